Source: an optimization exercise on an open RTL-to-GDS flow (aim: a short achievable clock period and few clock cycles). Production flows keep margins and buffers that such runs may drop. Where RTL was checked, it was by simulation tests only, not by an equivalence proof against the original. Order is by start time. A run may have started before the one above it ended, and the first run may already hold edits. The series may have gaps, and a smaller design here may also do less where the tests do not look. The RTL of run 1 was laid out without a check of its function. Power figures rest on the tool's default switching activity, not on a simulated workload.

`design.v`:
```
`timescale 1ns / 1ps
module adder32(
    input [31:0] in1,
    input [31:0] in2,
    output [31:0] out
    );
    assign out = in1 + in2;
endmodule
`timescale 1ns / 1ps
module alu_control(
    input [1:0] alu_op,
    input [2:0] fun3,
    input [6:0] fun7,
    output reg [3:0] out,
    output reg invert
    );
    always @(*) begin
    invert = 0;
        case(alu_op) 
            2'b00: out = 4'd2; 
            2'b01: begin     
                case (fun3)
                    3'b000: out = 4'd3;   
                    3'b001: begin out = 4'd3; invert = 1; end   
                    3'b100: begin out = 4'd6; invert = 1; end   
                    3'b101: begin out = 4'd6; invert = 0; end 
                    3'b110: begin out = 4'd7; invert = 1; end  
                    3'b111: begin out = 4'd7; invert = 0; end
                    default: out = 4'd0;
                endcase
            end
            2'b10: begin       
                case ({fun7[5], fun3})   
                    4'b0000: out = 4'd2;  
                    4'b0111: out = 4'd0;  
                    4'b0110: out = 4'd1;  
                    4'b0100: out = 4'd4;  
                    4'b0010: out = 4'd6;  
                    4'b0011: out = 4'd7;  
                    4'b0001: out = 4'd5; 
                    4'b1000: out = 4'd2;  
                    4'b1111: out = 4'd0;  
                    4'b1110: out = 4'd1;  
                    4'b1100: out = 4'd4;  
                    4'b1010: out = 4'd6;  
                    4'b1011: out = 4'd7;  
                    4'b1001: out = 4'd5; 
                    4'b0101: out = 4'd8; 
                    4'b1101: out = 4'd9; 
                    default: out = 4'd0;
                endcase
            end
            2'b11: begin        
                case ({fun7[5], fun3})
                    4'b0000: out = 4'd2;  
                    4'b1000: out = 4'd3; 
                    4'b0111: out = 4'd0; 
                    4'b0110: out = 4'd1; 
                    4'b0100: out = 4'd4; 
                    4'b0001: out = 4'd5; 
                    4'b0101: out = 4'd8; 
                    4'b1101: out = 4'd9; 
                    4'b0010: out = 4'd6;  
                    4'b0011: out = 4'd7;  
                    default: out = 4'd0;
                endcase
            end          
        endcase 
    end
endmodule
`timescale 1ns / 1ps
module control_unit (
    input [6:0] opcode,
    input [2:0] func3,
    output reg byte_op,
    output reg half_op,
    output reg unsigned_op, 
    output reg mem_read, mem_write, reg_write,
    output reg [1:0] alu_op, pc_src, alu_src,
    output reg [2:0] mem_to_reg
);
    always @(*) begin
        mem_read   = 0;
        mem_write  = 0;
        reg_write  = 0;
        alu_src    = 0;
        alu_op     = 2'b00;
        pc_src     = 2'b00;
        mem_to_reg = 3'b000;
        byte_op = 0;
        half_op = 0;
        unsigned_op = 0;
        if (opcode == 7'd3 || opcode == 7'd35) begin
            case (func3)
                3'd0: begin  
                    byte_op = 1;
                    half_op = 0;
                    unsigned_op = 0;
                end
                3'd1: begin  
                    byte_op = 0;
                    half_op = 1;
                    unsigned_op = 0;
                end
                3'd2: begin  
                    byte_op = 0;
                    half_op = 0;
                    unsigned_op = 0;
                end
                3'd4: begin  
                    byte_op = 1;
                    half_op = 0;
                    unsigned_op = 1;
                end
                3'd5: begin  
                    byte_op = 0;
                    half_op = 1;
                    unsigned_op = 1;
                end
            endcase
        end
        case (opcode)
            7'd51: begin
            alu_src = 0;
            mem_to_reg = 3'b000;
            reg_write = 1;
            mem_read = 0;
            mem_write = 0;
            alu_op = 2'b11;
            pc_src = 2'b00;
            end
            7'd19: begin
            alu_src = 1;
            mem_to_reg = 3'b000;
            reg_write = 1;
            mem_read = 0;
            mem_write = 0;
            alu_op = 2'b10;
            pc_src = 2'b00;
            end
            7'd3: begin
            alu_src = 1;
            mem_to_reg = 3'b001;
            reg_write = 1;
            mem_read = 1;
            mem_write = 0;
            alu_op = 2'b00;
            pc_src = 2'b00;
            end
            7'd35: begin
            alu_src = 2;
            mem_to_reg = 3'b000; 
            reg_write = 0;
            mem_read = 0;
            mem_write = 1;
            alu_op = 2'b00;
            pc_src = 2'b00;
            end
            7'd99: begin
            alu_src = 0;
            mem_to_reg = 3'b000; 
            reg_write = 0;
            mem_read = 0;
            mem_write = 0;
            alu_op = 2'b01;
            pc_src = 2'b01;
            end
            7'd111: begin
            alu_src = 0;
            mem_to_reg = 3'b010; 
            reg_write = 1;
            mem_read = 0;
            mem_write = 0;
            alu_op = 2'b00; 
            pc_src = 2'b10;
            end
            7'd103: begin
            alu_src = 1;
            mem_to_reg = 3'b010; 
            reg_write = 1;
            mem_read = 0;
            mem_write = 0;
            alu_op = 2'b00;
            pc_src = 2'b11;
            end
            7'd55: begin
            alu_src = 0;
            mem_to_reg = 3'b011; 
            reg_write = 1;
            mem_read = 0;
            mem_write = 0;
            alu_op = 2'b00;
            pc_src = 2'b00;
            end
            7'd23: begin
            alu_src = 0;
            mem_to_reg = 3'b100; 
            reg_write = 1;
            mem_read = 0;
            mem_write = 0;
            alu_op = 2'b00;
            end
        endcase
    end
endmodule
`timescale 1ns / 1ps
module load_op(
    input byte_op,
    input half_op,
    input unsigned_op,
    input [1:0] byte_offset,
    input [31:0] data_from_mem,
    output reg [31:0] op_data
);
    always @(*) begin
        if(byte_op) begin
            case(byte_offset)
            2'b00:
            op_data = unsigned_op ?
                {24'b0, data_from_mem[7:0]} :
                {{24{data_from_mem[7]}}, data_from_mem[7:0]};
            2'b01:
            op_data = unsigned_op ?
                {24'b0, data_from_mem[15:8]} :
                {{24{data_from_mem[15]}}, data_from_mem[15:8]};
            2'b10:
            op_data = unsigned_op ?
                {24'b0, data_from_mem[23:16]} :
                {{24{data_from_mem[23]}}, data_from_mem[23:16]};
            2'b11:
            op_data = unsigned_op ?
                {24'b0, data_from_mem[31:24]} :
                {{24{data_from_mem[31]}}, data_from_mem[31:24]};
            endcase
        end else if(half_op) begin
            case(byte_offset[1])
            1'b0:
            op_data = unsigned_op ?
                {16'b0, data_from_mem[15:0]} :
                {{16{data_from_mem[15]}}, data_from_mem[15:0]};
            1'b1:
            op_data = unsigned_op ?
                {16'b0, data_from_mem[31:16]} :
                {{16{data_from_mem[31]}}, data_from_mem[31:16]};
            endcase
        end else begin
            op_data = data_from_mem;
        end
    end
endmodule
`timescale 1ns / 1ps
module main_alu(
    input invert,
    input [31:0] src1, src2,
    input [3:0] operation,
    output reg zero_flag,
    output reg [31:0] out
);
    always @(*) begin
        case (operation)
            4'b0000: out = src1 & src2;              
            4'b0001: out = src1 | src2;              
            4'b0010: out = src1 + src2;            
            4'b0011: out = src1 - src2;            
            4'b0100: out = src1 ^ src2;            
            4'b0101: out = src1 << src2[4:0];      
            4'b0110: out = ($signed(src1) < $signed(src2)) ? 1 : 0; 
            4'b0111: out = (src1 < src2) ? 1 : 0;  
            4'b1000: out = src1 >> src2[4:0];        
            4'b1001: out = $signed(src1) >>> src2[4:0]; 
            default: out = 32'h0;
        endcase
        if (invert == 1'b0)
            zero_flag = (out == 32'h0) ? 1'b1 : 1'b0; 
        else
            zero_flag = (out == 32'h0) ? 1'b0 : 1'b1;  
    end
endmodule
`timescale 1ns / 1ps
module mux_4X1(
    input [31:0] in0,
    input [31:0] in1,
    input [31:0] in2,
    input [31:0] in3,
    input [1:0]sel,
    output reg [31:0] out
    );
    always @(*) begin
        case(sel)
            2'b00: out = in0;
            2'b01: out = in1;
            2'b10: out = in2;
            2'b11: out = in3;
        endcase
    end
endmodule
`timescale 1ns / 1ps
module mux_5x1 (
    input  [31:0] in0,
    input  [31:0] in1,
    input  [31:0] in2,
    input  [31:0] in3,
    input  [31:0] in4,
    input  [2:0]  sel,
    output reg [31:0] out
);
    always @(*) begin
        case (sel)
            3'b000: out = in0;
            3'b001: out = in1;
            3'b010: out = in2;
            3'b011: out = in3;
            3'b100: out = in4;
            default: out = 32'b0;
        endcase
    end
endmodule
`timescale 1ns / 1ps
module pc(
    input clk,
    input rst,
    input [31:0] jump_address,
    output reg [31:0] pc_next
);
    reg [31:0] pc_value;
    always @(posedge clk or posedge rst) begin
        if (rst) begin
            pc_value <= 32'b0;   
        end else begin
            pc_value <= jump_address;
        end
    end
    always @(*) begin
        pc_next = pc_value;  
    end
endmodule
`timescale 1ns / 1ps
module pc_src_control(
    input [1:0] pc_mux_control,
    input zero_flag,
    output reg [1:0] pc_control
    );
    always @(*) begin
        if(pc_mux_control == 2'b01 && zero_flag == 1) begin
            pc_control = 01;
        end else if(pc_mux_control == 2'b10 || pc_mux_control == 2'b11) begin
            pc_control = pc_mux_control;
        end else begin
            pc_control = 00;
        end
    end
endmodule
`timescale 1ns / 1ps
module reg_file (
    input clk,
    input rst,
    input [4:0] dest_reg, src1_reg, src2_reg,
    input [31:0] reg_write_data,
    input reg_write_control,
    output [31:0] src1_reg_value, src2_reg_value
);
    reg [31:0] registers [0:31];
   integer i;
    always @(posedge clk or posedge rst) begin
        if (rst) begin
            for (i = 0; i < 32; i = i + 1)
                registers[i] <= 32'd0;
        end else if (reg_write_control && dest_reg != 0) begin
            registers[dest_reg] <= reg_write_data;
        end
    end
    assign src1_reg_value = registers[src1_reg];
    assign src2_reg_value = registers[src2_reg];
endmodule
`timescale 1ns / 1ps
module sign_ext_12_to_32(
    input [31:0] instruction,
    output [31:0] out, u_type_immediate, jal_offset, s_type_immediate, b_type_immediate
    );
    assign b_type_immediate = { {20{instruction[31]}}, instruction[7], instruction[30:25], instruction[11:8], 1'b0 };
    assign jal_offset = { {12{instruction[31]}}, instruction[19:12], instruction[20], instruction[30:21], 1'b0 };
    assign out = {{20{instruction[31]}}, instruction[31:20]};
    assign s_type_immediate = {{20{instruction[31]}}, instruction[31:25], instruction[11:7]};   
    assign u_type_immediate = {instruction[31:12], 12'b0};
endmodule
`timescale 1ns / 1ps
module single_cycle_rv32i_core(
    input clk,
    input rst,
    output [31:0] instruction_address,
    input [31:0] instruction,
    output mem_write,
    output mem_read,
    output byte_op,
    output half_op,
    output [31:0] mem_address,
    input [31:0] mem_data_from_mem,
    output [31:0] mem_data_to_mem
);
    wire [31:0] pc_in_add, pc_out_add;
    pc pc_instance(
        .clk(clk), 
        .rst(rst), 
        .jump_address(pc_in_add), 
        .pc_next(pc_out_add)
    );
    assign instruction_address = pc_out_add;
    wire [31:0] sign_ext_out_shifted;
    wire [31:0] sign_ext_out;
    wire [31:0] u_type_immediate, jal_offset, s_type_immediate, b_type_immediate;
    sign_ext_12_to_32 sign_ext_12_to_32_instance(
        .instruction(instruction), 
        .out(sign_ext_out), 
        .b_type_immediate(b_type_immediate),
        .u_type_immediate(u_type_immediate),
        .jal_offset(jal_offset),
        .s_type_immediate(s_type_immediate)
    );
    wire func3, reg_write_control, unsigned_op;
    wire [1:0] alu_op_control, pc_src, alu_src_control;
    wire [2:0] mem_to_reg_control;
    control_unit control_unit_instance(
        .opcode(instruction[6:0]),
        .func3(instruction[14:12]), 
        .mem_read(mem_read), 
        .mem_write(mem_write), 
        .alu_src(alu_src_control), 
        .reg_write(reg_write_control),
        .alu_op(alu_op_control), 
        .mem_to_reg(mem_to_reg_control),
        .pc_src(pc_src),
        .byte_op(byte_op),
        .half_op(half_op),
        .unsigned_op(unsigned_op)
    );
    wire [31:0] load_op_data;
    load_op load_op_instance(
        .byte_op(byte_op),
        .half_op(half_op),
        .unsigned_op(unsigned_op),
        .byte_offset(mem_address[1:0]),
        .data_from_mem(mem_data_from_mem),
        .op_data(load_op_data)
    );
    wire [3:0] alu_control_unit;
    wire invert;
    alu_control alu_control_instance(
        .alu_op(alu_op_control),
        .fun3(instruction[14:12]),
        .fun7(instruction[31:25]),
        .out(alu_control_unit),
        .invert(invert)
    );
    wire [1:0] pc_src_control;
    wire zero_flag;
    pc_src_control pc_src_control_instance(
        .pc_mux_control(pc_src),
        .zero_flag(zero_flag),
        .pc_control(pc_src_control)
    );
    wire [31:0] rs1, rs2, reg_write_data;
    reg_file reg_file_instance(
        .clk(clk),
        .rst(rst),
        .dest_reg(instruction[11:7]), 
        .src1_reg(instruction[19:15]), 
        .src2_reg(instruction[24:20]),
        .reg_write_data(reg_write_data),
        .reg_write_control(reg_write_control),
        .src1_reg_value(rs1), 
        .src2_reg_value(rs2)
    );
    assign mem_data_to_mem = rs2;
    wire [31:0] alu_src_value;
    mux_4X1 alu_src_mux(
        .in0(rs2),
        .in1(sign_ext_out),
        .in2(s_type_immediate),
        .in3(0),
        .sel(alu_src_control),
        .out(alu_src_value)
    ); 
    wire [31:0] alu_out;
    main_alu main_alu_instance(
        .invert(invert),
        .src1(rs1), 
        .src2(alu_src_value),
        .operation(alu_control_unit),
        .zero_flag(zero_flag),
        .out(alu_out)
    );
    assign mem_address = alu_out;
    wire [31:0] pc_plus_4;
    adder32 adder32_instance_const4(
        .in1(4),
        .in2(pc_out_add),
        .out(pc_plus_4)
    );
    wire [31:0] pc_plus_immediate_out;
    adder32 adder32_instance_immediate(
        .in1(pc_out_add),
        .in2(b_type_immediate),
        .out(pc_plus_immediate_out)
    );
    wire [31:0] jal_pc;
    adder32 jal_adder(
        .in1(pc_out_add),
        .in2(jal_offset),
        .out(jal_pc)
    );
    wire [31:0] jalr_pc;
    assign jalr_pc = {alu_out[31:1], 1'b0};
    mux_4X1 pc_mux(
        .in0(pc_plus_4),
        .in1(pc_plus_immediate_out),
        .in2(jal_pc), 
        .in3(jalr_pc), 
        .sel(pc_src_control),
        .out(pc_in_add)
    );
    wire [31:0] pc_plus_u_type_immediate;
    adder32 u_type_adder(
        .in1(u_type_immediate),
        .in2(pc_out_add),
        .out(pc_plus_u_type_immediate)
    );
    mux_5x1 reg_write_mux(
        .in0(alu_out),
        .in1(load_op_data),
        .in2(pc_plus_4), 
        .in3(u_type_immediate), 
        .in4(pc_plus_u_type_immediate),
        .sel(mem_to_reg_control),
        .out(reg_write_data)
    );
endmodule
```
`config.mk`:
```
export PLATFORM = sky130hd
export DESIGN_NAME = single_cycle_rv32i_core
export DESIGN_NICKNAME = single_cycle_rv32i_core
export VERILOG_FILES = /design/flow/design.v
export SDC_FILE = /design/flow/constraint.sdc
export NUM_CORES = 4
export LEC_CHECK = 0
export CAP_MARGIN = 20
export CORE_MARGIN = 2
export CORE_UTILIZATION = 25
export PLACE_DENSITY = 0.4
export SLEW_MARGIN = 20
```
`constraint.sdc`:
```
create_clock -name core_clock -period 13.0 [get_ports {clk}]
set_input_delay 2.6000 -clock core_clock [delete_from_list [all_inputs] [get_ports {clk}]]
set_output_delay 2.6000 -clock core_clock [all_outputs]
set_load 0.01 [all_outputs]
```
`run.sh`:
```
#!/bin/bash
# synth_recipe.tcl (not shown) runs the flow's synth.tcl, then flattens the netlist and writes it again
# the make line also repeats each setting of config.mk as NAME=value (left out here)
make -C /OpenROAD-flow-scripts/flow DESIGN_CONFIG=/design/flow/config.mk WORK_HOME=/design/flow/orfs CLKGATE_MAP_FILE= SYNTH_SCRIPT=/design/flow/synth_recipe.tcl finish
```
==> run summary, run 1 <==
- For the pin with the worst max-slew slack, the measured transition is 1.31 ns.
* Clock buffers created by TritonCTS: between 100 and 150
- Synth Flop Type: dfrtp_1
* Number of pins with negative max-slew slack in the final report: 0
- Biggest area contributors in the synthesized netlist: dfrtp_1 40%, a21oi_1 7.4%, nand3_1 7.1%
* Fraction of final layout cells with drive strength greater than 1: 0.102
* Maximum level of the CTS H-tree: 4
* FF-to-FF setup slack: 4.20 ns
* Row Count: 187
- Starting utilization of the core area: 0.251
- Bufs on Longest Clock Path: 3
* Syn Nets: around 8.4k
- Period utilization: 0.981
* Unrepaired setup endpoints after global routing: no
* Number of buffers inserted for hold repair after clock tree synthesis: 0
- Max-slew headroom: 0.119
* Total global-route track usage: 0.314
- The final-report hold violation count was 0.
- The area growth from synthesis to layout is 17.6%.
* Area of the mapped netlist: 65300 um2
- Max-cap violations in this run came to 0.
* Fraction of the yosys area taken by sequential cells: 0.404
- At the end of routability-driven placement, the weighted congestion stood at 0.979.
* Total setup violations reported at the end of the flow: 0
* CTS tree: done
- Worst Setup Path Type: input pin to output pin
- Proportion of synthesized flip-flops having asynchronous set or reset: 1.00
- After detailed routing, the number of vias per cell comes to 6.16.
- Biggest fanout along the worst timing path: 18
- Yosys synthesis warning count: 10
- The number of global-route vias before repair came to 66.9k.
- Count of mapped cells out of synthesis: 8162
- Once layout is complete, the cells apart from fillers number approximately 12k.
- Across all setup checks in the final design, the least slack found is 0.251 ns.
* Number of remaining DRC errors: 0
- Worst setup slack before clock tree synthesis: -0.339 ns
* Hpwl dp: 292000 um
* Pin count of the biggest net entering global routing: 143
- Worst ir drop on vdd: ~0.15 mV
- Of the total synthesized cell area, the portion taken by XOR and XNOR cells is 0.0126.
- For the worst setup path, the data required time is approximately 10 ns.
- In this run the count of I/O pins placed on the die edge is 166.
- Data arrival time of the worst path: 10.15 ns
- The min-delay analysis places its worst path in the category register to register.
- After the last flow step, the layout net total stands at 8320.
* Buffers inserted during post-CTS setup optimization: 0
- In this design, the critical path's most frequently occurring cell is buf_4.
- From left edge to right edge, the die measures 515 um.
* Synthesized flop and latch total: about 1.1k
* Routed length per instance: approximately 37 um
- Starting DRT DRC Count: 10.7k
- The flow ran to the end and the layout has no timing, DRC or antenna violations.
* Detailed Routing Iterations Pass 1: 10
- Clock-pin slew reported for the worst setup and hold paths after clock tree synthesis: 0.06 ns
* Fin Setup TNS: 0 ns
- The number of antenna violations at the first check in global routing was 20.
- In the post-synthesis netlist, the cell with the most instances is nor2_1.
- For this run, the share of the core covered by cells in the final layout is 0.296.
* Clock latency at the later pin of the worst-skew pair: 0.83 ns
* Full die area: about 270000 um2
- Pwr Density: 138 nW/um2
* Vert. Die Dim: roughly 520 um
- Proportion of synthesized area in mux cells: 0.0162
- On the critical path, the stage with the largest delay is an instance of clkdlybuf4s50_1.
- Dominant combinational cell family by area after synthesis: simple AND/OR/NAND/NOR gates
- Number of buffers inserted by port buffering: 164
- The root buffer cell chosen for the clock tree is clkbuf_16.
* Placed Cells incl. Taps: 11.4k
* Buffers plus inverters on the worst setup path: 9
* Compound-cell area share of the yosys netlist: 0.239
- Area of the core: between 200000 and 300000 um2
- The finished cells cover 76800 um2.
* Final critical delay including setup and external delays: 12.75 ns
- Post-Synth Adder-Cell Area: 0.0303
- In this design, the stage delay of the slowest critical-path cell is 0.60 ns.
- The worst setup path is launched from an input pin.
- The count of nets left with antenna violations once routing finished came out at 0.
- Setup crit end kind: output pin
- Post-synth EDFFs: 0
* Max Freq: 78.4 MHz
- Remaining Overflow, GRT: 0
- Top cell type by total area after synthesis: dfrtp_1
- The average instance in the mapped netlist occupies 8.00 um2.
- Of the total synthesized cell area, the portion taken by AND, OR, NAND and NOR gates is 0.242.
* Placement-stage cell area: 72400 um2
- Post-detailed-routing wire length: 430000 um
- Detailed-route via count: ~71k
- Summed over all cells, the static leakage comes to 33.3 nW.
- Of the post-synthesis cell area, the dominant cell type holds 0.404.
- Ranking of synthesized cells by instance count: 1081 x nor2_1, 1055 x dfrtp_1, 971 x a21oi_1
- Count of unique library cells instantiated by Yosys: approximately 100
* Wire length of the first global-routing pass: 584000 um
- In this design, the largest share of critical-path delay is due to buffers and inverters.
- The clock drives 1055 sinks.
* Worst clock skew: between 0.04 and 0.05 ns
[report_power, final]
| group | internal, W | switching [W] | total, W | leakage [nW] |
|---|---|---|---|---|
| Clock | 0.00222 | 0.00161 | 0.00383 | 2.13 |
| Combinational | 0.000915 | 0.00195 | 0.00286 | 16.7 |
| Sequential | 0.00354 | 0.000386 | 0.00393 | 14.4 |
[cells by family (layout without fill, tap and decap cells)]
logic type	Yosys count	count (layout)
muxes	101	101
buffers and inverters	913	945
xor gates and xnor gates	94	94
other	1	9
DFF	1055	1055
AOI/OAI and AO/OA	2458	2458
and+or+nand+nor	3384	3384
adders and majority gates	156	156
[cell type report]
class | instances | area [um2]
well taps | 3402 | 4260
repair buffers | 583 | 5080
diodes | 8 | 20.0
multi-input cells | 6194 | 36200
flip-flops and latches | 1055 | 26400
clock buffers | 190 | 3850
inverters | 131 | 495
fillers | 27800 | 183000
clock inverters | 41 | 513
[worst reg2reg max path: cells and delay by family, from the launching register on]
family	cells	cell delay, ns
flip-flops	1	0.48
AND/OR/NAND/NOR	7	2.12
AO/OA/AOI/OAI	15	4.34
XOR/XNOR	1	0.09
buffers and inverters	4	0.96
adder cells (fa/ha/maj)	2	0.64
[layer usage]
layer	share of wire	vias to the layer above	global-route usage
li1	-	29700	-
met1	0.42	35800	0.426
met2	0.42	4721	0.460
met3	0.099	1174	0.0764
met4	0.060	22	0.161
met5	0.00034	-	0
[per-stage QoR]
step	total power [W]	hold slack [ns]
6_report	0.0106	0.403
5_1_grt	0.0110	0.415
4_1_cts	0.0106	0.404
3_5_place_dp	0.00675	0.391
3_3_place_gp	0.00675	0.392
2_1_floorplan	0.00536	0.451
[sequential cells by signal, indices dropped and copies added (netlist names)]
name,flops
reg_file_instance.registers,1024
pc_instance.pc_value,31
[final timing paths]
check,cells after the start,end,start
worst min-delay path,0,reg_file_instance.registers[0][17]$_DFFE_PP0P_,reg_file_instance.registers[0][17]$_DFFE_PP0P_
min in group asynchronous,2,reg_file_instance.registers[24][19]$_DFFE_PP0P_,rst
worst max register to register,29,pc_instance.pc_value[31]$_DFF_PP0_,reg_file_instance.registers[11][1]$_DFFE_PP0P_
worst max-delay path,28,mem_address[31],instruction[22]
max in group asynchronous,5,reg_file_instance.registers[24][13]$_DFFE_PP0P_,rst
worst min register to register,0,reg_file_instance.registers[0][17]$_DFFE_PP0P_,reg_file_instance.registers[0][17]$_DFFE_PP0P_
[placed cells by master (no fill, tap or decap), types with 89 or more instances in the layout]
| cell type | count |
|---|---|
| a221oi_1 | 89 |
| nand3_1 | 924 |
| and3_1 | 117 |
| dfrtp_1 | 1055 |
| clkdlybuf4s50_1 | 154 |
| ha_1 | 151 |
| nor3_1 | 92 |
| nand4_1 | 239 |
| a21oi_1 | 959 |
| nand2_1 | 631 |
| clkbuf_16 | 137 |
| o21ai_0 | 337 |
| nor2_1 | 1024 |
| inv_1 | 123 |
| a22oi_1 | 402 |
| buf_4 | 394 |
[repair_timing]
item | in CTS | in global routing
endpoints found under the setup margin | 2 | 5
gates resized for setup | 6 | 12
gates cloned | 0 | 0
==> run 2, diff against run 1 <==
--- a/design.v
+++ b/design.v
@@ -399,138 +399,163 @@
 );
-    wire [31:0] pc_in_add, pc_out_add;
-    pc pc_instance(
-        .clk(clk), 
-        .rst(rst), 
-        .jump_address(pc_in_add), 
-        .pc_next(pc_out_add)
-    );
-    assign instruction_address = pc_out_add;
-    wire [31:0] sign_ext_out_shifted;
-    wire [31:0] sign_ext_out;
-    wire [31:0] u_type_immediate, jal_offset, s_type_immediate, b_type_immediate;
-    sign_ext_12_to_32 sign_ext_12_to_32_instance(
-        .instruction(instruction), 
-        .out(sign_ext_out), 
-        .b_type_immediate(b_type_immediate),
-        .u_type_immediate(u_type_immediate),
-        .jal_offset(jal_offset),
-        .s_type_immediate(s_type_immediate)
-    );
-    wire func3, reg_write_control, unsigned_op;
-    wire [1:0] alu_op_control, pc_src, alu_src_control;
-    wire [2:0] mem_to_reg_control;
-    control_unit control_unit_instance(
-        .opcode(instruction[6:0]),
-        .func3(instruction[14:12]), 
-        .mem_read(mem_read), 
-        .mem_write(mem_write), 
-        .alu_src(alu_src_control), 
-        .reg_write(reg_write_control),
-        .alu_op(alu_op_control), 
-        .mem_to_reg(mem_to_reg_control),
-        .pc_src(pc_src),
-        .byte_op(byte_op),
-        .half_op(half_op),
-        .unsigned_op(unsigned_op)
-    );
-    wire [31:0] load_op_data;
-    load_op load_op_instance(
-        .byte_op(byte_op),
-        .half_op(half_op),
-        .unsigned_op(unsigned_op),
-        .byte_offset(mem_address[1:0]),
-        .data_from_mem(mem_data_from_mem),
-        .op_data(load_op_data)
-    );
-    wire [3:0] alu_control_unit;
-    wire invert;
-    alu_control alu_control_instance(
-        .alu_op(alu_op_control),
-        .fun3(instruction[14:12]),
-        .fun7(instruction[31:25]),
-        .out(alu_control_unit),
-        .invert(invert)
-    );
-    wire [1:0] pc_src_control;
-    wire zero_flag;
-    pc_src_control pc_src_control_instance(
-        .pc_mux_control(pc_src),
-        .zero_flag(zero_flag),
-        .pc_control(pc_src_control)
-    );
-    wire [31:0] rs1, rs2, reg_write_data;
-    reg_file reg_file_instance(
-        .clk(clk),
-        .rst(rst),
-        .dest_reg(instruction[11:7]), 
-        .src1_reg(instruction[19:15]), 
-        .src2_reg(instruction[24:20]),
-        .reg_write_data(reg_write_data),
-        .reg_write_control(reg_write_control),
-        .src1_reg_value(rs1), 
-        .src2_reg_value(rs2)
-    );
-    assign mem_data_to_mem = rs2;
-    wire [31:0] alu_src_value;
-    mux_4X1 alu_src_mux(
-        .in0(rs2),
-        .in1(sign_ext_out),
-        .in2(s_type_immediate),
-        .in3(0),
-        .sel(alu_src_control),
-        .out(alu_src_value)
-    ); 
-    wire [31:0] alu_out;
-    main_alu main_alu_instance(
-        .invert(invert),
-        .src1(rs1), 
-        .src2(alu_src_value),
-        .operation(alu_control_unit),
-        .zero_flag(zero_flag),
-        .out(alu_out)
-    );
-    assign mem_address = alu_out;
-    wire [31:0] pc_plus_4;
-    adder32 adder32_instance_const4(
-        .in1(4),
-        .in2(pc_out_add),
-        .out(pc_plus_4)
-    );
-    wire [31:0] pc_plus_immediate_out;
-    adder32 adder32_instance_immediate(
-        .in1(pc_out_add),
-        .in2(b_type_immediate),
-        .out(pc_plus_immediate_out)
-    );
-    wire [31:0] jal_pc;
-    adder32 jal_adder(
-        .in1(pc_out_add),
-        .in2(jal_offset),
-        .out(jal_pc)
-    );
-    wire [31:0] jalr_pc;
-    assign jalr_pc = {alu_out[31:1], 1'b0};
-    mux_4X1 pc_mux(
-        .in0(pc_plus_4),
-        .in1(pc_plus_immediate_out),
-        .in2(jal_pc), 
-        .in3(jalr_pc), 
-        .sel(pc_src_control),
-        .out(pc_in_add)
-    );
-    wire [31:0] pc_plus_u_type_immediate;
-    adder32 u_type_adder(
-        .in1(u_type_immediate),
-        .in2(pc_out_add),
-        .out(pc_plus_u_type_immediate)
-    );
-    mux_5x1 reg_write_mux(
-        .in0(alu_out),
-        .in1(load_op_data),
-        .in2(pc_plus_4), 
-        .in3(u_type_immediate), 
-        .in4(pc_plus_u_type_immediate),
-        .sel(mem_to_reg_control),
-        .out(reg_write_data)
-    );
+    reg  [31:0] pc;
+    reg         e_valid;
+    reg  [31:0] e_a, e_b, e_sdata;
+    reg  [31:0] e_pc4, e_btarget, e_alt;
+    reg  [4:0]  e_rd;
+    reg         e_wr, e_load, e_store, e_br, e_jalr, e_pred;
+    reg  [2:0]  e_f3;
+    reg         e_add, e_sub, e_sll, e_slt, e_sltu, e_xor, e_sr, e_sra, e_or, e_and, e_alt_sel;
+    reg         m_wr, m_load, m_store;
+    reg  [4:0]  m_rd;
+    reg  [31:0] m_res, m_sdata;
+    reg  [2:0]  m_f3;
+    assign mem_address     = m_res;
+    assign mem_read        = m_load;
+    assign mem_write       = m_store;
+    assign byte_op         = (m_f3[1:0] == 2'b00);
+    assign half_op         = (m_f3[1:0] == 2'b01);
+    assign mem_data_to_mem = m_sdata;
+    reg [31:0] ld_val;
+    always @(*) begin
+        case (m_f3[1:0])
+            2'b00: begin
+                case (m_res[1:0])
+                    2'b00: ld_val = {{24{~m_f3[2] & mem_data_from_mem[7]}},  mem_data_from_mem[7:0]};
+                    2'b01: ld_val = {{24{~m_f3[2] & mem_data_from_mem[15]}}, mem_data_from_mem[15:8]};
+                    2'b10: ld_val = {{24{~m_f3[2] & mem_data_from_mem[23]}}, mem_data_from_mem[23:16]};
+                    default: ld_val = {{24{~m_f3[2] & mem_data_from_mem[31]}}, mem_data_from_mem[31:24]};
+                endcase
+            end
+            2'b01: begin
+                if (m_res[1]) ld_val = {{16{~m_f3[2] & mem_data_from_mem[31]}}, mem_data_from_mem[31:16]};
+                else          ld_val = {{16{~m_f3[2] & mem_data_from_mem[15]}}, mem_data_from_mem[15:0]};
+            end
+            default: ld_val = mem_data_from_mem;
+        endcase
+    end
+    wire [31:0] m_result = m_load ? ld_val : m_res;
+    reg  [31:1] rvld;
+    wire [31:0] rf [0:31];
+    assign rf[0] = 32'd0;
+    genvar gi;
+    generate
+        for (gi = 1; gi < 32; gi = gi + 1) begin : g_rf
+            reg [31:0] r;
+            always @(posedge clk)
+                if (m_wr && m_rd == gi) r <= m_result;
+            assign rf[gi] = r & {32{rvld[gi]}};
+        end
+    endgenerate
+    always @(posedge clk or posedge rst) begin
+        if (rst) rvld <= 31'd0;
+        else if (m_wr) rvld <= rvld | (31'd1 << (m_rd - 5'd1));
+    end
+    wire [31:0] e_sum = e_a + (e_b ^ {32{e_sub}}) + {31'd0, e_sub};
+    wire        e_eq  = (e_a == e_b);
+    wire        e_ltu = (e_a < e_b);
+    wire        e_lt  = ($signed(e_a) < $signed(e_b));
+    wire [31:0] e_shl = e_a << e_b[4:0];
+    wire [31:0] e_shr = $signed({e_sra & e_a[31], e_a}) >>> e_b[4:0];
+    wire [31:0] e_result =
+          ({32{e_add | e_sub}} & e_sum)
+        | ({32{e_sll}}  & e_shl)
+        | ({32{e_slt}}  & {31'd0, e_lt})
+        | ({32{e_sltu}} & {31'd0, e_ltu})
+        | ({32{e_xor}}  & (e_a ^ e_b))
+        | ({32{e_sr}}   & e_shr)
+        | ({32{e_or}}   & (e_a | e_b))
+        | ({32{e_and}}  & (e_a & e_b))
+        | ({32{e_alt_sel}} & e_alt);
+    wire e_cond  = e_f3[2] ? (e_f3[1] ? e_ltu : e_lt) : e_eq;
+    wire e_taken = e_cond ^ e_f3[0];
+    wire e_mispredict = e_valid & ((e_br & (e_taken ^ e_pred)) | e_jalr);
+    wire [31:0] e_target = e_jalr ? {e_sum[31:1], 1'b0} : (e_taken ? e_btarget : e_pc4);
+    always @(posedge clk or posedge rst) begin
+        if (rst) begin
+            m_wr <= 1'b0; m_load <= 1'b0; m_store <= 1'b0;
+            m_rd <= 5'd0; m_res <= 32'd0; m_sdata <= 32'd0; m_f3 <= 3'd0;
+        end else begin
+            m_wr    <= e_valid & e_wr;
+            m_load  <= e_valid & e_load;
+            m_store <= e_valid & e_store;
+            m_rd    <= e_rd;
+            m_res   <= e_result;
+            m_sdata <= e_sdata;
+            m_f3    <= e_f3;
+        end
+    end
+    assign instruction_address = pc;
+    wire [31:0] ins = instruction;
+    wire [4:0]  opc = ins[6:2];
+    wire [4:0]  f_rd  = ins[11:7];
+    wire [4:0]  f_rs1 = ins[19:15];
+    wire [4:0]  f_rs2 = ins[24:20];
+    wire [2:0]  f_f3  = ins[14:12];
+    wire op_lui   = (opc == 5'b01101);
+    wire op_auipc = (opc == 5'b00101);
+    wire op_jal   = (opc == 5'b11011);
+    wire op_jalr  = (opc == 5'b11001);
+    wire op_br    = (opc == 5'b11000);
+    wire op_load  = (opc == 5'b00000);
+    wire op_store = (opc == 5'b01000);
+    wire op_alui  = (opc == 5'b00100);
+    wire op_alur  = (opc == 5'b01100);
+    wire use_rs1 = op_jalr | op_br | op_load | op_store | op_alui | op_alur;
+    wire use_rs2 = op_br | op_store | op_alur;
+    wire f_wr    = (op_lui | op_auipc | op_jal | op_jalr | op_load | op_alui | op_alur) & (f_rd != 5'd0);
+    wire [31:0] i_imm = {{20{ins[31]}}, ins[31:20]};
+    wire [31:0] s_imm = {{20{ins[31]}}, ins[31:25], ins[11:7]};
+    wire [31:0] b_imm = {{19{ins[31]}}, ins[31], ins[7], ins[30:25], ins[11:8], 1'b0};
+    wire [31:0] j_imm = {{11{ins[31]}}, ins[31], ins[19:12], ins[20], ins[30:21], 1'b0};
+    wire [31:0] u_imm = {ins[31:12], 12'd0};
+    wire [31:0] pc4      = pc + 32'd4;
+    wire [31:0] pc_b     = pc + b_imm;
+    wire [31:0] pc_j     = pc + j_imm;
+    wire [31:0] pc_u     = pc + u_imm;
+    wire e_fw = e_valid & e_wr;
+    wire [31:0] rs1v = (e_fw && e_rd == f_rs1) ? e_result :
+                       (m_wr && m_rd == f_rs1) ? m_result : rf[f_rs1];
+    wire [31:0] rs2v = (e_fw && e_rd == f_rs2) ? e_result :
+                       (m_wr && m_rd == f_rs2) ? m_result : rf[f_rs2];
+    wire stall = e_valid & e_load & e_wr &
+                 ((use_rs1 & (f_rs1 == e_rd)) | (use_rs2 & (f_rs2 == e_rd)));
+    wire f_redirect = op_jal | (op_br & ins[31]);
+    always @(posedge clk or posedge rst) begin
+        if (rst) pc <= 32'd0;
+        else if (e_mispredict) pc <= e_target;
+        else if (stall) pc <= pc;
+        else if (f_redirect) pc <= op_jal ? pc_j : pc_b;
+        else pc <= pc4;
+    end
+    always @(posedge clk or posedge rst) begin
+        if (rst) e_valid <= 1'b0;
+        else e_valid <= ~(e_mispredict | stall);
+    end
+    always @(posedge clk) begin
+        e_a       <= rs1v;
+        e_b       <= (op_alur | op_br) ? rs2v : (op_store ? s_imm : i_imm);
+        e_sdata   <= rs2v;
+        e_pc4     <= pc4;
+        e_btarget <= pc_b;
+        e_alt     <= op_lui ? u_imm : (op_auipc ? pc_u : pc4);
+        e_rd      <= f_rd;
+        e_wr      <= f_wr;
+        e_load    <= op_load;
+        e_store   <= op_store;
+        e_br      <= op_br;
+        e_jalr    <= op_jalr;
+        e_pred    <= ins[31];
+        e_f3      <= f_f3;
+        e_add     <= op_load | op_store | ((op_alui | (op_alur & ~ins[30])) & f_f3 == 3'd0);
+        e_sub     <= op_alur & ins[30] & f_f3 == 3'd0;
+        e_sll     <= (op_alui | op_alur) & f_f3 == 3'd1;
+        e_slt     <= (op_alui | op_alur) & f_f3 == 3'd2;
+        e_sltu    <= (op_alui | op_alur) & f_f3 == 3'd3;
+        e_xor     <= (op_alui | op_alur) & f_f3 == 3'd4;
+        e_sr      <= (op_alui | op_alur) & f_f3 == 3'd5;
+        e_sra     <= (op_alui | op_alur) & f_f3 == 3'd5 & ins[30];
+        e_or      <= (op_alui | op_alur) & f_f3 == 3'd6;
+        e_and     <= (op_alui | op_alur) & f_f3 == 3'd7;
+        e_alt_sel <= op_lui | op_auipc | op_jal | op_jalr;
+    end
 endmodule
==> run 2 against run 1 <==
Sequential cell count up 292. Critical path depth down 17. Worst setup slack better by 5.2 ns. Hold slack worse by 0.10 ns. First-iteration DRC count up 28%. Clock-buffer cell count up 36. Routed wire length up 6.3%. Synthesized cell count down 11%. Clock skew up 0.075 ns. Largest power group unchanged. Final cell count down 3.6%. Die area up 9.7%. Maximum frequency up 69%.
==> run summary, run 2 <==
- The chip width is 539 um (+4.7%).
* Final critical delay including setup and external delays: 7.53 ns (-5.22 ns)
- Max Freq: 133 MHz (+69%)
* Post-detailed-routing wire length: 457000 um (+6.3%)
* Area of the core: 285000 um2 (+9.8%)
* Worst setup slack before clock tree synthesis: 5.06 ns (+5.40 ns)
- The total number of vias came to 71.4k (-0.18%).
- The insertion delay to the later sink of the worst-skew pair came to 0.91 ns (+0.08 ns).
- Final number of hold-violating endpoints: 0 (unchanged)
- The placed cell area was 79100 um2 (+9.3%).
- The post-route antenna net violation count was 0 (unchanged).
* Remaining Overflow, GRT: 0 (unchanged)
- Fraction of final layout cells with drive strength greater than 1: 0.124 (+0.0228)
- The count of distinct cell types in the synthesized netlist was 80 (-21%).
- Final weighted congestion in routability-driven placement: 0.962 (-1.8%)
- Hpwl dp: 282000 um (-3.3%)
* Fin Setup TNS: 0 ns (unchanged)
* Syn Nets: 7493 (-11%)
- The violation count after the first detailed-routing iteration is 13.7k (+28%).
- The relative slew slack is 0.137 (+0.0172).
* Worst Setup Path Type: input pin to register
* Final net count: 7533 (-9.5%)
- Fraction of the yosys area taken by sequential cells: 0.524 (+0.120)
- Buffers inserted during post-CTS setup optimization: 0 (unchanged)
- Element type at the critical path start: input pin
- Area of the mapped netlist: 71700 um2 (+9.8%)
* Most common cell after layout, fill and taps aside: nand3_1
* Wire length of the first global-routing pass: 602000 um (+3.0%)
- Register containing the most flip-flops in the final layout: g_rf.r
- Vias in the first global route: 66.0k (-1.4%)
- The tightest min-delay check is of the register to register type.
- The post-synthesis sequential element count was 1347 (+28%).
- The met3 usage is 0.113 (+0.0370).
* Commonest cells after routing, fill and taps aside: 2040 x nand3_1, 992 x edfxtp_1, 441 x nand4_1
* Unrepaired setup endpoints after global routing: no
- The CTS buffer count was 166 (+25%).
- After synthesis, the most frequently instantiated cells are 2040 x nand3_1, 992 x edfxtp_1, 525 x clkbuf_1.
- The pin count of the biggest net entering global routing is 72 (-50%).
* Proportion of synthesized flip-flops having asynchronous set or reset: 0.103 (-0.897)
* Full die area: 291000 um2 (+9.7%)
- Vias per inst: 6.38 (+3.5%)
- In the post-synthesis netlist, the cell with the most instances is nand3_1.
* Synth Flop Type: edfxtp_1
* Antenna violations before repair: 37 (+85%)
- The biggest area contributor in the post-synthesis netlist is edfxtp_1.
- The count of final max-slew check failures is 0 (unchanged).
- Maximum level of the CTS H-tree: 4 (unchanged)
* Number of flip-flops in the largest register: 992 (-3.1%)
- Met2 demand-to-capacity share in global routing: 0.422 (-0.0382)
* Vert. Die Dim: 539 um (+4.7%)
- Max_cap viols: 0 (unchanged)
- The final setup skew came to 0.125 ns (+0.0753 ns).
- Worst ir drop on vdd: 0.115 mV (-25%)
- Bufs on Longest Clock Path: 4 (+1)
* Number of remaining DRC errors: 0 (unchanged)
* Yosys synthesis warning count: 1 (-9)
- Leakage: 29.3 nW (-12%)
* Routed length per instance: 40.9 um (+10%)
- The number of standard-cell rows in the floorplan came to 196 (+4.8%).
- Post-cts sizing count: 0 (-6)
- The flow ran to the end and the layout has no timing, DRC or antenna violations.
- The met1 usage is 0.396 (-0.0303).
- The average cell area after synthesis was 9.90 um2 (+24%).
* CTS root buf: clkbuf_16
- Ports: 166 (unchanged)
- Final critical-path setup slack: 5.47 ns (+5.22 ns)
- The CTS clock-pin slew for the worst setup and hold paths is 0.06 ns (about the same).
- The number of instances in the synthesized netlist came to 7241 (-11%).
* Post-synth EDFFs: 992 (+992)
- Detailed Routing Iterations Pass 1: 7 (-3)
* Crit path required time: 13.72 ns (+3.32 ns)
- TritonCTS built the clock tree.
* Biggest fanout along the worst timing path: 14 (-4)
- Actual slew at the worst max-slew pin: 1.30 ns (-0.0157 ns)
- Synthesis-to-finish area growth: 17.8%
- Biggest area contributors in the synthesized netlist: edfxtp_1 42%, nand3_1 14%, dfxtp_1 6.0%
- Total global-route track usage: 0.302 (-0.0124)
- Proportion of netlist area held by the largest area contributor: 0.416 (+0.0113)
* Period utilization: 0.579 (-0.402)
* Number of buffers inserted for hold repair after clock tree synthesis: 0 (unchanged)
* Finished Cell Area: 84400 um2 (+9.9%)
* Number of buffers inserted by port buffering: 163 (-0.61%)
- The count of clock tree sinks is 1347 (+28%).
* Starting utilization of the core area: 0.251 (about the same)
- met2 is the most crowded layer.
- The worst setup path is captured at a register.
* Pwr Density: 163 nW/um2 (+18%)
- Total power: 0.0138 W (+29%)
* Total setup violations reported at the end of the flow: 0 (unchanged)
- Data arrival time of the worst path: 8.24 ns (-1.91 ns)
==> run 2: per-stage QoR <==
step                      cells  utilization  hold slack, ns
after floorplan            7241            -           0.316
after global placement    10900        0.277           0.320
after detailed placement  10900        0.277           0.320
after CTS                 11200        0.296           0.286
after global routing      11200        0.296           0.294
final                     11200        0.296           0.298
==> run 2: routing by layer <==
layer  wire length [um]  vias to the layer above  share of wire
li1                   -                    27600              -
met1             178000                    35700           0.39
met2             182000                     6411           0.40
met3              65700                     1556           0.14
met4              31800                       38          0.070
met5                298                        -        0.00065
==> run 2: power by group <==
group | total (W) | internal (W) | leakage (nW) | switching [W]
Clock | 0.00465 | 0.00265 | 2.58 | 0.00200
Sequential | 0.00563 | 0.00500 | 12.7 | 0.000632
Combinational | 0.00348 | 0.00111 | 14.0 | 0.00237
==> run 2: kinds of logic (layout without fill, tap and decap cells) <==
family / count (synthesis) / after routing / share of synthesized area
adders and majority gates: 186 / 186 / 0.0329
xor gates and xnor gates: 166 / 166 / 0.0203
buffers and inverters: 766 / 932 / 0.0407
AOI/OAI and AO/OA: 958 / 958 / 0.0861
and+or+nand+nor: 3621 / 3621 / 0.256
muxes: 197 / 197 / 0.0397
DFF: 1347 / 1347 / 0.524
other: 0 / 18 / 0
==> run 2: cell type report <==
class / instances / area [um2]
Fill cell: 29700 / 201000
Sequential cell: 1347 / 37700
Multi-Input combinational cell: 5128 / 32000
Tap cell: 3762 / 4710
Clock buffer: 226 / 4680
Timing Repair Buffer: 491 / 4150
Clock inverter: 68 / 563
Inverter: 147 / 559
Antenna cell: 18 / 45.0
==> run 2: worst max-delay path, stage by stage <==
cell             delay, ns
clkdlybuf4s50_1       1.19
nand2_1               0.75
nor2_4                0.75
buf_4                 0.51
buf_4                 0.52
nand3_1               0.16
nand4_1               0.17
nor4_1                0.08
a21oi_1               0.90
a211oi_1              0.34
a21oi_1               0.21
==> run 2: path summary, 6_finish.rpt <==
kind	startpoint	to	slack, ns	cells past startpoint
max in group asynchronous	rst	rvld[2]$_DFFE_PP0P_	9.49	3
min in group asynchronous	rst	pc[22]$_DFFE_PP0P_	2.26	2
setup / recovery	instruction[18]	e_a[31]$_DFF_P_	5.47	11
hold / removal	e_sdata[10]$_DFF_P_	m_sdata[10]$_DFF_PP0_	0.30	0
setup reg to reg	e_a[31]$_DFF_P_	pc[24]$_DFFE_PP0P_	6.58	14
hold reg to reg	e_sdata[10]$_DFF_P_	m_sdata[10]$_DFF_PP0_	0.30	0
Testbench counts for the RTL of run 2, summed over its fixed seeds: cycles 126,436.
==> run 3, diff against run 2 <==
--- a/design.v
+++ b/design.v
@@ -401,9 +401,16 @@
     reg         e_valid;
-    reg  [31:0] e_a, e_b, e_sdata;
-    reg  [31:0] e_pc4, e_btarget, e_alt;
+    reg  [31:0] e_rd1, e_rd2;           
+    reg         e_bm1, e_bm2;           
+    reg         e_bw1, e_bw2;           
+    reg  [31:0] e_imm;                  
+    reg  [20:0] e_off;                  
+    reg  [19:0] e_uimm;
+    reg         e_use_imm;
+    reg  [31:0] e_pc, e_pc4;
     reg  [4:0]  e_rd;
-    reg         e_wr, e_load, e_store, e_br, e_jalr, e_pred;
+    reg         e_wr, e_load, e_store, e_br, e_jal, e_jalr, e_pred, e_mis_static;
     reg  [2:0]  e_f3;
-    reg         e_add, e_sub, e_sll, e_slt, e_sltu, e_xor, e_sr, e_sra, e_or, e_and, e_alt_sel;
-    reg         m_wr, m_load, m_store;
+    reg         e_add, e_sub, e_sll, e_slt, e_sltu, e_xor, e_sr, e_sra, e_or, e_and;
+    reg         e_lui, e_auipc, e_link;
+    reg         m_wr, m_load, m_store, m_byte, m_half;
     reg  [4:0]  m_rd;
@@ -411,2 +418,3 @@
     reg  [2:0]  m_f3;
+    reg  [31:0] w_res;
     assign mem_address     = m_res;
@@ -414,4 +422,4 @@
     assign mem_write       = m_store;
-    assign byte_op         = (m_f3[1:0] == 2'b00);
-    assign half_op         = (m_f3[1:0] == 2'b01);
+    assign byte_op         = m_byte;
+    assign half_op         = m_half;
     assign mem_data_to_mem = m_sdata;
@@ -436,5 +444,5 @@
     wire [31:0] m_result = m_load ? ld_val : m_res;
+    always @(posedge clk) w_res <= m_result;
     reg  [31:1] rvld;
-    wire [31:0] rf [0:31];
-    assign rf[0] = 32'd0;
+    wire [31:0] rf [1:31];
     genvar gi;
@@ -445,3 +453,3 @@
                 if (m_wr && m_rd == gi) r <= m_result;
-            assign rf[gi] = r & {32{rvld[gi]}};
+            assign rf[gi] = r;
         end
@@ -452,4 +460,9 @@
     end
+    wire [31:0] e_a  = e_bm1 ? m_res : (e_bw1 ? w_res : e_rd1);
+    wire [31:0] e_r2 = e_bm2 ? m_res : (e_bw2 ? w_res : e_rd2);
+    wire [31:0] e_b  = e_use_imm ? e_imm : e_r2;
     wire [31:0] e_sum = e_a + (e_b ^ {32{e_sub}}) + {31'd0, e_sub};
-    wire        e_eq  = (e_a == e_b);
+    wire        e_eq  = (e_a == e_r2);
+    wire        e_ltu_b = (e_a < e_r2);
+    wire        e_lt_b  = ($signed(e_a) < $signed(e_r2));
     wire        e_ltu = (e_a < e_b);
@@ -458,2 +471,4 @@
     wire [31:0] e_shr = $signed({e_sra & e_a[31], e_a}) >>> e_b[4:0];
+    wire [31:0] e_ttarget = e_pc + {{11{e_off[20]}}, e_off};
+    wire [31:0] e_upc = {e_pc[31:12] + e_uimm, e_pc[11:0]};
     wire [31:0] e_result =
@@ -467,7 +482,12 @@
         | ({32{e_and}}  & (e_a & e_b))
-        | ({32{e_alt_sel}} & e_alt);
-    wire e_cond  = e_f3[2] ? (e_f3[1] ? e_ltu : e_lt) : e_eq;
-    wire e_taken = e_cond ^ e_f3[0];
-    wire e_mispredict = e_valid & ((e_br & (e_taken ^ e_pred)) | e_jalr);
-    wire [31:0] e_target = e_jalr ? {e_sum[31:1], 1'b0} : (e_taken ? e_btarget : e_pc4);
+        | ({32{e_lui}}  & {e_uimm, 12'd0})
+        | ({32{e_auipc}} & e_upc)
+        | ({32{e_link}} & e_pc4);
+    wire e_cond  = e_f3[2] ? (e_f3[1] ? e_ltu_b : e_lt_b) : e_eq;
+    wire e_taken = e_br & (e_cond ^ e_f3[0]);
+    wire e_mispredict = e_valid & (e_mis_static | e_jalr |
+                                   (e_br & (e_taken ^ e_pred)) |
+                                   (e_jal & ~e_pred));
+    wire [31:0] e_jt  = e_a + e_imm;
+    wire [31:0] e_target = e_jalr ? {e_jt[31:1], 1'b0} : ((e_taken | e_jal) ? e_ttarget : e_pc4);
     always @(posedge clk or posedge rst) begin
@@ -475,3 +495,2 @@
             m_wr <= 1'b0; m_load <= 1'b0; m_store <= 1'b0;
-            m_rd <= 5'd0; m_res <= 32'd0; m_sdata <= 32'd0; m_f3 <= 3'd0;
         end else begin
@@ -480,6 +499,24 @@
             m_store <= e_valid & e_store;
-            m_rd    <= e_rd;
-            m_res   <= e_result;
-            m_sdata <= e_sdata;
-            m_f3    <= e_f3;
+        end
+    end
+    always @(posedge clk) begin
+        m_rd    <= e_rd;
+        m_res   <= e_result;
+        m_sdata <= e_r2;
+        m_f3    <= e_f3;
+        m_byte  <= (e_f3[1:0] == 2'b00);
+        m_half  <= (e_f3[1:0] == 2'b01);
+    end
+    reg  [15:0] btb_v;
+    reg  [25:0] btb_tag [0:15];
+    reg  [29:0] btb_tgt [0:15];
+    wire [3:0]  e_bi = e_pc[5:2];
+    always @(posedge clk or posedge rst) begin
+        if (rst) btb_v <= 16'd0;
+        else if (e_valid & (e_br | e_jal)) btb_v[e_bi] <= e_taken | e_jal;
+    end
+    always @(posedge clk) begin
+        if (e_valid & (e_br | e_jal)) begin
+            btb_tag[e_bi] <= e_pc[31:6];
+            btb_tgt[e_bi] <= e_ttarget[31:2];
         end
@@ -487,2 +524,5 @@
     assign instruction_address = pc;
+    wire [3:0]  f_bi  = pc[5:2];
+    wire        f_hit = btb_v[f_bi] && (btb_tag[f_bi] == pc[31:6]);
+    wire [31:0] f_ptarget = {btb_tgt[f_bi], 2'b00};
     wire [31:0] ins = instruction;
@@ -507,23 +547,22 @@
     wire [31:0] s_imm = {{20{ins[31]}}, ins[31:25], ins[11:7]};
-    wire [31:0] b_imm = {{19{ins[31]}}, ins[31], ins[7], ins[30:25], ins[11:8], 1'b0};
-    wire [31:0] j_imm = {{11{ins[31]}}, ins[31], ins[19:12], ins[20], ins[30:21], 1'b0};
-    wire [31:0] u_imm = {ins[31:12], 12'd0};
-    wire [31:0] pc4      = pc + 32'd4;
-    wire [31:0] pc_b     = pc + b_imm;
-    wire [31:0] pc_j     = pc + j_imm;
-    wire [31:0] pc_u     = pc + u_imm;
-    wire e_fw = e_valid & e_wr;
-    wire [31:0] rs1v = (e_fw && e_rd == f_rs1) ? e_result :
-                       (m_wr && m_rd == f_rs1) ? m_result : rf[f_rs1];
-    wire [31:0] rs2v = (e_fw && e_rd == f_rs2) ? e_result :
-                       (m_wr && m_rd == f_rs2) ? m_result : rf[f_rs2];
-    wire stall = e_valid & e_load & e_wr &
+    wire [20:0] b_off = {{8{ins[31]}}, ins[31], ins[7], ins[30:25], ins[11:8], 1'b0};
+    wire [20:0] j_off = {ins[31], ins[19:12], ins[20], ins[30:21], 1'b0};
+    wire [31:0] pc4 = pc + 32'd4;
+    reg [31:0] rd1, rd2;
+    integer k;
+    always @(*) begin
+        rd1 = 32'd0;
+        rd2 = 32'd0;
+        for (k = 1; k < 32; k = k + 1) begin
+            rd1 = rd1 | (rf[k] & {32{rvld[k] & (f_rs1 == k)}});
+            rd2 = rd2 | (rf[k] & {32{rvld[k] & (f_rs2 == k)}});
+        end
+    end
+    wire stall = e_valid & e_load & e_wr & ~e_mis_static &
                  ((use_rs1 & (f_rs1 == e_rd)) | (use_rs2 & (f_rs2 == e_rd)));
-    wire f_redirect = op_jal | (op_br & ins[31]);
+    wire [31:0] pc_nostall = e_mispredict ? e_target : (f_hit ? f_ptarget : pc4);
     always @(posedge clk or posedge rst) begin
         if (rst) pc <= 32'd0;
-        else if (e_mispredict) pc <= e_target;
         else if (stall) pc <= pc;
-        else if (f_redirect) pc <= op_jal ? pc_j : pc_b;
-        else pc <= pc4;
+        else pc <= pc_nostall;
     end
@@ -534,8 +573,14 @@
     always @(posedge clk) begin
-        e_a       <= rs1v;
-        e_b       <= (op_alur | op_br) ? rs2v : (op_store ? s_imm : i_imm);
-        e_sdata   <= rs2v;
+        e_rd1     <= rd1;
+        e_rd2     <= rd2;
+        e_bm1     <= e_valid & e_wr & (f_rs1 == e_rd);
+        e_bm2     <= e_valid & e_wr & (f_rs2 == e_rd);
+        e_bw1     <= m_wr & (f_rs1 == m_rd);
+        e_bw2     <= m_wr & (f_rs2 == m_rd);
+        e_imm     <= op_store ? s_imm : i_imm;
+        e_off     <= op_jal ? j_off : b_off;
+        e_uimm    <= ins[31:12];
+        e_use_imm <= ~(op_alur | op_br);
+        e_pc      <= pc;
         e_pc4     <= pc4;
-        e_btarget <= pc_b;
-        e_alt     <= op_lui ? u_imm : (op_auipc ? pc_u : pc4);
         e_rd      <= f_rd;
@@ -545,4 +590,6 @@
         e_br      <= op_br;
+        e_jal     <= op_jal;
         e_jalr    <= op_jalr;
-        e_pred    <= ins[31];
+        e_pred    <= f_hit;
+        e_mis_static <= f_hit & ~(op_br | op_jal | op_jalr);
         e_f3      <= f_f3;
@@ -558,3 +605,5 @@
         e_and     <= (op_alui | op_alur) & f_f3 == 3'd7;
-        e_alt_sel <= op_lui | op_auipc | op_jal | op_jalr;
+        e_lui     <= op_lui;
+        e_auipc   <= op_auipc;
+        e_link    <= op_jal | op_jalr;
     end
==> flow/run.sh (new file) <==
#!/bin/bash
set -euo pipefail
bash standard.sh ADDER_MAP_FILE= synth > synth.log 2>&1
bash standard.sh SETUP_SLACK_MARGIN=9.5 "BUFFER_PORTS_ARGS=-buffer_cell sky130_fd_sc_hd__buf_8" finish > layout.log 2>&1
==> standard.sh (new file) <==
#!/bin/bash
# synth_recipe.tcl (not shown) runs the flow's synth.tcl, then flattens the netlist and writes it again
# the make line also repeats each setting of config.mk as NAME=value (left out here)
make -C /OpenROAD-flow-scripts/flow DESIGN_CONFIG=/design/flow/config.mk WORK_HOME=/design/flow/orfs CLKGATE_MAP_FILE= SYNTH_SCRIPT=/design/flow/synth_recipe.tcl "${@:-finish}"
--- a/config.mk
+++ b/config.mk
@@ -7,2 +7,3 @@
 export LEC_CHECK = 0
+export ABC_CLOCK_PERIOD_IN_PS = 1000
 export CAP_MARGIN = 20
removed: run.sh
==> run 3 against run 2 <==
Die area rose by 43%. Clock skew shrank 0.041 ns. Non-clock buffer count rose by 865. Worst setup slack better by 2.7 ns. Area after synthesis increased by 43%. Cell area increased by 67%. First-iteration DRC count rose by 6.0%. Utilization is 4.8 points higher. Critical path depth grew 5. Sequential power is 67% higher. Global-route usage down 2.4 points. Highest routed layer unchanged.
==> run summary, run 3 <==
- Yosys instantiated no cell more often than edfxtp_1.
- The number of antenna violations at the first check in global routing is 49 (+32%).
* Reg-to-reg startpoint: e_bw2$_DFF_P_
- Synthesis-to-finish area growth: 37.3%
* Biggest fanout along the worst timing path: 5 (-9)
- Top cell type by total area after synthesis: edfxtp_1
- The ratio of final minimum period to clock period was 0.372 (-0.207).
* Number of buffers inserted by port buffering: 163 (unchanged)
- Remaining Overflow, GRT: 0 (unchanged)
- Placement-stage cell area: 115000 um2 (+45%)
* Average instance area after synthesis: 13.5 um2 (+37%)
- The post-synthesis sequential element count was 2272 (+69%).
* Reg power frac: 0.393 (-0.016)
- Final number of hold-violating endpoints: 0 (unchanged)
- The total number of vias came to 86.5k (+21%).
- Total global-route track usage: 0.278 (-0.0240)
* Max_cap viols: 0 (unchanged)
- Number of remaining DRC errors: 0 (unchanged)
- The CTS buffer count was 248 (+49%).
- The post-route antenna net violation count came to 0 (unchanged).
- Outcome: timing/DRC/antenna clean
- The total of hold buffers inserted after clock tree synthesis came to 0 (unchanged).
* Launching instance or port of the critical path: e_bw2$_DFF_P_
* Final weighted congestion in routability-driven placement: 0.967 (+0.56%)
* CTS tree: done
- Worst ir drop on vdd: 0.110 mV (-4.2%)
- CTS placed an instance of clkbuf_16 at the clock tree root.
* Syn Nets: 7662 (+2.3%)
- Internal power: 0.0160 W (+83%)
- The area share of the largest cell type after synthesis is 0.551 (+0.136).
- Area of the mapped netlist: 103000 um2 (+43%)
- The min-delay analysis places its worst path in the category register to register.
- Routed length per instance: 42.6 um (+4.4%)
* Vias in the first global route: 80.1k (+21%)
* Area of the core: 410000 um2 (+44%)
* Ports: 166 (unchanged)
* Maximum level of the CTS H-tree: 4 (unchanged)
* Vias per inst: 6.04 (-5.3%)
- Largest registers: g_rf.r: 992 flops, btb_tgt: 480 flops, btb_tag: 416 flops
- In the layout the commonest cells are 1888 x edfxtp_1, 644 x buf_4, 456 x nand2_1.
* FF-to-FF setup slack: 8.16 ns (+1.58 ns)
- Sinks on Clock Net: 2272 (+69%)
- Element type at the critical path start: register
- The worst setup margin is 8.16 ns (+2.69 ns).
- Total setup violations reported at the end of the flow: 0 (unchanged)
* Bufs on Longest Clock Path: 4 (unchanged)
- The insertion delay to the later sink of the worst-skew pair came to 0.97 ns (+0.06 ns).
* Detailed Routing Iterations Pass 1: 10 (+3)
* Die Width: 645 um (+20%)
* Unrepaired setup endpoints after global routing: yes
- Filler instances: 39.5k (+33%)
* Ranking of synthesized cells by instance count: 1888 x edfxtp_1, 559 x a22oi_1, 483 x nand2_1
- The required time reported for the critical path endpoint was 13.73 ns (about the same).
* Finished Cell Area: 141000 um2 (+67%)
* Data arrival time of the worst path: 5.57 ns (-2.67 ns)
- Final net count: 8697 (+15%)
- The relative slew slack was 0.0195 (-0.117).
* Yosys synthesis warning count: 1 (unchanged)
* Post-detailed-routing wire length: 611000 um (+34%)
- Fin Setup TNS: 0 ns (unchanged)
- Switching part of the total power: 0.331 (-0.0320)
- Synth Flop Type: edfxtp_1
- Last element of the critical path: m_res[27]$_DFF_P_
- Starting utilization of the core area: 0.251 (-0.000307)
* Starting DRT DRC Count: 14.6k (+6.0%)
- Worst flop-to-flop path endpoint: m_res[27]$_DFF_P_
- The share of the yosys chip area belonging to registers came to 0.630 (+0.106).
- Pin count of the biggest net entering global routing: 88 (+22%)
* Row Count: 235 (+20%)
- The worst-case reg-to-reg path depth is 16 (+2).
- Ranked by total cell area, the synthesized netlist is headed by edfxtp_1 55%, mux4_2 6.0%, dfxtp_1 5.9%.
* Fraction of final layout cells with drive strength greater than 1: 0.371 (+0.247)
- Actual slew at the worst max-slew pin: 1.47 ns (+0.170 ns)
- The floorplan die height is 645 um (+20%).
- Worst setup slack before clock tree synthesis: 6.48 ns (+1.41 ns)
- Post-synth EDFFs: 1888 (+90%)
* Clock-pin slew reported for the worst setup and hold paths after clock tree synthesis: 0.07 ns (about the same)
* Number of flip-flops in the largest register: 992 (unchanged)
- Worst clock skew: 0.0836 ns (-0.0413 ns)
* Switching power: 0.00792 W (+59%)
* Pwr Density: 169 nW/um2 (+4.0%)
- Count of unique library cells instantiated by Yosys: 103 (+29%)
- Worst Setup Path Type: register to register
- The total power was 0.0239 W (+74%).
- Leakage: 47.8 nW (+63%)
- The maximum clock frequency is 207 MHz (+56%).
* Full die area: 416000 um2 (+43%)
* Clock network fraction of total power: 0.301 (-0.037)
- The number of instances in the synthesized netlist came to 7596 (+4.9%).
* Most common cell after layout, fill and taps aside: edfxtp_1
- Proportion of synthesized flip-flops having asynchronous set or reset: 0.0365 (-0.0667)
- Hpwl dp: 314000 um (+11%)
- Fraction of power consumed by combinational cells: 0.306 (+0.053)
- Register containing the most flip-flops in the final layout: g_rf.r
- The count of final max-slew check failures came to 0 (unchanged).
- Final critical delay including setup and external delays: 4.84 ns (-2.69 ns)
- Setup crit end kind: register
- Wire length of the first global-routing pass: 779000 um (+29%)
-- run 3: cell types whose count changed in the layout (fill, tap and decap cells not counted), moves of 182 or more --
cell,change
a22oi_1,+406
buf_12,+189
buf_4,+322
buf_8,+182
edfxtp_1,+896
ha_1,-182
mux4_2,+210
nand3_1,-1799
nand4_1,-340
-- run 3: metrics by stage --
stage          hold WS, ns   util  instances
2_1_floorplan        0.329      -       7596
3_3_place_gp         0.399  0.280      12900
3_5_place_dp         0.386  0.280      12900
4_1_cts              0.405  0.334      14100
5_1_grt              0.413  0.344      14300
6_report             0.400  0.345      14300
-- run 3: cell type report --
type	instances	area (um2)	area share
Multi-Input combinational cell	4674	42300	0.300
Sequential cell	2272	65100	0.461
Inverter	79	332	0.00235
Clock buffer	328	6790	0.0481
Clock inverter	127	1220	0.00864
Antenna cell	41	103	0.000727
Tap cell	5451	6820	0.0483
Timing Repair Buffer	1356	18500	0.131
-- run 3: per-layer routing --
metal / track usage / routed length (um) / vias to the layer above / share of wire
met3: 0.0730 / 68000 / 2186 / 0.11
met4: 0.206 / 59600 / 20 / 0.098
li1: - / - / 32900 / -
met2: 0.418 / 260000 / 6888 / 0.43
met1: 0.343 / 223000 / 44600 / 0.36
met5: 0.00116 / 432 / - / 0.00071
-- run 3: logic make-up after synthesis --
family,share of synthesized area
AOI/OAI and AO/OA,0.150
and+or+nand+nor,0.0806
adders and majority gates,0.00516
DFF,0.630
xor gates and xnor gates,0.0257
buffers and inverters,0.0264
muxes,0.0817
-- run 3: what timing repair did --
item / CTS / global route
pin swaps: 323 / 267
setup buffers: 613 / 166
resized for setup: 1298 / 395
setup endpoints to repair: 1320 / 904
cloned: 118 / 29
-- run 3: worst max-delay path, stage by stage, from the launching register on --
cell and delay, ns:
dfxtp_4 0.51, buf_16 0.18, buf_12 0.14, mux2_2 0.43
o211ai_1 0.38, nand2_1 0.17, maj3_1 0.37, nand2_2 0.12
o311a_4 0.25, o211ai_1 0.25, a2111oi_4 0.56, o211ai_1 0.15
buf_4 0.18, a21boi_2 0.15, xor2_1 0.22, mux2i_1 0.27
o211ai_1 0.28
-- run 3: power groups by stage --
stage	Sequential [W]	Combinational, W	Clock [W]
after floorplan	0.00925	0.00328	0
after global placement	0.00968	0.00539	0
after detailed placement	0.00968	0.00543	0
after CTS	0.00938	0.00699	0.00725
after global routing	0.00940	0.00763	0.00750
final	0.00939	0.00733	0.00719
-- run 3: worst min path at each step --
stage                          from              end  slack [ns]  depth (start not counted)
finish              e_rd[0]$_DFF_P_  m_rd[0]$_DFF_P_        0.40                          0
detailed placement  e_rd[4]$_DFF_P_  m_rd[4]$_DFF_P_        0.39                          0
global placement    e_rd[2]$_DFF_P_  m_rd[2]$_DFF_P_        0.40                          0
floorplan           e_f3[0]$_DFF_P_  m_f3[0]$_DFF_P_        0.33                          0
global route        e_rd[4]$_DFF_P_  m_rd[4]$_DFF_P_        0.41                          0
CTS                 e_rd[0]$_DFF_P_  m_rd[0]$_DFF_P_        0.40                          0
Testbench counts for the RTL of run 3, summed over its fixed seeds: cycles 126,408.
==> run 4, diff against run 3 <==
--- a/design.v
+++ b/design.v
@@ -403,3 +403,2 @@
     reg         e_bm1, e_bm2;           
-    reg         e_bw1, e_bw2;           
     reg  [31:0] e_imm;                  
@@ -410,3 +409,3 @@
     reg  [4:0]  e_rd;
-    reg         e_wr, e_load, e_store, e_br, e_jal, e_jalr, e_pred, e_mis_static;
+    reg         e_wr, e_load, e_store, e_br, e_jal, e_jalr, e_pred, e_mis_static, e_replay;
     reg  [2:0]  e_f3;
@@ -418,6 +417,7 @@
     reg  [2:0]  m_f3;
-    reg  [31:0] w_res;
-    assign mem_address     = m_res;
-    assign mem_read        = m_load;
-    assign mem_write       = m_store;
+    reg  [31:0] o_pc, o_addr;
+    reg         o_read, o_write;
+    assign mem_address     = o_addr;
+    assign mem_read        = o_read;
+    assign mem_write       = o_write;
     assign byte_op         = m_byte;
@@ -444,3 +444,2 @@
     wire [31:0] m_result = m_load ? ld_val : m_res;
-    always @(posedge clk) w_res <= m_result;
     reg  [31:1] rvld;
@@ -460,9 +459,14 @@
     end
-    wire [31:0] e_a  = e_bm1 ? m_res : (e_bw1 ? w_res : e_rd1);
-    wire [31:0] e_r2 = e_bm2 ? m_res : (e_bw2 ? w_res : e_rd2);
+    wire [31:0] e_a  = e_bm1 ? m_res : e_rd1;
+    wire [31:0] e_r2 = e_bm2 ? m_res : e_rd2;
     wire [31:0] e_b  = e_use_imm ? e_imm : e_r2;
     wire [31:0] e_sum = e_a + (e_b ^ {32{e_sub}}) + {31'd0, e_sub};
-    wire        e_eq  = (e_a == e_r2);
-    wire        e_ltu_b = (e_a < e_r2);
-    wire        e_lt_b  = ($signed(e_a) < $signed(e_r2));
+    wire eq00 = (e_rd1 == e_rd2), eq10 = (m_res == e_rd2), eq01 = (e_rd1 == m_res);
+    wire lu00 = (e_rd1 < e_rd2),  lu10 = (m_res < e_rd2),  lu01 = (e_rd1 < m_res);
+    wire ls00 = ($signed(e_rd1) < $signed(e_rd2));
+    wire ls10 = ($signed(m_res) < $signed(e_rd2));
+    wire ls01 = ($signed(e_rd1) < $signed(m_res));
+    wire e_eq    = e_bm1 ? (e_bm2 ? 1'b1 : eq10) : (e_bm2 ? eq01 : eq00);
+    wire e_ltu_b = e_bm1 ? (e_bm2 ? 1'b0 : lu10) : (e_bm2 ? lu01 : lu00);
+    wire e_lt_b  = e_bm1 ? (e_bm2 ? 1'b0 : ls10) : (e_bm2 ? ls01 : ls00);
     wire        e_ltu = (e_a < e_b);
@@ -487,3 +491,4 @@
     wire e_taken = e_br & (e_cond ^ e_f3[0]);
-    wire e_mispredict = e_valid & (e_mis_static | e_jalr |
+    wire e_live = e_valid & ~e_replay;
+    wire e_mispredict = e_valid & (e_replay | e_mis_static | e_jalr |
                                    (e_br & (e_taken ^ e_pred)) |
@@ -491,3 +496,3 @@
     wire [31:0] e_jt  = e_a + e_imm;
-    wire [31:0] e_target = e_jalr ? {e_jt[31:1], 1'b0} : ((e_taken | e_jal) ? e_ttarget : e_pc4);
+    wire [31:0] e_target = e_replay ? e_pc : e_jalr ? {e_jt[31:1], 1'b0} : ((e_taken | e_jal) ? e_ttarget : e_pc4);
     always @(posedge clk or posedge rst) begin
@@ -496,5 +501,5 @@
         end else begin
-            m_wr    <= e_valid & e_wr;
-            m_load  <= e_valid & e_load;
-            m_store <= e_valid & e_store;
+            m_wr    <= e_live & e_wr;
+            m_load  <= e_live & e_load;
+            m_store <= e_live & e_store;
         end
@@ -507,2 +512,5 @@
         m_byte  <= (e_f3[1:0] == 2'b00);
+        o_read  <= ~rst & e_live & e_load;
+        o_write <= ~rst & e_live & e_store;
+        if (e_valid) o_addr <= e_result;
         m_half  <= (e_f3[1:0] == 2'b01);
@@ -515,6 +523,6 @@
         if (rst) btb_v <= 16'd0;
-        else if (e_valid & (e_br | e_jal)) btb_v[e_bi] <= e_taken | e_jal;
+        else if (e_live & (e_br | e_jal)) btb_v[e_bi] <= e_taken | e_jal;
     end
     always @(posedge clk) begin
-        if (e_valid & (e_br | e_jal)) begin
+        if (e_live & (e_br | e_jal)) begin
             btb_tag[e_bi] <= e_pc[31:6];
@@ -523,3 +531,3 @@
     end
-    assign instruction_address = pc;
+    assign instruction_address = o_pc;
     wire [3:0]  f_bi  = pc[5:2];
@@ -560,21 +568,24 @@
     end
-    wire stall = e_valid & e_load & e_wr & ~e_mis_static &
+    wire f_replay = e_valid & e_load & e_wr &
                  ((use_rs1 & (f_rs1 == e_rd)) | (use_rs2 & (f_rs2 == e_rd)));
-    wire [31:0] pc_nostall = e_mispredict ? e_target : (f_hit ? f_ptarget : pc4);
+    wire [31:0] f_next  = f_hit ? f_ptarget : pc4;
+    wire [31:0] br_t    = e_pred ? f_next : e_ttarget;    
+    wire [31:0] br_n    = e_pred ? e_pc4 : f_next;        
+    wire        e_other = e_valid & (e_replay | e_mis_static | e_jalr | (e_jal & ~e_pred));
+    wire [31:0] o_next  = e_other ? (e_replay ? e_pc : e_jalr ? {e_jt[31:1], 1'b0} : e_ttarget) : f_next;
+    wire [31:0] pc_next = (e_live & e_br) ? (e_taken ? br_t : br_n) : o_next;
     always @(posedge clk or posedge rst) begin
         if (rst) pc <= 32'd0;
-        else if (stall) pc <= pc;
-        else pc <= pc_nostall;
+        else pc <= pc_next;
     end
+    always @(posedge clk) o_pc <= rst ? 32'd0 : pc_next;
     always @(posedge clk or posedge rst) begin
         if (rst) e_valid <= 1'b0;
-        else e_valid <= ~(e_mispredict | stall);
+        else e_valid <= ~e_mispredict;
     end
     always @(posedge clk) begin
-        e_rd1     <= rd1;
-        e_rd2     <= rd2;
-        e_bm1     <= e_valid & e_wr & (f_rs1 == e_rd);
-        e_bm2     <= e_valid & e_wr & (f_rs2 == e_rd);
-        e_bw1     <= m_wr & (f_rs1 == m_rd);
-        e_bw2     <= m_wr & (f_rs2 == m_rd);
+        e_rd1     <= (m_wr && f_rs1 == m_rd) ? m_result : rd1;
+        e_rd2     <= (m_wr && f_rs2 == m_rd) ? m_result : rd2;
+        e_bm1     <= e_live & e_wr & (f_rs1 == e_rd);
+        e_bm2     <= e_live & e_wr & (f_rs2 == e_rd);
         e_imm     <= op_store ? s_imm : i_imm;
@@ -593,2 +604,3 @@
         e_pred    <= f_hit;
+        e_replay  <= f_replay;
         e_mis_static <= f_hit & ~(op_br | op_jal | op_jalr);
--- a/config.mk
+++ b/config.mk
@@ -10,4 +10,4 @@
 export CORE_MARGIN = 2
-export CORE_UTILIZATION = 25
-export PLACE_DENSITY = 0.4
+export CORE_UTILIZATION = 35
+export PLACE_DENSITY = 0.5
 export SLEW_MARGIN = 20
==> run 4 against run 3 <==
Still clean. Final cell count is 7.6% lower. Maximum frequency increased by 11%. Clock skew increased by 0.016 ns. Critical path depth down 4. Global-route usage up 7.5 points. Critical endpoint is now o_pc[5]$_SDFF_PP0_.
==> run summary, run 4 <==
- Clock-pin slew reported for the worst setup and hold paths after clock tree synthesis: 0.06 ns (about the same)
- Data arrival time of the worst path: 5.13 ns (-0.44 ns)
- Post-detailed-routing wire length: 569000 um (-6.9%)
- Largest registers: g_rf.r: 992 flops, btb_tgt: 480 flops, btb_tag: 416 flops
- Compound-cell area share of the yosys netlist: 0.149 (-0.000913)
* Fin Setup TNS: 0 ns (unchanged)
- The maximum clock frequency came to 229 MHz (+11%).
* Final net count: 9083 (+4.4%)
- In the synthesized netlist the dominant register cell turns out to be edfxtp_1.
- The design internal power was 0.0164 W (+2.6%).
* Area of the mapped netlist: 106000 um2 (+3.4%)
* Hold WC Path Type: register to register
- The fraction of layout instances using a drive strength above 1 is 0.368 (-0.00325).
* Count of unique library cells instantiated by Yosys: 108 (+4.9%)
- The chip width is 555 um (-14%).
* Worst slack on hold paths: 0.383 ns (-0.0177 ns)
* Largest incremental delay on the critical path: 0.61 ns (+0.05 ns)
- Switching part of the total power: 0.337 (+0.00625)
- Row Count: 202 (-14%)
* Total global-route track usage: 0.353 (+0.0748)
- Final critical delay including setup and external delays: 4.36 ns (-0.479 ns)
- The final-report hold violation count is 0 (unchanged).
* Max_cap viols: 0 (unchanged)
- Worst setup slack before clock tree synthesis: 6.60 ns (+0.128 ns)
* Multi-input gate area in the final layout: 46000 um2 (+8.8%)
- Placed Cells incl. Taps: 11.8k (-8.9%)
* Simple-gate portion of the synthesized area: 0.0835 (+0.00291)
* Final critical-path setup slack: 8.64 ns (+0.479 ns)
- Fraction of power consumed by combinational cells: 0.308 (+0.002)
- Average instance area after synthesis: 13.4 um2 (-1.1%)
- The number of antenna violations at the first check in global routing came to 53 (+8.2%).
- Unrepaired setup endpoints after global routing: yes
- Syn Nets: 8014 (+4.6%)
- The number of instances in the synthesized netlist is 7948 (+4.6%).
- The half-perimeter wire length after placement is 302000 um (-3.8%).
* Cell at the slowest stage of the critical path: or4_4
- Bufs on Longest Clock Path: 4 (unchanged)
- FF-to-FF setup slack: 8.64 ns (+0.48 ns)
- Maximum level of the CTS H-tree: 5 (+1)
- Number of buffers inserted for hold repair after clock tree synthesis: 0 (unchanged)
- Top cell type by total area after synthesis: edfxtp_1
- In the layout the commonest cells are 1920 x edfxtp_1, 588 x buf_4, 395 x nor2_1.
- Yosys synthesis warning count: 1 (unchanged)
- The share of the synthesized netlist area taken by xor and xnor gates was 0.0272 (+0.00151).
- The cell sitting at the root of the clock tree is a clkbuf_16.
- Filler instances: 25.8k (-35%)
* Reg-to-reg startpoint: pc[2]$_DFF_PP0_
- HP Start: pc[0]$_DFF_PP0_
- The ratio of final minimum period to clock period was 0.335 (-0.0368).
* Ports: 166 (unchanged)
- CTS tree: done
* Outcome: timing/DRC/antenna clean
- Post-synth EDFFs: 1920 (+1.7%)
- By startpoint and endpoint, the worst setup path is classified as register to register.
- The routed length per placed instance was 42.9 um (+0.71%).
* Ranking of synthesized cells by instance count: 1920 x edfxtp_1, 481 x clkbuf_1, 467 x nor2_1
- The critical path goes through buf_16, mux4_2, mux4_2, xnor2_4, nand4_1, or4_4, nor2_8, buf_4, mux2i_2, nor3_1, a211o_1, and2_1.
- Leakage: 49.7 nW (+4.1%)
- The final setup violation count is 0 (unchanged).
- The post-synthesis sequential element count was 2304 (+1.4%).
* Most common cell after layout, fill and taps aside: edfxtp_1
* Setup crit end kind: register
* Switching power: 0.00836 W (+5.6%)
* Cell depth of the worst flop-to-flop path: 12 (-4)
- Synthesis-to-finish area growth: 35.8%
* Biggest fanout along the worst timing path: 5 (unchanged)
- The violation count after the first detailed-routing iteration is 17.1k (+17%).
* Worst flop-to-flop path endpoint: o_pc[5]$_SDFF_PP0_
- The number of iterations in the first detailed-routing pass was 14 (+4).
* Post-Synth Adder-Cell Area: 0.00795 (+0.00279)
* Area occupied by registers: 66100 um2 (+1.5%)
* Kind of cell adding the most delay to the critical path: multiplexers
- After synthesis, the largest family of logic cells by area is compound AO/OA/AOI/OAI gates.
- The power density normalized to cell area was 172 nW/um2 (+1.2%).
- The sequential share of power came to 0.393 (about the same).
- The total number of vias is 91.1k (+5.3%).
- Actual slew at the worst max-slew pin: 1.31 ns (-0.157 ns)
* Worst clock skew: 0.0996 ns (+0.0160 ns)
* Vias in the first global route: 84.4k (+5.4%)
- Fraction of the yosys area taken by sequential cells: 0.618 (-0.0119)
* Critical path's most frequent cell: mux4_2
- Most frequent cell after synthesis: edfxtp_1
- The port buffer count is 163 (unchanged).
- The number of cells in the finished layout apart from fillers is 13.2k (-7.6%).
- Clock buffers created by TritonCTS: 262 (+5.6%)
- The path with the worst hold slack has its endpoint at e_pc4[0]$_DFF_P_.
* Biggest area contributors in the synthesized netlist: edfxtp_1 54%, mux4_2 5.9%, dfxtp_1 5.7%
- Buffers plus inverters on the worst setup path: 2 (-1)
- Worst ir drop on vdd: 0.152 mV (+38%)
- The initial core utilization came to 0.351 (+0.100).
- The wire length of the first global-routing pass is 744000 um (-4.4%).
* Full die area: 308000 um2 (-26%)
- Number of nets with antenna violations after routing: 0 (unchanged)
- The number of flip-flops in the largest register was 992 (unchanged).
- Vias per inst: 6.88 (+14%)
- The routability-driven placement congestion ratio is 1.03 (+6.2%).
- Clock network fraction of total power: 0.299 (-0.002)
- The count of final max-slew check failures came to 0 (unchanged).
* Element type at the critical path start: register
- Remaining Overflow, GRT: 0 (unchanged)
* Register containing the most flip-flops in the final layout: g_rf.r
- The area share of the largest cell type after synthesis came to 0.542 (-0.00927).
* Vert. Die Dim: 555 um (-14%)
- The worst hold path depth came to 0 (unchanged).
- Area of the core: 303000 um2 (-26%)
- Proportion of synthesized area in mux cells: 0.0860 (+0.00424)
- Pin count of the biggest net entering global routing: 80 (-9.1%)
* Clock latency at the later pin of the worst-skew pair: 0.94 ns (-0.03 ns)
- The relative slew slack came to 0.128 (+0.108).
* Sinks on Clock Net: 2304 (+1.4%)
- Crit path required time: 13.77 ns (+0.04 ns)
- Number of remaining DRC errors: 0 (unchanged)
- Proportion of synthesized flip-flops having asynchronous set or reset: 0.0356 (-0.000941)
-- run 4: cell count changes after synthesis, moves of 28 or more --
cell,change
nand3_1,-40
nand2_1,-76
edfxtp_1,+32
buf_2,+28
nor3_1,+47
or4_1,-36
a22o_1,+100
a22oi_1,-216
mux2i_1,+53
a221oi_1,+124
nand2b_1,+34
nor2_1,+97
-- run 4: cell families (layout without fill, tap and decap cells) --
kind of cell / Yosys count / in the layout
other cells: 0 / 39
compound gates: 2131 / 2184
simple gates: 1823 / 1832
buf+inv: 726 / 1937
fa+ha+maj: 84 / 84
flops: 2304 / 2304
mux: 551 / 551
xor+xnor: 329 / 329
-- run 4: worst max-delay path by stage --
stage,start,endpoint,slack [ns],cells past startpoint
floorplan,m_rd[0]$_DFF_P_,g_rf[13].r[0]$_DFFE_PP_,8.61,3
global placement,pc[2]$_DFF_PP0_,o_pc[25]$_SDFF_PP0_,6.52,14
detailed placement,pc[2]$_DFF_PP0_,o_pc[25]$_SDFF_PP0_,6.60,14
CTS,pc[2]$_DFF_PP0_,o_pc[5]$_SDFF_PP0_,8.73,12
global route,pc[2]$_DFF_PP0_,o_pc[30]$_SDFF_PP0_,8.61,12
finish,pc[2]$_DFF_PP0_,o_pc[5]$_SDFF_PP0_,8.64,12
-- run 4: per-stage QoR --
stage                     instance area [um2]  power (W)   util
final                                  144000     0.0248  0.477
after global routing                   144000     0.0253  0.477
after CTS                              140000     0.0243  0.463
after detailed placement               116000     0.0158  0.384
after global placement                 116000     0.0157  0.384
after floorplan                        110000     0.0131      -
-- run 4: power groups by stage --
stage / clock [W] / combinational, W / sequential [W]
4_1_cts: 0.00744 / 0.00718 / 0.00970
2_1_floorplan: 0 / 0.00367 / 0.00947
3_5_place_dp: 0 / 0.00587 / 0.00990
3_3_place_gp: 0 / 0.00581 / 0.00988
6_report: 0.00741 / 0.00763 / 0.00973
5_1_grt: 0.00773 / 0.00786 / 0.00974
-- run 4: repair_timing --
action | 4_1_cts | 5_1_grt
resized for setup | 1466 | 442
buffers inserted | 625 | 176
pin swaps | 424 | 341
endpoints found under the setup margin | 2003 | 1333
gates cloned | 154 | 20
-- run 4: cell type report --
| class | count | share of cell area |
|---|---|---|
| Multi-Input combinational cell | 4980 | 0.319 |
| Antenna cell | 39 | 0.000676 |
| Inverter | 93 | 0.00256 |
| Clock buffer | 343 | 0.0501 |
| Timing Repair Buffer | 1376 | 0.128 |
| Tap cell | 3978 | 0.0345 |
| Clock inverter | 125 | 0.00801 |
| Sequential cell | 2304 | 0.458 |
-- run 4: per-layer routing --
| layer | track usage | vias up | routed length, um |
|---|---|---|---|
| li1 | - | 34300 | - |
| met1 | 0.426 | 45700 | 197000 |
| met2 | 0.498 | 8359 | 231000 |
| met3 | 0.152 | 2662 | 84600 |
| met4 | 0.255 | 77 | 53700 |
| met5 | 0.0142 | - | 1770 |
Testbench counts for the RTL of run 4, summed over its fixed seeds: cycles 127,234.
==> run 5, diff against run 4 <==
--- a/design.v
+++ b/design.v
@@ -514,3 +514,3 @@
         o_write <= ~rst & e_live & e_store;
-        if (e_valid) o_addr <= e_result;
+        o_addr  <= e_jt;             
         m_half  <= (e_f3[1:0] == 2'b01);
@@ -533,3 +533,10 @@
     wire [3:0]  f_bi  = pc[5:2];
-    wire        f_hit = btb_v[f_bi] && (btb_tag[f_bi] == pc[31:6]);
+    wire [15:0] f_match;
+    genvar bi;
+    generate
+        for (bi = 0; bi < 16; bi = bi + 1) begin : g_btb
+            assign f_match[bi] = btb_v[bi] & (f_bi == bi) & (btb_tag[bi] == pc[31:6]);
+        end
+    endgenerate
+    wire        f_hit = |f_match;
     wire [31:0] f_ptarget = {btb_tgt[f_bi], 2'b00};
==> run 5 against run 4 <==
Sequential power fell by 0.9%. Utilization rose by 0.44 points. Critical endpoint is now e_rd1[1]$_DFF_P_. Combinational power increased by 7.9%. Largest cell class unchanged. Still clean on timing, DRC and antenna. Area after synthesis increased by 1.3%. Clock-buffer cell count decreased by 16. Sequential share of layout area shrank 1.2 points. Largest power group unchanged. Global-route usage grew 0.66 points. Critical path depth shrank 2. Final cell count is 5.1% higher.
==> run summary, run 5 <==
- The share of the yosys chip area belonging to registers was 0.607 (-0.0111).
* Ports: 166 (unchanged)
- The CTS buffer count came to 268 (+2.3%).
* Post-Synth Adder-Cell Area: 0.00654 (-0.00142)
* Count of mapped cells out of synthesis: 8445 (+6.3%)
- The port buffer count came to 163 (unchanged).
- Max Freq: 214 MHz (-6.5%)
- The count of warnings emitted by yosys came to 1 (unchanged).
* Internal power: 0.0164 W (about the same)
* CTS tree: done
- Pin count of the biggest net entering global routing: 73 (-8.8%)
* Syn Nets: 8511 (+6.2%)
- The CTS clock-pin slew for the worst setup and hold paths was 0.07 ns (about the same).
- The cell depth of the worst setup path came to 10 (-2).
- The violation count after the first detailed-routing iteration was 17.5k (+2.3%).
- Clock network fraction of total power: 0.300 (about the same)
- Maximum level of the CTS H-tree: 5 (unchanged)
- From synthesis to final layout, the design area changed by 36.8%.
- The total number of vias is 94.5k (+3.7%).
* Largest incremental delay on the critical path: 1.03 ns (+0.42 ns)
* Cell depth of the worst flop-to-flop path: 18 (+6)
* Max_cap viols: 0 (unchanged)
* Final core occ: 0.482 (+0.00438)
- Compound-cell area share of the yosys netlist: 0.150 (+0.000818)
- Switching part of the total power: 0.357 (+0.0192)
- Area of the core: 306000 um2 (+1.2%)
* Biggest fanout along the worst timing path: 26 (+21)
- Final critical delay including setup and external delays: 4.66 ns (+0.302 ns)
- Unrepaired setup endpoints after global routing: yes
* Pwr Density: 173 nW/um2 (+0.87%)
- Ranked by flip-flop count, first place goes to g_rf.r.
- The floorplan die height was 559 um (+0.66%).
- Sinks on Clock Net: 2304 (unchanged)
* Total power: 0.0255 W (+3.0%)
- Routed length per instance: 42.1 um (-2.1%)
- The static leakage was 50.3 nW (+1.1%).
- The via density per instance is 6.79 (-1.3%).
- Hpwl dp: 304000 um (+0.85%)
- The post-synthesis sequential element count is 2304 (unchanged).
- Largest registers: g_rf.r: 992 flops, btb_tgt: 480 flops, btb_tag: 416 flops
* Wire length of the first global-routing pass: 762000 um (+2.4%)
* Die Width: 559 um (+0.66%)
* Data arrival time of the worst path: 5.42 ns (+0.29 ns)
* Final weighted congestion in routability-driven placement: 0.998 (-2.8%)
- Worst clock skew: 0.0930 ns (-0.00662 ns)
* FF-to-FF setup slack: 8.82 ns (+0.18 ns)
- By instance count, the leading cell after synthesis is edfxtp_1.
- The share of the synthesized netlist area taken by xor and xnor gates was 0.0593 (+0.0321).
- The library cell used most frequently in the layout, excluding fill and tap cells, is edfxtp_1.
- The maximum buffer depth of the clock tree is 4 (unchanged).
* Number of flip-flops in the largest register: 992 (unchanged)
* Proportion of synthesized flip-flops having asynchronous set or reset: 0.0356 (unchanged)
- The initial core utilization came to 0.352 (+0.000590).
- edfxtp_1 takes more of the synthesized area than any other cell.
- Worst Setup Path Type: input pin to register
- The slew at the pin closest to its max-slew limit came to 1.30 ns (-0.0131 ns).
- Vias in the first global route: 85.4k (+1.2%)
- The number of standard-cell rows in the floorplan was 203 (+0.50%).
- The final setup violation count was 0 (unchanged).
* Fin Setup TNS: 0 ns (unchanged)
- Setup crit end kind: register
- The final-report hold violation count is 0 (unchanged).
- By area the synthesized netlist is led by edfxtp_1 53%, dfxtp_1 6.2%, xnor2_1 4.9%.
- CTS root buf: clkbuf_16
- Fraction of power consumed by combinational cells: 0.323 (+0.015)
- The ratio of final minimum period to clock period came to 0.359 (+0.0232).
- Average instance area after synthesis: 12.8 um2 (-4.6%)
- Crit path required time: 13.76 ns (about the same)
* List of cells traversed by the critical path: buf_16, buf_4, nand2_1, nor2_1, and3_4, buf_12, a22oi_1, nand3_1, nor4_4, a21oi_2
* Element type at the critical path start: input pin
* Final net count: 9647 (+6.2%)
- HP Start: pc[0]$_DFF_PP0_
- Fraction of final layout cells with drive strength greater than 1: 0.366 (-0.00257)
* Count of unique library cells instantiated by Yosys: 115 (+6.5%)
- Kind of cell adding the most delay to the critical path: simple AND/OR/NAND/NOR gates
* Total global-route track usage: 0.359 (+0.00658)
- The worst supply voltage drop on vdd was 0.133 mV (-13%).
- Number of pins with negative max-slew slack in the final report: 0 (unchanged)
* Number of stages on the worst hold path: 0 (unchanged)
- Number of remaining DRC errors: 0 (unchanged)
- Among all stages on the critical path, the largest delay is contributed by nor4_4.
* Buffers plus inverters on the worst setup path: 3 (+1)
* Ranking of synthesized cells by instance count: 1888 x edfxtp_1, 604 x xnor2_1, 510 x nor2_1
* Clock latency at the later pin of the worst-skew pair: 0.97 ns (+0.03 ns)
* Remaining Overflow, GRT: 0 (unchanged)
- The share of cell area taken by muxes after synthesis came to 0.0574 (-0.0285).
* Outcome: timing/DRC/antenna clean
- Detailed Routing Iterations Pass 1: 11 (-3)
* Post-synth EDFFs: 1888 (-1.7%)
* Area of the mapped netlist: 108000 um2 (+1.3%)
- The post-route antenna net violation count is 0 (unchanged).
- Dominant combinational cell family by area after synthesis: compound AO/OA/AOI/OAI gates
* Hold WC Path Type: register to register
- The die outline area was 312000 um2 (+1.3%).
- Proportion of netlist area held by the largest area contributor: 0.526 (-0.0161)
- In the layout the commonest cells are 1888 x edfxtp_1, 666 x buf_4, 555 x xnor2_1.
- Switching power: 0.00910 W (+8.8%)
- The final routed wirelength across all metal layers was 585000 um (+3.0%).
* Max-slew headroom: 0.137 (+0.00876)
- Hold-critical path endpoint: e_pc4[0]$_DFF_P_
- Synth Flop Type: edfxtp_1
- The total of hold buffers inserted after clock tree synthesis is 0 (unchanged).
- Simple-gate portion of the synthesized area: 0.0911 (+0.00754)
* Worst slack on hold paths: 0.388 ns (+0.00549 ns)
- The endpoint identified for the worst register-to-register timing path is m_res[30]$_DFF_P_.
* Reg power frac: 0.378 (-0.015)
* Reg-to-reg startpoint: e_bm2$_DFF_P_
- Antenna violations before repair: 48 (-9.4%)
[run 5: cell types whose count changed in the layout (fill, tap and decap cells not counted), sizes merged, moves of 37 or more]
cell   delta
buf      +73
mux4    -127
nand4   +104
nor2     +47
nor4     +37
o21ai    +75
xnor2   +357
xor2     +43
[run 5: worst max-delay path by stage]
stage / startpoint / end / slack, ns
5_1_grt: instruction[19] / e_rd1[1]$_DFF_P_ / 8.52
4_1_cts: e_f3[0]$_DFF_P_ / m_res[30]$_DFF_P_ / 8.90
6_report: instruction[19] / e_rd1[1]$_DFF_P_ / 8.34
2_1_floorplan: m_rd[0]$_DFF_P_ / g_rf[13].r[0]$_DFFE_PP_ / 8.60
3_3_place_gp: instruction[21] / e_rd2[1]$_DFF_P_ / 6.95
3_5_place_dp: e_bm1$_DFF_P_ / o_pc[29]$_SDFF_PP0_ / 6.99
[run 5: through the flow]
step / worst slack, ns / instance area, um2 / instances
after floorplan: 8.60 / 111000 / 8445
after global placement: 6.95 / 117000 / 12400
after detailed placement: 6.99 / 117000 / 12400
after CTS: 8.90 / 142000 / 13600
after global routing: 8.52 / 147000 / 13900
final: 8.34 / 147000 / 13900
[run 5: final cells by class]
cell class | instances | area [um2]
clock buffers | 327 | 7080
clock inverters | 154 | 1610
multi-input cells | 5466 | 48700
flip-flops and latches | 2304 | 65700
inverters | 99 | 385
well taps | 4100 | 5130
fillers | 26200 | 159000
diodes | 27 | 67.6
repair buffers | 1442 | 18700
[run 5: kinds of logic (layout without fill, tap and decap cells)]
logic type / count (synthesis) / after routing
muxes: 410 / 412
other: 0 / 27
DFF: 2304 / 2304
and+or+nand+nor: 2000 / 2005
AOI/OAI and AO/OA: 2184 / 2251
xor gates and xnor gates: 728 / 728
buffers and inverters: 749 / 2022
adders and majority gates: 70 / 70
[run 5: worst register-to-register path, cell delays in order, from the launching register on]
cell	delay, ns
dfxtp_4	0.39
buf_6	0.13
buf_12	0.14
buf_4	0.14
mux2_4	0.26
mux2i_4	0.11
buf_12	0.17
maj3_2	0.34
o311ai_4	0.31
a22oi_2	0.16
o21ai_4	0.22
a211oi_4	0.09
buf_6	0.16
o21ai_4	0.28
a21oi_4	0.12
maj3_2	0.35
a2111oi_4	0.46
a211oi_2	0.13
o21ai_1	0.15
[run 5: what timing repair did]
item / CTS / global route
cloned: 142 / 18
gates resized for setup: 1607 / 662
buffers inserted: 605 / 280
endpoints found under the setup margin: 1854 / 1250
pin swaps: 495 / 444
[run 5: power by group through the flow]
stage | sequential, W | combinational [W] | clock, W
final | 0.00964 | 0.00823 | 0.00764
after CTS | 0.00962 | 0.00746 | 0.00764
after detailed placement | 0.00979 | 0.00652 | 0
after global placement | 0.00979 | 0.00646 | 0
after global routing | 0.00966 | 0.00844 | 0.00794
after floorplan | 0.00949 | 0.00371 | 0
[run 5: metal layers]
layer / vias up / wire (um) / part of all wire / track usage
met3: 2649 / 89200 / 0.15 / 0.151
met2: 8872 / 235000 / 0.40 / 0.503
met1: 47100 / 206000 / 0.35 / 0.445
met5: - / 846 / 0.0014 / 0.00108
li1: 35800 / - / - / -
met4: 48 / 54200 / 0.093 / 0.251
Testbench counts for the RTL of run 5, summed over its fixed seeds: cycles 127,234.

==> afterwards: timing with drivers on the ports <==
The results above use ideal ports. As a check the final layouts listed here were re-extracted and re-timed, cells and wires unchanged. Step 1 assumes that a clkbuf_16 drives the clock port and a buf_2 every other input. Step 2 adds t to the input delays and takes it off the output delays; t is the mean of the earliest and latest rising clock arrival at the registers after step 1. Input paths then give back, and output paths get back, about the clock's delay inside the block. Slacks: no drivers / after step 1 / after step 2; pairs: no drivers / after step 1.
| run | shift t [ns] | setup WS [ns] | worst hold slack (ns) | worst slew at a driven data input, ns |
|---|---|---|---|---|
| run 1 | 0.896 | 0.251 / 0.159 / 0.159 | 0.403 / 0.403 / 0.403 | 0.14 |
| run 2 | 0.940 | 5.474 / 5.546 / 4.607 | 0.298 / 0.298 / 0.298 | 0.05 |
| run 3 | 1.032 | 8.162 / 8.162 / 7.583 | 0.400 / 0.400 / 0.400 | 0.41 |
| run 4 | 0.996 | 8.640 / 8.640 / 7.772 | 0.383 / 0.383 / 0.383 | 0.31 |
| run 5 | 1.024 | 8.338 / 8.365 / 7.342 | 0.388 / 0.388 / 0.388 | 0.27 |
After both steps setup and hold are still met in every run listed. For run 5, which loses most, drivers alone change the setup slack by +0.027 ns; drivers and shift together by -0.996 ns.
